This design comes from an exercise in tuning for small area on the open sky130 flow, not from production work.
RTL that was checked went through simulation tests only; none was proved equivalent to the original.
Runs are listed by start time; runs that overlapped did not see each other's results, and the first one shown may already differ from the original design.
The series may have gaps, and a smaller design here may also do less where the tests do not look.
Only the layout flow was run in run 11; the RTL was not checked for function there.
No driver is modelled on the clock port, so clock power and skew are understated where the tree is cut down; a real chip needs a root buffer or a tree.
No activity file was given, so power comes from the tool's default toggle rates.

==> flow/design.v <==
`timescale 1ns / 1ps
module myDISP(
		input           clk,
		input           rst_n,
		input           key,
		output   [4:0]  vga_r,
		output   [5:0]  vga_g,
		output   [4:0]  vga_b,
		output          vga_vsync,
		output          vga_hsync,
		output  reg [16:0]    rom_addr,  
		input   [3:0]     rom_data   
    );
    parameter          HPIXEL    =  800;  
    parameter          VPIXEL    =  600;  
    parameter          VCLK      =  60;   
    parameter          VSYNCWIDTH      =  4;   
    parameter          VBACKPORCH      =  23;   
    parameter          VFRONTPORCH     =  1;   
    parameter          HSYNCWIDTH      =  128;   
    parameter          HBACKPORCH      =  88;   
    parameter          HFRONTPORCH     =  40;   
    parameter          VMAX            =  VSYNCWIDTH + VBACKPORCH + VPIXEL + VFRONTPORCH;  
    parameter          HMAX            =  HSYNCWIDTH + HBACKPORCH + HPIXEL + HFRONTPORCH;  
    reg    [11 : 0]    vcnt,hcnt;
	 reg    [15 : 0]    vga_color1,vga_color2;
    always@(posedge clk or negedge rst_n) begin
        if(!rst_n) begin
            hcnt <= 12'h000;
        end
        else begin
		      if(hcnt==HMAX)
                hcnt <= 12'h000;
				else 
				    hcnt <= hcnt + 12'h001;
        end 
    end
    always@(posedge clk or negedge rst_n) begin
        if(!rst_n) begin
            vcnt <= 12'h000;
        end
        else begin
    		  if(vcnt == VMAX) vcnt <= 12'h000;
			  else if(hcnt==HMAX) vcnt <= vcnt + 12'h001;
         end
    end
    assign vga_hsync =  ( (hcnt >= 0) && (hcnt < HSYNCWIDTH) ) ? 1'b0:1'b1;
    assign vga_vsync =  ( (vcnt >= 0) && (vcnt < VSYNCWIDTH) ) ? 1'b0:1'b1;
	 always@(negedge clk or negedge rst_n) begin
        if(!rst_n) vga_color1 <= 16'h0000;
        else begin
            if( hcnt==(HSYNCWIDTH + HBACKPORCH) ) 
					 vga_color1  <= {5'b11111,6'b00_0000,5'b00000};  
            else if( hcnt== (HSYNCWIDTH + HBACKPORCH  +100) )
                vga_color1<= {5'b11111,6'b10_0000,5'b00000};  
            else if( hcnt== (HSYNCWIDTH + HBACKPORCH +200) )        
                vga_color1  <= {5'b11111,6'b11_1111,5'b00000};  
            else if( hcnt== (HSYNCWIDTH + HBACKPORCH +300) )
                vga_color1  <= {5'b00000,6'b11_1111,5'b00000};  
            else if( hcnt== (HSYNCWIDTH + HBACKPORCH +400)  )
                vga_color1  <= {5'b00000,6'b11_1111,5'b11111};  
            else if( hcnt== (HSYNCWIDTH + HBACKPORCH +500) )
                vga_color1  <= {5'b00000,6'b00_0000,5'b11111};  
            else if( hcnt== (HSYNCWIDTH + HBACKPORCH +600) )
                vga_color1  <= {5'b10111,6'b00_0000,5'b11111};   
            else if( hcnt== (HSYNCWIDTH + HBACKPORCH +700) )
                vga_color1  <= {5'b11111,6'b11_1111,5'b11111};   
            else if ( hcnt > HSYNCWIDTH + HBACKPORCH +800 )  
                vga_color1  <= 16'h0000;
        end  
    end  
	 always@(posedge clk or negedge rst_n) begin
        if(!rst_n) begin
		       vga_color2  <= 16'hffff;
 				 rom_addr  <= 17'h0000;	
		  end
        else begin
				if ( ( vcnt >= VSYNCWIDTH+VBACKPORCH ) &&(vcnt < VSYNCWIDTH+VBACKPORCH + 300) 
				&& (hcnt>= HSYNCWIDTH+HBACKPORCH)&&(hcnt < HSYNCWIDTH+HBACKPORCH + 400 ))  begin
				    rom_addr <= ((vcnt- VSYNCWIDTH - VBACKPORCH))*400 + (hcnt- HSYNCWIDTH - HBACKPORCH);
					 vga_color2  <= {rom_data,1'b0,rom_data,2'b00,rom_data,1'b0}; 
				end
				else if ( ( vcnt >= VSYNCWIDTH+VBACKPORCH + 300) &&(vcnt < VSYNCWIDTH+VBACKPORCH + 600) 
				&& (hcnt>= HSYNCWIDTH+HBACKPORCH)&&(hcnt < HSYNCWIDTH+HBACKPORCH + 400 ))  begin
				    rom_addr <= ((vcnt- VSYNCWIDTH - VBACKPORCH -300))*400 + (hcnt- HSYNCWIDTH - HBACKPORCH);
					 vga_color2  <= {rom_data,1'b0,rom_data,2'b00,rom_data,1'b0}; 
				end
				else if ( ( vcnt >= VSYNCWIDTH+VBACKPORCH ) &&(vcnt < VSYNCWIDTH+VBACKPORCH + 300) 
				&& (hcnt>= HSYNCWIDTH+HBACKPORCH +400)&&(hcnt < HSYNCWIDTH+HBACKPORCH + 800 ))  begin
				    rom_addr <= ((vcnt- VSYNCWIDTH - VBACKPORCH))*400 + (hcnt- HSYNCWIDTH - HBACKPORCH-400);
					 vga_color2  <= {rom_data,1'b0,rom_data,2'b00,rom_data,1'b0}; 
				end
				else if ( ( vcnt >= VSYNCWIDTH+VBACKPORCH +300 ) &&(vcnt < VSYNCWIDTH+VBACKPORCH + 600) 
				&& (hcnt>= HSYNCWIDTH+HBACKPORCH +400)&&(hcnt < HSYNCWIDTH+HBACKPORCH + 800 ))  begin
				    rom_addr <= ((vcnt- VSYNCWIDTH - VBACKPORCH -300))*400 + (hcnt- HSYNCWIDTH - HBACKPORCH-400);
					 vga_color2  <= {rom_data,1'b0,rom_data,2'b00,rom_data,1'b0}; 
				end
				else begin
				    rom_addr <= 17'h0000;
					 vga_color2  <= 16'h0000; 
				end
        end  
    end  
	assign { vga_r, vga_g, vga_b} = key?vga_color2:vga_color1;
endmodule
==> flow/run.sh <==
#!/bin/bash
# synth_recipe.tcl (not shown) runs the flow's synth.tcl, then flattens the netlist and writes it again
# the make line also repeats each setting of config.mk as NAME=value (left out here)
make -C /OpenROAD-flow-scripts/flow DESIGN_CONFIG=/design/flow/config.mk WORK_HOME=/design/flow/orfs CLKGATE_MAP_FILE= SYNTH_SCRIPT=/design/flow/synth_recipe.tcl finish
==> flow/config.mk <==
export PLATFORM = sky130hd
export DESIGN_NAME = myDISP
export DESIGN_NICKNAME = myDISP
export VERILOG_FILES = /design/flow/design.v
export SDC_FILE = /design/flow/constraint.sdc
export NUM_CORES = 4
export LEC_CHECK = 0
export CAP_MARGIN = 20
export CORE_MARGIN = 2
export CORE_UTILIZATION = 40
export SLEW_MARGIN = 20
==> flow/constraint.sdc <==
create_clock -name core_clock -period 10.0 [get_ports {clk}]
set_input_delay 2.0000 -clock core_clock [delete_from_list [all_inputs] [get_ports {clk}]]
set_output_delay 2.0000 -clock core_clock [all_outputs]
set_load 0.01 [all_outputs]
==> impl_results.md, run 1 <==
* Outcome: finished clean
* WL final at 16,920 um
* Post-route DRC at 0
* Vias in the first global route at 5,718
* Clock latency at the later pin of the worst-skew pair at 320 ps
* Sequential area share after synthesis at 17.93%
* Setup Buffers After CTS at 0
* DRT iter0 DRCs at 398
* Maximum clock path buffer count at 2
* Htree depth at 2
* I/O Buffers at 41
* Count leader, synth: ha_1
* Clock skew at 24.00 ps
* Die Y at 137.7 um
* Post-Layout Cell Count at 1,119
* Core region area at around 17,000 um^2
* CTS root buffer: clkbuf_16
* Mapped Area at 7153 um^2
* Ys flop type: dfrtp_1
* Cells after Synth at slightly below 900
* Post-DP HPWL at 13,790 um
* Syn Nets at 1,005
* Chip width at 137.7 um
* Synth-to-layout area growth at 10.62%
* Critical path peak fanout at 5
* Ys async rst share at 100.0%
* Post-Place Cells at between 1k and 1.5k
* TritonCTS clock tree: yes
* Die Area at 18,970 um^2
* Largest stage delay on the critical path at 530 ps
* Overflow after GRT at 0
* PostCTS Resize Cnt at 0
* Critical path required time at approximately 8000 ps
* Setup TNS at 0 ps
* CP Launch Type: register
* Worst relative slew slack at 37.35%
* Largest net degree at the start of global routing at 34
* Vias at 5,957
* CTS Buf Count at 5
* # IOs at 42
* Initial Util at 41.07%
* Gpl congestion at 0.8784
* Row count at 48
* Sink Count at 51
* Min-delay worst type: reg2reg
* Yosys warning count at 1
* Kind of critical path: reg2out
* Arrival time worst endpoint at 6490 ps
* #FFs+latches synth at between 50 and 60
* Clock Pin Slew Worst Setup and Hold Paths at 50 ps
* Area share of the largest cell type after synthesis at 20.29%
* GRT Util Overall at around a fifth
* Worst-Margin Slew at 939.8 ps
* Fin nets at 1,032
* MaxCap Viol Count at 0
* CP endpoint kind: output pin
* Unrepaired setup endpoints after global routing: no
* Layout cells sized above 1 at 4.251%
* Synth top area cells: ha_1 20%, dfrtp_1 14%, xnor2_1 9.4%
* Commonest cells in the netlist: 116 x ha_1, 84 x inv_1, 77 x xnor2_1
* Mean Syn Cell Area at just over 8 um^2
* Hold buffers post-CTS at 0
* Antenna viol nets, final at 0
* Vias per cell at 5.324
* Post-synth top area cell: ha_1
* Placed cell area at 7767 um^2
* Slowest cell on crit path: clkdlybuf4s50_1
* Final Cell Area at between 7000 and 8000 um^2
* Initial antenna violation count at 0
* Distinct cells, synth at 73
* Post-synth EDFFs at 0
* Worst-path cell chain: nand2b_1, nand2_1, clkdlybuf4s50_1
* Final setup viols at 0
* WL/cell at 15.12 um
* Crit path max-delay family: buffers and inverters
* Initial DRT Pass Iterations at 5
* Global-route wire length before repair at between 20,000 and 30,000 um
* Antenna cell count at 0
* Max-slew violations at 0
* Hold Fails Final Rpt at 0
* Buf/Inv on CP at 1
metrics by stage:
| step | util (%) | worst slack, ps | hold WS, ps |
|---|---|---|---|
| after CTS | 45.43 | 1495 | 432.6 |
| after global routing | 45.43 | 1433 | 462.0 |
| after global placement | 44.60 | 1859 | 422.5 |
| after detailed placement | 44.60 | 1839 | 432.7 |
| after floorplan | - | 2256 | 411.0 |
| final | 45.43 | 1512 | 435.3 |
layout make-up:
| type | instances | area (um^2) |
|---|---|---|
| Fill cell | 1779 | 9504 |
| Multi-Input combinational cell | 705 | 5445 |
| Sequential cell | 51 | 1282 |
| Timing Repair Buffer | 46 | 442.9 |
| Inverter | 84 | 315.3 |
| Tap cell | 225 | 281.5 |
| Clock buffer | 5 | 125.1 |
| Clock inverter | 3 | 20.02 |
metal layers:
layer  share of wire, %  global-route usage [%]  vias up
met5                  0                       0        -
met4                1.6                   4.762        0
met3                3.3                   1.766       20
met2                 46                   31.45      119
met1                 49                   26.80     2753
li1                   -                       -     3065
cells by family after synthesis:
| family | count (synthesis) | synth area share, % |
|---|---|---|
| mux | 5 | 0.7346 |
| xor+xnor | 115 | 14.66 |
| fa+ha+maj | 132 | 24.77 |
| simple gates | 266 | 18.49 |
| compound gates | 186 | 17.42 |
| flops | 51 | 17.93 |
| other cells | 1 | 0.05242 |
| buf+inv | 110 | 5.947 |
registers in the layout, indices dropped and copies added (netlist names):
name,cells
vga_color1,5
hcnt,12
rom_addr,17
vga_color2,5
vcnt,12
path summary, 6_finish.rpt:
kind	depth (start not counted)	startpoint	endpoint	slack [ps]
max	3	vga_color1[4]	vga_b[1]	1510
min	1	vga_color1[9]	vga_color1[9]	440
max reg2reg	9	hcnt[0]	vga_color1[13]	2470
min reg2reg	1	vga_color1[9]	vga_color1[9]	440
max in group asynchronous	1	rst_n	vga_color1[14]	2800
min in group asynchronous	1	rst_n	hcnt[2]	1800
placed cells by master, fill, tap and decap left out, types with 9 or more instances in the layout:
cell and instances:
dfrtp_1 41, o21ai_0 28, nand2_1 72, clkdlybuf4s50_1 40, nor2b_1 13, a21oi_1 58, nor2_1 65, xnor2_1 77
o21bai_1 9, ha_1 116, nor3_1 20, nand3_1 26, xor2_1 35, fa_1 16, a21o_1 23, inv_1 84
Power of run 1 is not shown: the default activity estimate is doubtful for this run.
==> run 2, diff against run 1 <==
==> flow/design.v (replaced) <==
`timescale 1ns / 1ps
module myDISP(
		input           clk,
		input           rst_n,
		input           key,
		output   [4:0]  vga_r,
		output   [5:0]  vga_g,
		output   [4:0]  vga_b,
		output          vga_vsync,
		output          vga_hsync,
		output  [16:0]  rom_addr,
		input   [3:0]   rom_data
    );
    reg  [1:0]  hp, vp;
    reg  [8:0]  x;
    reg  [12:0] u;
    reg  [3:0]  d;
    wire hp0 = (hp == 2'd0);
    wire hp1 = (hp == 2'd1);
    wire hp2 = (hp == 2'd2);
    wire hp3 = (hp == 2'd3);
    wire ht  = hp1 | hp2;
    wire vt  = vp[0] ^ vp[1];
    wire x216 = x[7] & x[6] & x[4] & x[3];
    wire x399 = x[8] & x[7] & x[3] & x[2] & x[1] & x[0];
    wire x39  = x[5] & x[2] & x[1] & x[0];
    wire hend = (hp0 & x216) | (ht & x399) | (hp3 & x39);
    wire wrap = hp3 & x39;                   
    always @(posedge clk or negedge rst_n) begin
        if (!rst_n) begin
            hp <= 2'd0;
            x  <= 9'd0;
        end else if (hend) begin
            hp <= hp + 2'd1;
            x  <= 9'd0;
        end else begin
            x  <= x + 9'd1;
        end
    end
    wire u26   = u[4] & u[3] & u[1];
    wire u7499 = u[12] & u[11] & u[10] & u[8] & u[6] & u[3] & u[1] & u[0];
    wire vend  = (vp == 2'd0) ? u26 : u7499;
    always @(posedge clk or negedge rst_n) begin
        if (!rst_n) begin
            vp <= 2'd0;
            u  <= 13'd0;
        end else if (vp == 2'd3 && u[0]) begin
            vp <= 2'd0;
            u  <= 13'd0;
        end else if (wrap) begin
            if (vp != 2'd3 && vend) begin
                vp <= vp + 2'd1;
                u  <= 13'd0;
            end else begin
                u  <= u + 13'd1;
            end
        end else if (vt && ht) begin
            if (x399) begin
                if (hp1) u <= u - 13'd24;
            end else if (x[3:0] == 4'hf) begin
                u <= u + 13'd1;
            end
        end
    end
    always @(posedge clk) d <= rom_data;
    wire vis = vt & ht;
    assign rom_addr = vis ? {u, x[3:0]} : 17'd0;
    assign vga_hsync = ~(hp0 & ~x[8] & ~x[7]);
    assign vga_vsync = ~((vp == 2'd0) & ~u[4] & ~u[3] & ~u[2]);
    wire z = hp0 & (x[7:0] == 8'd0) & (vp == 2'd0) & (u[4:0] == 5'd0);
    wire [3:0] c2 = {4{z}} | ({4{vis}} & d);
    wire e     = hp0 & x216;                 
    wire f     = hp1 & x399;                 
    wire lt99  = x < 9'd99;
    wire lt199 = x < 9'd199;
    wire lt299 = x < 9'd299;
    wire ra = e | (hp1 & lt299) | (hp2 & ~lt199);
    wire rb = e | (hp1 & lt299) | (hp2 & ~lt299);
    wire ga = (hp1 & ~lt99)  | (hp2 & (lt99 | ~lt299));
    wire gb = (hp1 & ~lt199) | (hp2 & (lt99 | ~lt299));
    wire bb = hp2 | f;
    assign vga_r = key ? {c2, z}       : {ra, rb, ra, ra, ra};
    assign vga_g = key ? {c2, z, z}    : {ga, gb, gb, gb, gb, gb};
    assign vga_b = key ? {c2, z}       : {bb, bb, bb, bb, bb};
endmodule
==> impl_results.md, run 2 <==
* Outcome: finished clean
* Global-route wire length before repair at 10,400 um (-64%)
* Initial DRT Pass Iterations at 4 (-1)
* Fin nets at 333 (-68%)
* Simple-gate share of the synthesized area at 26.67% (+8.2 points)
* Final setup viols at 0 (unchanged)
* Vias per cell at 5.876 (+10%)
* Initial antenna violation count at 0 (unchanged)
* Clock Pin Slew Worst Setup and Hold Paths at 70 ps (+20 ps)
* MaxCap Viol Count at 0 (unchanged)
* Xor/xnor share of the synthesized area at 3.042% (-12 points)
* Post-synth top area cell: dfrtp_1
* Peak Freq at roughly 170 MHz
* CP Launch Type: input port
* Vias in the first global route at 2,042 (-64%)
* Clock power share at 42.4%
* Final period utilization at 59.30%
* Synth top area cells: dfrtp_1 28%, ha_1 6.0%, and3_1 5.7%
* Total power at 0.2440 mW
* Unrepaired setup endpoints after global routing: no
* Top Registers: u: 13 flops, x: 9 flops, d: 4 flops
* Overflow after GRT at 0 (unchanged)
* Setup Buffers After CTS at 0 (unchanged)
* Initial Util at 41.58% (+0.51 points)
* WL final at 6249 um (-63%)
* Layout cells sized above 1 at 5.380% (+1.1 points)
* PostCTS Resize Cnt at 0 (unchanged)
* Fin util at 50.77% (+5.3 points)
* Ys flop type: dfrtp_1
* Arrival time worst endpoint at 3930 ps (-2560 ps)
* Gpl congestion at 0.8621 (-1.9%)
* DRT iter0 DRCs at 166 (-58%)
* Max-slew violations at 0 (unchanged)
* Hold slack at 510.1 ps (+74.77 ps)
* Yosys warning count at 1 (unchanged)
* Pwr per Cell Area at 86.76 nW/um^2
* Compound-Gate Fraction of Synth Area at 22.76% (+5.3 points)
* Die Area at 6382 um^2 (-66%)
* Sequential area share after synthesis at 31.72% (+14 points)
* Minimum clock period at between 5000 and 6000 ps
* Mux cell area share after synthesis at 2.662% (+1.9 points)
* Buf/Inv on CP at 2 (+1)
* Worst relative slew slack at 38.88% (+1.5 points)
* Worst-Margin Slew at 909.8 ps (-29.94 ps)
* Ys async rst share at 86.67% (-13 points)
* GRT Util Overall at 20.84% (+1.8 points)
* I/O Buffers at 41 (unchanged)
* #FFs+latches synth at 30 (-41%)
* Slowest cell on crit path: a2111oi_0
* Hold Fails Final Rpt at 0 (unchanged)
* Post-DP HPWL at 4498 um (-67%)
* Syn Nets at 303 (-70%)
* Largest stage delay on the critical path at 760 ps (+230 ps)
* CP endpoint kind: output pin
* Antenna viol nets, final at 0 (unchanged)
* Most used cell along the critical path: clkdlybuf4s50_1
* Max IR drop VDD at 0.05462 mV
* Mapped Area at 2303 um^2 (-68%)
* Top reg by flops: u
* TritonCTS clock tree: yes
* Post-synth EDFFs at 0 (unchanged)
* Commonest non-fill, non-tap cells in the layout: 41 x clkdlybuf4s50_1, 26 x nor2_1, 26 x dfrtp_1, 21 x and3_1, 21 x nand2_1
* Chip width at 79.89 um (-42%)
* Largest net degree at the start of global routing at 27 (-21%)
* Synth Area in Adders at 5.975% (-19 points)
* Maximum clock path buffer count at 2 (unchanged)
* Synth-to-layout area growth at 22.11%
* Sw power at 0.05678 mW
* Critical path peak fanout at 11 (+6)
* Kind of critical path: in2out
* Setup TNS at 0 ps (unchanged)
* Cells after Synth at 285 (-67%)
* WL/cell at 16.11 um (+6.5%)
* Min-delay worst type: reg2reg
* Largest family of logic cells by synthesized area: simple AND/OR/NAND/NOR gates
* Vias at 2,280 (-62%)
* Sink Count at 30 (-41%)
* Core region area at 5540 um^2 (-68%)
* Htree depth at 2 (unchanged)
* Antenna cell count at 0 (unchanged)
* Crit path max-delay family: buffers and inverters
* Seq pwr share at 50.1%
* CTS root buffer: clkbuf_8
* Max reg flops at 13 (-4)
* LEAKAGE at approximately 1.2 nW
* Distinct cells, synth at 55 (-25%)
* Hold buffers post-CTS at 0 (unchanged)
* CTS Buf Count at 5 (unchanged)
* Post-route DRC at 0 (unchanged)
* Row count at 27 (-44%)
* Critical path required time at 8000 ps (about the same)
* Clock latency at the later pin of the worst-skew pair at 280 ps (-40 ps)
* Internal power at 0.1872 mW
* Mean Syn Cell Area at 8.082 um^2 (-2.2%)
* Die Y at 79.89 um (-42%)
* Logic pwr share at between 7 and 8%
* Sw Share at 23.27%
* Clock skew at 3.767 ps (-20.23 ps)
* # IOs at 42 (unchanged)
* Commonest non-fill, non-tap cell in the layout: clkdlybuf4s50_1
* Worst-path cell chain: clkdlybuf4s50_1, a2111oi_0, nor2_1, clkdlybuf4s50_1
* Area share of the largest cell type after synthesis at 28.25% (+8.0 points)
* Commonest cells in the netlist: 26 x dfrtp_1, 26 x nor2_1, 21 x and3_1, 21 x nand2_1, 18 x inv_1
==> run 2: cell types whose count changed after synthesis, sizes merged, moves of 16 or more <==
cell	before	now
o21ai	28	12
nand2	72	21
xor2	35	3
inv	84	18
nor2	65	26
fa	16	0
a21oi	58	15
ha	116	11
xnor2	77	5
a21o	23	2
==> run 2: area by class of cell <==
cell class / instances / area (um^2)
clock buffers: 7 / 86.33
clock inverters: 1 / 5.005
fillers: 561 / 2728
inverters: 18 / 67.56
multi-input cells: 217 / 1408
flip-flops and latches: 30 / 730.7
well taps: 72 / 90.09
repair buffers: 43 / 425.4
==> run 2: worst paths after layout <==
kind / from / endpoint / slack (ps) / cells past startpoint
worst max-delay path: key / vga_r[1] / 4070 / 4
worst min-delay path: u[12] / u[12] / 510 / 1
worst max register to register: hp[0] / u[7] / 7340 / 7
worst min register to register: u[12] / u[12] / 510 / 1
max in group asynchronous: rst_n / hp[0] / 7640 / 2
min in group asynchronous: rst_n / vp[1] / 2090 / 2
==> run 2: per-stage QoR <==
stage                     std cells  cell area [um^2]  worst slack, ps
after detailed placement        380              2721             4062
after CTS                       388              2813             4055
after global routing            388              2813             3835
after global placement          380              2721             4118
final                           388              2813             4070
after floorplan                 285              2303             5112
==> run 2: cells by family (layout without fill, tap and decap cells) <==
logic type,after synthesis,count (layout)
AO/OA/AOI/OAI,74,74
XOR/XNOR,8,8
adder cells (fa/ha/maj),11,11
buffers and inverters,38,69
flip-flops,30,30
multiplexers,6,6
AND/OR/NAND/NOR,118,118
==> run 2: power groups by stage <==
stage	combinational, mW	clock [mW]	sequential [mW]
floorplan	0.00679	0	0.125
global placement	0.0186	0	0.125
detailed placement	0.0186	0	0.125
CTS	0.0186	0.105	0.122
global route	0.0201	0.112	0.122
finish	0.0182	0.103	0.122
==> run 2: layer usage <==
metal	vias to the layer above	GRT usage, %	wire, um
li1	1104	-	-
met1	1110	32.22	3098
met2	61	29.00	2804
met3	5	4.072	292
met4	0	5.593	53
met5	-	0	0
==> run 3, diff against run 2 <==
--- a/flow/design.v
+++ b/flow/design.v
@@ -40,6 +40,8 @@
     wire u26   = u[4] & u[3] & u[1];
     wire u7499 = u[12] & u[11] & u[10] & u[8] & u[6] & u[3] & u[1] & u[0];
     wire vend  = (vp == 2'd0) ? u26 : u7499;
+    wire dn = vt & hp1 & x399;
+    wire up = wrap | (vt & ht & ~x399 & (x[3:0] == 4'hf));
     always @(posedge clk or negedge rst_n) begin
         if (!rst_n) begin
             vp <= 2'd0;
@@ -47,19 +49,11 @@
         end else if (vp == 2'd3 && u[0]) begin
             vp <= 2'd0;
             u  <= 13'd0;
-        end else if (wrap) begin
-            if (vp != 2'd3 && vend) begin
-                vp <= vp + 2'd1;
-                u  <= 13'd0;
-            end else begin
-                u  <= u + 13'd1;
-            end
-        end else if (vt && ht) begin
-            if (x399) begin
-                if (hp1) u <= u - 13'd24;
-            end else if (x[3:0] == 4'hf) begin
-                u <= u + 13'd1;
-            end
+        end else if (wrap & (vp != 2'd3) & vend) begin
+            vp <= vp + 2'd1;
+            u  <= 13'd0;
+        end else begin
+            u  <= u + {{8{dn}}, 1'b0, dn, 2'b00, up};
         end
     end
     always @(posedge clk) d <= rom_data;
==> flow/flow/run.sh (new file) <==
#!/bin/bash
# The standard layout (standard.sh, unchanged synthesis), except that the
# port buffers that buffer_ports inserts are buf_1 cells.
set -e
export BUFFER_PORTS_ARGS="-buffer_cell sky130_fd_sc_hd__buf_1"
bash standard.sh > standard.log 2>&1
==> flow/standard.sh (new file) <==
#!/bin/bash
# synth_recipe.tcl (not shown) runs the flow's synth.tcl, then flattens the netlist and writes it again
# the make line also repeats each setting of config.mk as NAME=value (left out here)
make -C /OpenROAD-flow-scripts/flow DESIGN_CONFIG=/design/flow/config.mk WORK_HOME=/design/flow/orfs CLKGATE_MAP_FILE= SYNTH_SCRIPT=/design/flow/synth_recipe.tcl "${@:-finish}"
removed: flow/run.sh
==> impl_results.md, run 3 <==
* Worst-Margin Slew at 684.3 ps (-225.5 ps)
* Commonest non-fill, non-tap cell in the layout: buf_1
* Vias in the first global route at 1,754 (-14%)
* Critical path peak fanout at 8 (-3)
* Min-delay worst type: reg2reg
* Mapped Area at 2091 um^2 (-9.2%)
* Overflow after GRT at 0 (unchanged)
* Slack of the worst reg-to-reg path at 6610 ps (-730 ps)
* Multi-input gate area at 1257 um^2 (-11%)
* CTS root buffer: clkbuf_8
* Minimum clock period at 4978 ps (-952.1 ps)
* Ys async rst share at 86.67% (unchanged)
* Final setup viols at 0 (unchanged)
* Clock skew at 7.170 ps (+3.403 ps)
* Antenna cell count at 0 (unchanged)
* Chip width at 76.30 um (-4.5%)
* Worst hold endpoint: x[0]
* Slowest cell on crit path: o31a_1
* Setup TNS at 0 ps (unchanged)
* Clock latency at the later pin of the worst-skew pair at 280 ps (about the same)
* #FFs+latches synth at 30 (unchanged)
* Top Registers: u: 13 flops, x: 9 flops, d: 4 flops
* PostCTS Resize Cnt at 0 (unchanged)
* Hold Fails Final Rpt at 0 (unchanged)
* Path depth of the worst reg2reg path at 10 (+3)
* Clock Pin Slew Worst Setup and Hold Paths at 60 ps (about the same)
* CTS Buf Count at 5 (unchanged)
* Sink Count at 30 (unchanged)
* CP Launch Type: input port
* Count leader, synth: nor2_1
* Mean Syn Cell Area at 8.604 um^2 (+6.5%)
* Kind of critical path: in2out
* WL final at 5021 um (-20%)
* Worst relative slew slack at 54.38% (+16 points)
* Commonest cells in the netlist: 30 x nor2_1, 26 x dfrtp_1, 23 x nand2_1
* I/O Buffers at 41 (unchanged)
* Pwr per Cell Area at 105.6 nW/um^2 (+22%)
* TritonCTS clock tree: yes
* Post-DP HPWL at 3682 um (-18%)
* Die Y at 76.30 um (-4.5%)
* Gpl congestion at 0.8235 (-4.5%)
* Fin util at 47.19% (-3.6 points)
* Register area at 730.7 um^2 (unchanged)
* Post-synth EDFFs at 0 (unchanged)
* WL/cell at 14.22 um (-12%)
* Area share of the largest cell type after synthesis at 31.12% (+2.9 points)
* DRT iter0 DRCs at 61 (-63%)
* Maximum clock path buffer count at 2 (unchanged)
* Buf/Inv on CP at 2 (unchanged)
* Top Layer Used: met4
* Met2 wire len at 2315 um (-17%)
* Sw Share at 21.35% (-1.9 points)
* Setup Buffers After CTS at 0 (unchanged)
* Max IR drop VDD at 0.05383 mV (-1.5%)
* Final period utilization at 49.78% (-9.5 points)
* Vias at 1,849 (-19%)
* Hold path depth at 1 (unchanged)
* Commonest non-fill, non-tap cells in the layout: 41 x buf_1, 30 x nor2_1, 26 x dfrtp_1, 23 x nand2_1, 18 x ha_1
* Die Area at 5821 um^2 (-8.8%)
* Post-route DRC at 0 (unchanged)
* Syn Nets at 268 (-12%)
* Initial DRT Pass Iterations at 4 (unchanged)
* Antenna viol nets, final at 0 (unchanged)
* Max-slew violations at 0 (unchanged)
* Crit path max-delay family: buffers and inverters
* Post-synth top area cell: dfrtp_1
* Distinct cells, synth at 48 (-13%)
* Logic pwr share at 4.5% (-3.0 points)
* Ys flop type: dfrtp_1
* Seq pwr share at 48.3% (-1.8 points)
* Largest stage delay on the critical path at 330 ps (-430 ps)
* Arrival time worst endpoint at 2980 ps (-950 ps)
* MaxCap Viol Count at 0 (unchanged)
* Internal power at 0.1989 mW (+6.2%)
* GRT Util Overall at 17.80% (-3.0 points)
* Hold_sp: x[0]
* Row count at 26 (-3.7%)
* Met1 wire length at 2458 um (-21%)
* Largest net degree at the start of global routing at 27 (unchanged)
* Peak Freq at 200.9 MHz (+19%)
* Sequential area share after synthesis at 34.95% (+3.2 points)
* Top reg by flops: u
* Initial Util at 41.20% (-0.38 points)
* Wire length on met3 at 208 um (-29%)
* CP endpoint kind: output pin
* Yosys warning count at 1 (unchanged)
* LEAKAGE at 1.163 nW (+0.32%)
* Fillers at 529 (-5.7%)
* Synth top area cells: dfrtp_1 31%, ha_1 11%, xnor2_1 5.4%
* Core region area at 5075 um^2 (-8.4%)
* Vias per cell at 5.238 (-11%)
* Fin nets at 307 (-7.8%)
* Critical path required time at 8000 ps (about the same)
* Initial antenna violation count at 0 (unchanged)
* Sw power at 0.05398 mW (-4.9%)
* Clock power share at 47.1% (+4.7 points)
* Hold buffers post-CTS at 0 (unchanged)
* Global-route wire length before repair at 8397 um (-19%)
* Cells after Synth at 243 (-15%)
* Max reg flops at 13 (unchanged)
* Outcome: finished clean
* Synth-to-layout area growth at 14.54%
* Unrepaired setup endpoints after global routing: no
* Layout cells sized above 1 at 7.420% (+2.0 points)
* Critical R2R Launch: hp[0]
* Reg-to-reg endpoint: u[11]
* # IOs at 42 (unchanged)
* Most used cell along the critical path: buf_1
* Worst-path cell chain: buf_1, o31a_1, or2_1, nand2_1, buf_1
* Htree depth at 2 (unchanged)
-- run 3: area by class of cell --
cell class	count	area share, %
well taps	70	3.657
clock buffers	5	2.874
repair buffers	43	7.053
clock inverters	3	1.672
inverters	11	1.724
flip-flops and latches	30	30.51
multi-input cells	191	52.51
-- run 3: how the worst max path moves through the flow --
stage / start / to / slack (ps) / cells past startpoint
after detailed placement: key / vga_b[3] / 5030 / 5
after global placement: key / vga_b[3] / 5040 / 5
after floorplan: key / vga_g[1] / 5370 / 4
after CTS: key / vga_b[3] / 5020 / 5
final: key / vga_b[3] / 5020 / 5
after global routing: key / vga_b[3] / 4890 / 5
-- run 3: cell families (layout without fill, tap and decap cells) --
| logic type | count (synthesis) | after routing | synth area share (%) |
|---|---|---|---|
| compound gates | 40 | 40 | 13.11 |
| xor+xnor | 20 | 20 | 8.378 |
| fa+ha+maj | 18 | 18 | 10.77 |
| buf+inv | 22 | 62 | 4.907 |
| flops | 30 | 30 | 34.95 |
| mux | 1 | 1 | 0.4788 |
| simple gates | 112 | 112 | 27.41 |
-- run 3: metal layers --
layer / GRT usage (%) / up-vias
li1: - / 938
met1: 23.50 / 861
met2: 29.91 / 45
met3: 4.028 / 5
met4: 3.818 / 0
met5: 0 / -
-- run 3: power by group through the flow --
stage	Combinational [mW]	Clock (mW)	Sequential [mW]
2_1_floorplan	0.00563	0	0.124
3_3_place_gp	0.0116	0	0.125
3_5_place_dp	0.0118	0	0.125
4_1_cts	0.0118	0.124	0.122
5_1_grt	0.0130	0.129	0.122
6_report	0.0115	0.119	0.122
-- run 3: worst reg2reg max path, cell delays in order, from the launching register on --
cell and delay [ps]:
dfrtp_1 370, inv_1 100, ha_1 710, nand2_1 210, o31ai_1 360, ha_1 270, nand4_1 180, a2111oi_0 630
a221oi_1 220, xor2_1 180, nor2_1 90
-- run 3: metrics by stage --
stage                     hold slack, ps  worst slack, ps  instances  instance area, um^2  power (mW)
after floorplan                    494.0             5371        243                 2091      0.1301
after global placement             537.0             5044        345                 2286      0.1362
after detailed placement           536.6             5031        345                 2286      0.1363
after CTS                          547.8             5024        353                 2395      0.2579
after global routing               587.6             4887        353                 2395      0.2641
final                              554.4             5022        353                 2395      0.2529
==> run 4, diff against run 3 <==
--- a/flow/config.mk
+++ b/flow/config.mk
@@ -8,4 +8,7 @@
 export CAP_MARGIN = 20
 export CORE_MARGIN = 2
 export CORE_UTILIZATION = 40
+export CTS_BUF_LIST = sky130_fd_sc_hd__clkbuf_4
+export CTS_CLUSTER_DIAMETER = 200
+export CTS_CLUSTER_SIZE = 40
 export SLEW_MARGIN = 20
==> impl_results.md, run 4 <==
* Outcome: finished clean
* Count leader, synth: nor2_1
* MaxCap Viol Count at 0 (unchanged)
* Final setup viols at 0 (unchanged)
* CTS root buffer: clkbuf_4
* Register area at 730.7 um^2 (unchanged)
* Ys flop type: dfrtp_1
* Syn Nets at 268 (unchanged)
* Setup Buffers After CTS at 0 (unchanged)
* Overflow after GRT at 0 (unchanged)
* Slack of the worst reg-to-reg path at 6600 ps (about the same)
* Row count at 26 (unchanged)
* Antenna viol nets, final at 0 (unchanged)
* DRT iter0 DRCs at 78 (+28%)
* Commonest non-fill, non-tap cell in the layout: buf_1
* Layout cells sized above 1 at 7.420% (unchanged)
* Worst relative slew slack at 53.87% (-0.51 points)
* Sequential area share after synthesis at 34.95% (unchanged)
* Sw Share at 22.65% (+1.3 points)
* Hold buffers post-CTS at 0 (unchanged)
* LEAKAGE at 1.150 nW (-1.1%)
* Critical path peak fanout at 8 (unchanged)
* Seq pwr share at 53.3% (+5.0 points)
* Worst hold endpoint: x[0]
* Pwr per Cell Area at 96.97 nW/um^2 (-8.2%)
* Top Registers: u: 13 flops, x: 9 flops, d: 4 flops
* Minimum clock period at 4977 ps (-1.080 ps)
* Internal power at 0.1773 mW (-11%)
* Buf/Inv on CP at 2 (unchanged)
* CTS Buf Count at 5 (unchanged)
* Post-synth top area cell: dfrtp_1
* Cells after Synth at 243 (unchanged)
* Vias at 1,861 (+0.65%)
* Ys async rst share at 86.67% (unchanged)
* Clock latency at the later pin of the worst-skew pair at 340 ps (+60 ps)
* #FFs+latches synth at 30 (unchanged)
* Maximum clock path buffer count at 2 (unchanged)
* Slowest cell on crit path: o31a_1
* Antenna cell count at 0 (unchanged)
* Crit path max-delay family: buffers and inverters
* CP endpoint kind: output pin
* Vias in the first global route at 1,771 (+0.97%)
* Initial Util at 41.20% (unchanged)
* WL final at 5016 um (about the same)
* Clock power share at 41.7% (-5.4 points)
* Hold_sp: x[0]
* Hold path depth at 1 (unchanged)
* Chip width at 76.30 um (unchanged)
* Sink Count at 30 (unchanged)
* Mapped Area at 2091 um^2 (unchanged)
* Sw power at 0.05190 mW (-3.8%)
* Post-synth EDFFs at 0 (unchanged)
* Clock skew at 13.28 ps (+6.111 ps)
* Kind of critical path: in2out
* Commonest cells in the netlist: 30 x nor2_1, 26 x dfrtp_1, 23 x nand2_1
* Initial antenna violation count at 0 (unchanged)
* Post-DP HPWL at 3682 um (unchanged)
* PostCTS Resize Cnt at 0 (unchanged)
* Logic pwr share at 5.0% (+0.5 points)
* TritonCTS clock tree: yes
* Max reg flops at 13 (unchanged)
* Unrepaired setup endpoints after global routing: no
* Path depth of the worst reg2reg path at 10 (unchanged)
* Commonest non-fill, non-tap cells in the layout: 41 x buf_1, 30 x nor2_1, 26 x dfrtp_1, 23 x nand2_1, 18 x ha_1
* Gpl congestion at 0.8235 (unchanged)
* Critical R2R Launch: hp[0]
* Multi-input gate area at 1257 um^2 (unchanged)
* Critical path required time at 8000 ps (about the same)
* Final period utilization at 49.77% (about the same)
* Worst-Margin Slew at 692.0 ps (+7.687 ps)
* I/O Buffers at 41 (unchanged)
* Htree depth at 2 (unchanged)
* Top reg by flops: u
* Fin nets at 307 (unchanged)
* Yosys warning count at 1 (unchanged)
* Area share of the largest cell type after synthesis at 31.12% (unchanged)
* Distinct cells, synth at 48 (unchanged)
* Worst-path cell chain: buf_1, o31a_1, or2_1, nand2_1, buf_1
* Min-delay worst type: reg2reg
* Vias per cell at 5.272 (+0.65%)
* Peak Freq at 200.9 MHz (about the same)
* WL/cell at 14.21 um (about the same)
* Synth top area cells: dfrtp_1 31%, ha_1 11%, xnor2_1 5.4%
* Most used cell along the critical path: buf_1
* Hold slack at 556.0 ps (+1.621 ps)
* GRT Util Overall at 17.93% (+0.13 points)
* # IOs at 42 (unchanged)
* Mean Syn Cell Area at 8.604 um^2 (unchanged)
* Core region area at 5075 um^2 (unchanged)
* CP Launch Type: input port
* Clock Pin Slew Worst Setup and Hold Paths at 90 ps (+30 ps)
* Initial DRT Pass Iterations at 4 (unchanged)
* Total power at 0.2292 mW (-9.4%)
* Largest stage delay on the critical path at 330 ps (about the same)
* Global-route wire length before repair at 8480 um (+0.99%)
* Max-slew violations at 0 (unchanged)
* Post-route DRC at 0 (unchanged)
* Fillers at 536 (+1.3%)
* Setup TNS at 0 ps (unchanged)
* Die Y at 76.30 um (unchanged)
* Max IR drop VDD at 0.05239 mV (-2.7%)
* Synth-to-layout area growth at 13.05%
* Hold Fails Final Rpt at 0 (unchanged)
* Die Area at 5821 um^2 (unchanged)
* Reg-to-reg endpoint: u[11]
* Largest net degree at the start of global routing at 27 (unchanged)
* Arrival time worst endpoint at 2980 ps (about the same)
## run 4: cell count changes in the layout (fill, tap and decap cells not counted)
cell,change
clkbuf_4,+5
clkbuf_8,-5
## run 4: worst reg2reg max path, stage by stage, from the launching register on
cell	delay, ps
dfrtp_1	380
inv_1	90
ha_1	720
nand2_1	210
o31ai_1	370
ha_1	280
nand4_1	180
a2111oi_0	620
a221oi_1	220
xor2_1	180
nor2_1	90
## run 4: worst max path at each step
stage | slack [ps] | startpoint | cells past startpoint | end
after floorplan | 5370 | key | 4 | vga_g[1]
after global placement | 5040 | key | 5 | vga_b[3]
after detailed placement | 5030 | key | 5 | vga_b[3]
after CTS | 5020 | key | 5 | vga_b[3]
after global routing | 4890 | key | 5 | vga_b[3]
final | 5020 | key | 5 | vga_b[3]
## run 4: power groups by stage
stage / Clock, mW / Sequential [mW] / Combinational (mW)
CTS: 0.0992 / 0.122 / 0.0118
global route: 0.105 / 0.122 / 0.0130
detailed placement: 0 / 0.125 / 0.0118
floorplan: 0 / 0.124 / 0.00563
global placement: 0 / 0.125 / 0.0116
finish: 0.0957 / 0.122 / 0.0115
## run 4: kinds of logic (layout without fill, tap and decap cells)
kind of cell / count (synthesis) / count (layout) / synth area share, %
compound gates: 40 / 40 / 13.11
xor+xnor: 20 / 20 / 8.378
fa+ha+maj: 18 / 18 / 10.77
buf+inv: 22 / 62 / 4.907
flops: 30 / 30 / 34.95
mux: 1 / 1 / 0.4788
simple gates: 112 / 112 / 27.41
## run 4: layout make-up
class,count,share of cell area [%]
clock buffer,5,1.588
clock inverter,3,1.694
inverter,11,1.747
multi-input combinational,191,53.20
sequential,30,30.92
tap,70,3.706
timing repair buffer,43,7.147
## run 4: metrics by stage
stage          util [%]  cell area (um^2)  cells  setup slack, ps
6_report          46.57              2364    353             5023
3_5_place_dp      45.04              2286    345             5031
2_1_floorplan         -              2091    243             5371
5_1_grt           46.57              2364    353             4887
3_3_place_gp      45.04              2286    345             5044
4_1_cts           46.57              2364    353             5024
## run 4: metal layers
metal | share of wire (%) | global-route usage, %
met3 | 4.6 | 3.318
met1 | 49 | 23.65
met2 | 45 | 29.82
met5 | 0 | 0
met4 | 1.7 | 5.636
==> run 5, diff against run 4 <==
==> flow/design.v (replaced) <==
`timescale 1ns / 1ps
module myDISP(
		input           clk,
		input           rst_n,
		input           key,
		output   [4:0]  vga_r,
		output   [5:0]  vga_g,
		output   [4:0]  vga_b,
		output          vga_vsync,
		output          vga_hsync,
		output  [16:0]  rom_addr,
		input   [3:0]   rom_data
    );
    reg  [1:0]  hp, vp;
    reg  [8:0]  x;
    reg  [12:0] u;
    reg  [3:0]  d;
    wire hp0 = (hp == 2'd0);
    wire hp1 = (hp == 2'd1);
    wire hp2 = (hp == 2'd2);
    wire hp3 = (hp == 2'd3);
    wire ht  = hp1 | hp2;
    wire vp0 = (vp == 2'd0);
    wire vp3 = (vp == 2'd3);
    wire vt  = vp[0] ^ vp[1];
    wire x216 = x[7] & x[6] & x[4] & x[3];
    wire x399 = x[8] & x[7] & x[3] & x[2] & x[1] & x[0];
    wire x39  = x[5] & x[2] & x[1] & x[0];
    wire hend = (hp0 & x216) | (ht & x399) | (hp3 & x39);
    wire wrap = hp3 & x39;                   
    always @(posedge clk) begin
        if (!rst_n) begin
            hp <= 2'd0;
            x  <= 9'd0;
        end else if (hend) begin
            hp <= hp + 2'd1;
            x  <= 9'd0;
        end else begin
            x  <= x + 9'd1;
        end
    end
    wire u26   = u[4] & u[3] & u[1];
    wire u7499 = u[12] & u[11] & u[10] & u[8] & u[6] & u[3] & u[1] & u[0];
    wire vend  = vp0 ? u26 : u7499;
    wire dn = vt & hp1 & x399;
    wire up = wrap | (vt & ht & ~x399 & (x[3:0] == 4'hf));
    always @(posedge clk) begin
        if (!rst_n) begin
            vp <= 2'd0;
            u  <= 13'd0;
        end else if (vp3 & u[0]) begin
            vp <= 2'd0;
            u  <= 13'd0;
        end else if (wrap & ~vp3 & vend) begin
            vp <= vp + 2'd1;
            u  <= 13'd0;
        end else begin
            u  <= u + {{8{dn}}, 1'b0, dn, 2'b00, up};
        end
    end
    always @(posedge clk) d <= rom_data;
    wire vis = vt & ht & rst_n;
    assign rom_addr = vis ? {u, x[3:0]} : 17'd0;
    assign vga_hsync = rst_n & ~(hp0 & ~x[8] & ~x[7]);
    assign vga_vsync = rst_n & ~(vp0 & ~u[4] & ~u[3] & ~u[2]);
    wire z = ~rst_n | (hp0 & (x[7:0] == 8'd0) & vp0 & (u[4:0] == 5'd0));
    wire kz = key & z;
    wire kv = key & vis;
    wire [3:0] nk2 = ~({4{kz}} | ({4{kv}} & d));
    wire nkz = ~kz;
    wire e     = hp0 & x216;                 
    wire f     = hp1 & x399;                 
    wire lt99  = x < 9'd99;
    wire lt199 = x < 9'd199;
    wire lt299 = x < 9'd299;
    wire nk    = ~key & rst_n;
    wire h1    = nk & hp1;
    wire h2    = nk & hp2;
    wire ek    = nk & e;
    wire fk    = nk & f;
    wire nra = ~(ek | (h1 & lt299) | (h2 & ~lt199));
    wire nrb = ~(ek | (h1 & lt299) | (h2 & ~lt299));
    wire nga = ~((h1 & ~lt99)  | (h2 & (lt99 | ~lt299)));
    wire ngb = ~((h1 & ~lt199) | (h2 & (lt99 | ~lt299)));
    wire nbb = ~(h2 | fk);
    assign vga_r = ~({nk2, nkz}      & {nra, nrb, nra, nra, nra});
    assign vga_g = ~({nk2, nkz, nkz} & {nga, ngb, ngb, ngb, ngb, ngb});
    assign vga_b = ~({nk2, nkz}      & {nbb, nbb, nbb, nbb, nbb});
endmodule
==> flow/flow/run.sh (replaced) <==
#!/bin/bash
# The standard layout (standard.sh, unchanged synthesis), except:
#  - the port buffers that buffer_ports inserts are buf_1 cells;
#  - CTS uses one sink cluster and no dummy loads.
set -e
export BUFFER_PORTS_ARGS="-buffer_cell sky130_fd_sc_hd__buf_1"
export CTS_ARGS="-sink_clustering_enable -repair_clock_nets -dont_use_dummy_load -sink_clustering_size 40 -sink_clustering_max_diameter 500 -buf_list sky130_fd_sc_hd__clkbuf_8 -root_buf sky130_fd_sc_hd__clkbuf_8"
bash standard.sh > standard.log 2>&1
--- a/flow/config.mk
+++ b/flow/config.mk
@@ -8,7 +8,4 @@
 export CAP_MARGIN = 20
 export CORE_MARGIN = 2
 export CORE_UTILIZATION = 40
-export CTS_BUF_LIST = sky130_fd_sc_hd__clkbuf_4
-export CTS_CLUSTER_DIAMETER = 200
-export CTS_CLUSTER_SIZE = 40
 export SLEW_MARGIN = 20
==> impl_results.md, run 5 <==
* Total power at 0.2288 mW (-0.18%)
* LEAKAGE at 0.8797 nW (-24%)
* Sw Share at 24.11% (+1.5 points)
* Hold slack at 476.8 ps (-79.21 ps)
* Post-synth EDFFs at 0 (unchanged)
* Vias per cell at 5.251 (-0.40%)
* MaxCap Viol Count at 0 (unchanged)
* Clock Pin Slew Worst Setup and Hold Paths at 50 ps (-40 ps)
* Post-synth top area cell: dfxtp_1
* Largest net degree at the start of global routing at 22 (-19%)
* Antenna cell count at 0 (unchanged)
* CP endpoint kind: output pin
* Vias in the first global route at 1,629 (-8.0%)
* Path depth of the worst reg2reg path at 11 (+1)
* Clock power share at 37.0% (-4.7 points)
* Commonest non-fill, non-tap cells in the layout: 41 x buf_1, 30 x dfxtp_1, 28 x nor2_1, 27 x nand2_1, 23 x and2_1
* Fin nets at 303 (-1.3%)
* Post-Layout Cell Count at 351 (-0.57%)
* Critical path peak fanout at 21 (+13)
* Mean Syn Cell Area at 8.073 um^2 (-6.2%)
* Chip width at 75.32 um (-1.3%)
* Cells after Synth at 252 (+3.7%)
* Post-Place Cells at 346 (+0.29%)
* Global-route wire length before repair at 7838 um (-7.6%)
* WL/cell at 13.51 um (-4.9%)
* Synth-to-layout area growth at 11.99%
* Hold buffers post-CTS at 0 (unchanged)
* Hold Fails Final Rpt at 0 (unchanged)
* Pwr per Cell Area at 100.4 nW/um^2 (+3.5%)
* Max reg flops at 13 (unchanged)
* Mapped Area at 2034 um^2 (-2.7%)
* Unrepaired setup endpoints after global routing: no
* Distinct cells, synth at 50 (+4.2%)
* Commonest non-fill, non-tap cell in the layout: buf_1
* Max IR drop VDD at 0.07065 mV (+35%)
* Reg-to-reg endpoint: u[12]
* Top Registers: u: 13 flops, x: 9 flops, d: 4 flops
* Clock skew at 6.003 ps (-7.277 ps)
* Final setup viols at 0 (unchanged)
* Crit path from: rst_n
* Critical path required time at 8000 ps (about the same)
* Sw power at 0.05515 mW (+6.3%)
* WL final at 4741 um (-5.5%)
* Sequential area share after synthesis at 29.52% (-5.4 points)
* Core region area at 4817 um^2 (-5.1%)
* CP Launch Type: input port
* Commonest cells in the netlist: 30 x dfxtp_1, 28 x nor2_1, 27 x nand2_1
* Initial DRT Pass Iterations at 4 (unchanged)
* # IOs at 42 (unchanged)
* Logic pwr share at 8.8% (+3.8 points)
* Slack of the worst reg-to-reg path at 7320 ps (+720 ps)
* Seq pwr share at 54.2% (+0.9 points)
* Gpl congestion at 0.8811 (+7.0%)
* Worst relative slew slack at 56.07% (+2.2 points)
* Row count at 25 (-3.8%)
* Overflow after GRT at 0 (unchanged)
* Internal power at 0.1736 mW (-2.1%)
* Kind of critical path: in2out
* Clock latency at the later pin of the worst-skew pair at 280 ps (-60 ps)
* Min-delay worst type: reg2reg
* Top reg by flops: u
* GRT Util Overall at 18.26% (+0.33 points)
* Arrival time worst endpoint at 3620 ps (+640 ps)
* Initial Util at 42.23% (+1.0 points)
* Maximum clock path buffer count at 2 (unchanged)
* Die Y at 75.32 um (-1.3%)
* Capture point of the critical path: vga_r[3]
* Critical R2R Launch: x[0]
* I/O Buffers at 41 (unchanged)
* Syn Nets at 269 (+0.37%)
* #FFs+latches synth at 30 (unchanged)
* Placed cell area at 2210 um^2 (-3.3%)
* Fin util at 47.30% (+0.73 points)
* CTS Buf Count at 5 (unchanged)
* Post-layout worst setup margin at 4377 ps (-645.9 ps)
* Final period utilization at 56.23% (+6.5 points)
* Synth top area cells: dfxtp_1 30%, and2_1 7.1%, ha_1 6.2%
* Layout cells sized above 1 at 7.042% (-0.38 points)
* Htree depth at 2 (unchanged)
* Antenna viol nets, final at 0 (unchanged)
* Minimum clock period at 5623 ps (+645.9 ps)
* Sink Count at 30 (unchanged)
* Initial antenna violation count at 0 (unchanged)
* Setup Buffers After CTS at 0 (unchanged)
* Ys async rst share at 0% (-87 points)
* Yosys warning count at 1 (unchanged)
* Post-route DRC at 0 (unchanged)
* Setup TNS at 0 ps (unchanged)
* Vias at 1,843 (-0.97%)
* Final Cell Area at 2278 um^2 (-3.6%)
* TritonCTS clock tree: yes
* PostCTS Resize Cnt at 0 (unchanged)
* Worst-Margin Slew at 659.0 ps (-33.03 ps)
* Pre-CTS setup slack at 4373 ps (-657.1 ps)
* Outcome: finished clean
* Area share of the largest cell type after synthesis at 29.52% (-1.6 points)
* Die Area at 5672 um^2 (-2.6%)
* Peak Freq at 177.9 MHz (-11%)
* CTS root buffer: clkbuf_8
* Max-slew violations at 0 (unchanged)
* Post-DP HPWL at 3563 um (-3.2%)
* Count leader, synth: dfxtp_1
* Ys flop type: dfxtp_1
* DRT iter0 DRCs at 116 (+49%)
run 5: cell count changes in the layout (fill, tap and decap cells not counted), moves of 5 or more:
cell      delta
dfrtp_1     -26
a31oi_1      -5
clkbuf_4     -5
ha_1         -8
nand3_1      +6
dfxtp_1     +26
and3_1      -11
and2_1      +22
clkbuf_8     +5
run 5: kinds of logic (layout without fill, tap and decap cells):
family,after synthesis,count (layout),synth area share (%)
XOR/XNOR,20,20,8.610
AO/OA/AOI/OAI,34,34,12.98
flip-flops,30,30,29.52
AND/OR/NAND/NOR,131,131,36.04
buffers and inverters,23,55,4.735
multiplexers,4,4,1.968
adder cells (fa/ha/maj),10,10,6.150
run 5: worst max-delay path, stage by stage:
cell	delay, ps
buf_1	330
and3_1	660
nand3_1	240
o21ai_0	120
or3_1	120
buf_1	150
run 5: area by class of cell:
cell class                 instances  area (um^2)
clock buffer                       5        68.82
fill                             534         2539
inverter                           9        33.78
multi-input combinational        199         1338
sequential                        30        600.6
tap                               67        83.83
timing repair buffer              41        153.9
run 5: per-layer routing:
layer / share of wire (%) / GRT usage, % / wire, um
met2: 43 / 26.38 / 2037
met4: 1.5 / 7.602 / 72
met5: 0 / 0 / 0
met1: 49 / 26.50 / 2343
met3: 6.1 / 3.571 / 287
run 5: worst min-delay path by stage:
| stage | startpoint | end | slack [ps] | cells past startpoint |
|---|---|---|---|---|
| floorplan | vp[1] | vp[1] | 450 | 2 |
| global placement | vp[1] | vp[1] | 470 | 2 |
| detailed placement | vp[1] | vp[1] | 470 | 2 |
| CTS | vp[1] | vp[1] | 480 | 2 |
| global route | vp[1] | vp[1] | 490 | 2 |
| finish | vp[1] | vp[1] | 480 | 2 |
run 5: power by group through the flow:
stage,clock network [mW],registers (mW),logic [mW]
2_1_floorplan,0,0.125,0.0146
3_3_place_gp,0,0.127,0.0200
3_5_place_dp,0,0.127,0.0202
4_1_cts,0.0871,0.124,0.0203
5_1_grt,0.0913,0.124,0.0225
6_report,0.0847,0.124,0.0201
==> run 6, diff against run 5 <==
==> flow/flow/run.sh (replaced) <==
#!/bin/bash
# The standard layout (standard.sh, unchanged synthesis), except:
#  - the port buffers that buffer_ports inserts are buf_1 cells;
#  - CTS uses one sink cluster and no dummy loads.
set -e
export BUFFER_PORTS_ARGS="-buffer_cell sky130_fd_sc_hd__buf_1"
export CTS_ARGS="-sink_clustering_enable -repair_clock_nets -dont_use_dummy_load -sink_clustering_size 40 -sink_clustering_max_diameter 500 -buf_list sky130_fd_sc_hd__clkbuf_4 -root_buf sky130_fd_sc_hd__clkbuf_4"
bash standard.sh > standard.log 2>&1
==> impl_results.md, run 6 <==
* Outcome: finished clean
* CTS Buf Count at 5 (unchanged)
* Kind of critical path: in2out
* Post-DP HPWL at 3563 um (unchanged)
* Internal power at 0.1522 mW (-12%)
* Synth-to-layout area growth at 10.46%
* Multi-input gate area at 1338 um^2 (unchanged)
* Gpl congestion at 0.8811 (unchanged)
* Sequential area share after synthesis at 29.52% (unchanged)
* Most used cell along the critical path: buf_1
* Post-Layout Cell Count at 351 (unchanged)
* Clock latency at the later pin of the worst-skew pair at 330 ps (+50 ps)
* Largest family of logic cells by synthesized area: simple AND/OR/NAND/NOR gates
* Mux cell area share after synthesis at 1.968% (unchanged)
* Worst-path cell chain: buf_1, and3_1, nand3_1, o21ai_0, or3_1, buf_1
* TritonCTS clock tree: yes
* Max-slew violations at 0 (unchanged)
* Ys flop type: dfxtp_1
* DRT iter0 DRCs at 83 (-28%)
* Vias at 1,859 (+0.87%)
* Die Y at 75.32 um (unchanged)
* Setup Buffers After CTS at 0 (unchanged)
* Buf/Inv on CP at 2 (unchanged)
* Clock Pin Slew Worst Setup and Hold Paths at 80 ps (+30 ps)
* Mapped Area at 2034 um^2 (unchanged)
* CP Launch Type: input port
* Core region area at 4817 um^2 (unchanged)
* Crit path max-delay family: simple AND/OR/NAND/NOR gates
* Fillers at 535 (+0.19%)
* Peak Freq at 178.3 MHz (+0.23%)
* PostCTS Resize Cnt at 0 (unchanged)
* Pre-CTS setup slack at 4373 ps (unchanged)
* Initial DRT Pass Iterations at 4 (unchanged)
* Worst-Margin Slew at 657.8 ps (-1.174 ps)
* Global-route wire length before repair at 7776 um (-0.79%)
* Syn Nets at 269 (unchanged)
* Top Registers: u: 13 flops, x: 9 flops, d: 4 flops
* Critical path peak fanout at 21 (unchanged)
* Largest stage delay on the critical path at 650 ps (about the same)
* Antenna cell count at 0 (unchanged)
* Min-delay worst type: reg2reg
* Grt met3 use at 3.571% (unchanged)
* Layout cells sized above 1 at 7.042% (unchanged)
* Hold buffers post-CTS at 0 (unchanged)
* Clock power share at 29.5% (-7.5 points)
* Unrepaired setup endpoints after global routing: no
* WL/cell at 13.49 um (-0.15%)
* Arrival time worst endpoint at 3610 ps (about the same)
* Maximum clock path buffer count at 2 (unchanged)
* Max reg flops at 13 (unchanged)
* Area share of the largest cell type after synthesis at 29.52% (unchanged)
* Slowest cell on crit path: and3_1
* Final setup viols at 0 (unchanged)
* Xor/xnor share of the synthesized area at 8.610% (unchanged)
* Sw Share at 25.46% (+1.4 points)
* Mean Syn Cell Area at 8.073 um^2 (unchanged)
* Count leader, synth: dfxtp_1
* LEAKAGE at 0.8668 nW (-1.5%)
* #FFs+latches synth at 30 (unchanged)
* Register area at 600.6 um^2 (unchanged)
* CP endpoint kind: output pin
* Chip width at 75.32 um (unchanged)
* Post-synth top area cell: dfxtp_1
* Setup TNS at 0 ps (unchanged)
* Top reg by flops: u
* Vias in the first global route at 1,633 (+0.25%)
* Commonest non-fill, non-tap cell in the layout: buf_1
* Die Area at 5672 um^2 (unchanged)
* Sink Count at 30 (unchanged)
* Initial Util at 42.23% (unchanged)
* Fin nets at 303 (unchanged)
* Post-layout worst setup margin at 4390 ps (+13.02 ps)
* Distinct cells, synth at 50 (unchanged)
* Synth top area cells: dfxtp_1 30%, and2_1 7.1%, ha_1 6.2%
* Critical path required time at 8000 ps (about the same)
* Clock skew at 12.64 ps (+6.637 ps)
* Largest net degree at the start of global routing at 22 (unchanged)
* # IOs at 42 (unchanged)
* Ys async rst share at 0% (unchanged)
* Yosys warning count at 1 (unchanged)
* Sw power at 0.05199 mW (-5.7%)
* Vias per cell at 5.296 (+0.87%)
* Antenna viol nets, final at 0 (unchanged)
* Post-route DRC at 0 (unchanged)
* Htree depth at 2 (unchanged)
* Post-Place Cells at 346 (unchanged)
* Row count at 25 (unchanged)
* Pwr per Cell Area at 90.86 nW/um^2 (-9.5%)
* CTS root buffer: clkbuf_4
* MaxCap Viol Count at 0 (unchanged)
* Post-synth EDFFs at 0 (unchanged)
* GRT Util Overall at 17.88% (-0.38 points)
* Worst relative slew slack at 56.15% (+0.078 points)
* Synth Area in Adders at 6.150% (unchanged)
* Global routing usage on met2 at 26.47% (+0.097 points)
* Commonest non-fill, non-tap cells in the layout: 41 x buf_1, 30 x dfxtp_1, 28 x nor2_1, 27 x nand2_1, 23 x and2_1
* Compound-Gate Fraction of Synth Area at 12.98% (unchanged)
* Final period utilization at 56.10% (-0.13 points)
* Hold Fails Final Rpt at 0 (unchanged)
* Commonest cells in the netlist: 30 x dfxtp_1, 28 x nor2_1, 27 x nand2_1
* Most used routing layer: met2
* Hold slack at 479.3 ps (+2.543 ps)
* Cells after Synth at 252 (unchanged)
* Total power at 0.2042 mW (-11%)
* Simple-gate share of the synthesized area at 36.04% (unchanged)
* WL final at 4734 um (-0.15%)
* I/O Buffers at 41 (unchanged)
* Minimum clock period at 5610 ps (-13.02 ps)
* Max IR drop VDD at 0.04248 mV (-40%)
* Overflow after GRT at 0 (unchanged)
* GR Util met1 at 26.28% (-0.22 points)
* Seq pwr share at 60.6% (+6.4 points)
* Initial antenna violation count at 0 (unchanged)
* Logic pwr share at 9.8% (+1.0 points)
==> run 6: cell counts after synthesis <==
No cell type changed its count.
==> run 6: routing by layer <==
layer | vias up | wire length, um
met5 | - | 0
met3 | 7 | 255
li1 | 927 | -
met4 | 0 | 45
met2 | 56 | 2017
met1 | 869 | 2415
==> run 6: final timing paths <==
path / endpoint / from / depth (start not counted) / slack, ps
setup / recovery: vga_r[3] / rst_n / 6 / 4390
hold / removal: vp[1] / vp[1] / 2 / 480
setup reg to reg: u[12] / x[0] / 11 / 7300
hold reg to reg: vp[1] / vp[1] / 2 / 480
==> run 6: cells by family after synthesis <==
group	after synthesis
flops	30
xor+xnor	20
mux	4
compound gates	34
buf+inv	23
fa+ha+maj	10
simple gates	131
==> run 6: through the flow <==
stage,utilization (%),cell area (um^2)
global placement,45.87,2210
detailed placement,45.87,2210
floorplan,-,2034
CTS,46.65,2247
global route,46.65,2247
finish,46.65,2247
==> run 6: final cells by class <==
type                            instances  share of cell area, %
Tap cell                               67                  3.731
Timing Repair Buffer                   41                  6.849
Multi-Input combinational cell        199                  59.52
Inverter                                9                  1.503
Clock buffer                            5                  1.670
Sequential cell                        30                  26.73
==> run 6: tightest hold or removal path: cells and delay by family, from the launching register on <==
family / cells / cell delay [ps]
AOI/OAI and AO/OA: 1 / 60
DFF: 1 / 330
and+or+nand+nor: 1 / 50
==> run 6: power groups by stage <==
stage	combinational, mW	sequential (mW)	clock, mW
5_1_grt	0.0225	0.124	0.0672
3_3_place_gp	0.0200	0.127	0
6_report	0.0201	0.124	0.0603
2_1_floorplan	0.0146	0.125	0
3_5_place_dp	0.0202	0.127	0
4_1_cts	0.0203	0.124	0.0632
==> run 7, diff against run 6 <==
==> flow/flow/run.sh (replaced) <==
#!/bin/bash
# The standard layout (standard.sh, unchanged synthesis), except:
#  - the port buffers that buffer_ports inserts are buf_1 cells;
#  - after floorplan, logic cells go back to their smallest drive strength;
#  - CTS options (no dummy loads).
set -e
export BUFFER_PORTS_ARGS="-buffer_cell sky130_fd_sc_hd__buf_1"
export POST_FLOORPLAN_TCL="$(pwd)/flow/downsize.tcl"
export CTS_ARGS="-repair_clock_nets -dont_use_dummy_load -buf_list sky130_fd_sc_hd__clkbuf_8 -root_buf sky130_fd_sc_hd__clkbuf_8"
bash standard.sh > standard.log 2>&1
==> flow/flow/downsize.tcl (new file) <==
set db [ord::get_db]
set n 0
foreach inst [[ord::get_db_block] getInsts] {
  set name [[$inst getMaster] getName]
  if {[regexp {^(sky130_fd_sc_hd__[a-z0-9]+)_([0-9]+)$} $name -> base drv] && $drv > 1} {
    foreach d {0 1} {
      set m [$db findMaster "${base}_$d"]
      if {$m != "NULL"} { break }
    }
    if {$m != "NULL" && [$m getName] != $name} {
      $inst swapMaster $m
      incr n
    }
  }
}
puts "downsize: $n cells set to their smallest drive strength"
==> impl_results.md, run 7 <==
* # IOs at 42 (unchanged)
* Synth top area cells: dfxtp_1 30%, and2_1 7.1%, ha_1 6.2%
* Pwr per Cell Area at 104.7 nW/um^2 (+15%)
* Setup Buffers After CTS at 0 (unchanged)
* Commonest cells in the netlist: 30 x dfxtp_1, 28 x nor2_1, 27 x nand2_1
* Post-synth top area cell: dfxtp_1
* TritonCTS clock tree: yes
* Initial DRT Pass Iterations at 4 (unchanged)
* Die Y at 75.32 um (unchanged)
* Setup TNS at 0 ps (unchanged)
* Chip width at 75.32 um (unchanged)
* Syn Nets at 269 (unchanged)
* Final setup viols at 0 (unchanged)
* Antenna cell count at 0 (unchanged)
* Ys async rst share at 0% (unchanged)
* Htree depth at 2 (unchanged)
* Vias per cell at 5.177 (-2.3%)
* Distinct cells, synth at 50 (unchanged)
* Commonest non-fill, non-tap cells in the layout: 41 x buf_1, 30 x dfxtp_1, 29 x nor2_1, 27 x nand2_1, 23 x and2_1
* Top Registers: u: 13 flops, x: 9 flops, d: 4 flops
* CP endpoint kind: output pin
* #FFs+latches synth at 30 (unchanged)
* Outcome: finished clean
* Die Area at 5672 um^2 (unchanged)
* Initial antenna violation count at 0 (unchanged)
* Mapped Area at 2034 um^2 (unchanged)
* Worst-Margin Slew at 1025 ps (+366.7 ps)
* Post-synth EDFFs at 0 (unchanged)
* Post-route DRC at 0 (unchanged)
* CP Launch Type: input port
* Sequential area share after synthesis at 29.52% (unchanged)
* Maximum clock path buffer count at 2 (unchanged)
* Yosys warning count at 1 (unchanged)
* Overflow after GRT at 0 (unchanged)
* Total power at 0.2283 mW (+12%)
* Vias at 1,817 (-2.3%)
* Reg-to-reg endpoint: u[8]
* Final period utilization at 54.93% (-1.2 points)
* GRT Util Overall at 16.56% (-1.3 points)
* Critical path required time at 8000 ps (about the same)
* Post-Place Cells at 346 (unchanged)
* Post-DP HPWL at 3438 um (-3.5%)
* I/O Buffers at 41 (unchanged)
* Layout cells sized above 1 at 1.761% (-5.3 points)
* Clock latency at the later pin of the worst-skew pair at 280 ps (-50 ps)
* Path depth of the worst reg2reg path at 10 (-1)
* Vias in the first global route at 1,542 (-5.6%)
* DRT iter0 DRCs at 93 (+12%)
* Hold Fails Final Rpt at 0 (unchanged)
* Hold buffers post-CTS at 0 (unchanged)
* Initial Util at 42.23% (unchanged)
* CTS Buf Count at 5 (unchanged)
* CTS root buffer: clkbuf_8
* Area share of the largest cell type after synthesis at 29.52% (unchanged)
* Sink Count at 30 (unchanged)
* Row count at 25 (unchanged)
* Critical path peak fanout at 21 (unchanged)
* Critical R2R Launch: x[2]
* Cells after Synth at 252 (unchanged)
* MaxCap Viol Count at 0 (unchanged)
* Largest net degree at the start of global routing at 22 (unchanged)
* Post-Layout Cell Count at 351 (unchanged)
* Synth-to-layout area growth at 7.134%
* Capture point of the critical path: vga_r[3]
* Gpl congestion at 0.8493 (-3.6%)
* Crit path from: rst_n
* Minimum clock period at 5493 ps (-116.6 ps)
* Clock skew at 11.54 ps (-1.105 ps)
* Unrepaired setup endpoints after global routing: no
* Max IR drop VDD at 0.06974 mV (+64%)
* WL final at 4466 um (-5.7%)
* Global-route wire length before repair at 7169 um (-7.8%)
* Max reg flops at 13 (unchanged)
* Fillers at 506 (-5.4%)
* Mean Syn Cell Area at 8.073 um^2 (unchanged)
* Arrival time worst endpoint at 3490 ps (-120 ps)
* Fin nets at 303 (unchanged)
* Peak Freq at 182.0 MHz (+2.1%)
* Kind of critical path: in2out
* Core region area at 4817 um^2 (unchanged)
* Ys flop type: dfxtp_1
* PostCTS Resize Cnt at 0 (unchanged)
* Antenna viol nets, final at 0 (unchanged)
* Max-slew violations at 0 (unchanged)
* LEAKAGE at 0.8416 nW (-2.9%)
* Hold slack at 488.9 ps (+9.579 ps)
* Min-delay worst type: reg2reg
* Slack of the worst reg-to-reg path at 7310 ps (about the same)
* Top reg by flops: u
* Commonest non-fill, non-tap cell in the layout: buf_1
* Clock Pin Slew Worst Setup and Hold Paths at 60 ps (-20 ps)
* WL/cell at 12.72 um (-5.7%)
* Worst relative slew slack at 31.17% (-25 points)
* Count leader, synth: dfxtp_1
-- run 7: cell counts after synthesis --
Identical to the previous run, type by type.
-- run 7: per-stage QoR --
stage	cell area, um^2	worst slack [ps]	utilization, %
final	2180	4507	45.25
after global routing	2180	4253	45.25
after CTS	2180	4450	45.25
after detailed placement	2111	4456	43.82
after global placement	2111	4521	43.82
after floorplan	2034	4870	-
-- run 7: metal layers --
| layer | wire, um | GRT usage [%] | vias up |
|---|---|---|---|
| li1 | - | - | 931 |
| met1 | 2233 | 23.84 | 849 |
| met2 | 2033 | 24.83 | 31 |
| met3 | 154 | 4.233 | 6 |
| met4 | 45 | 4.094 | 0 |
| met5 | 0 | 0 | - |
-- run 7: report_power, final --
part	switching, mW	internal, mW	leakage (nW)
clock network	0.0409	0.0447	0.0359
logic	0.0122	0.00713	0.562
registers	0.00196	0.121	0.244
total	0.0550	0.173	0.842
-- run 7: worst min path at each step --
stage                     cells past startpoint  endpoint  slack [ps]   from
after detailed placement                      2     vp[1]         480  vp[1]
final                                         2     vp[1]         490  vp[1]
after global placement                        2     vp[1]         470  vp[1]
after floorplan                               2     vp[1]         450  vp[1]
after CTS                                     2     vp[1]         490  vp[1]
after global routing                          2     vp[1]         520  vp[1]
-- run 7: kinds of logic after synthesis --
kind of cell               synth area share (%)
and+or+nand+nor                           36.04
AOI/OAI and AO/OA                         12.98
DFF                                       29.52
buffers and inverters                     4.735
xor gates and xnor gates                  8.610
adders and majority gates                 6.150
muxes                                     1.968
-- run 7: worst max-delay path, stage by stage --
cell     delay (ps)
buf_1           290
and3_1          580
nand3_1         230
o21ai_0         110
or3_1           120
buf_1           150
-- run 7: layout make-up --
| type | instances | area (um^2) | area share (%) |
|---|---|---|---|
| timing repair buffer | 41 | 153.9 | 7.061 |
| tap | 67 | 83.83 | 3.846 |
| clock buffer | 5 | 68.82 | 3.157 |
| sequential | 30 | 600.6 | 27.55 |
| multi-input combinational | 199 | 1239 | 56.83 |
| inverter | 9 | 33.78 | 1.550 |
==> run 8, diff against run 7 <==
--- a/flow/flow/run.sh
+++ b/flow/flow/run.sh
@@ -6,5 +6,5 @@
 set -e
 export BUFFER_PORTS_ARGS="-buffer_cell sky130_fd_sc_hd__buf_1"
 export POST_FLOORPLAN_TCL="$(pwd)/flow/downsize.tcl"
-export CTS_ARGS="-repair_clock_nets -dont_use_dummy_load -buf_list sky130_fd_sc_hd__clkbuf_8 -root_buf sky130_fd_sc_hd__clkbuf_8"
+export CTS_ARGS="-sink_clustering_enable -repair_clock_nets -dont_use_dummy_load -buf_list sky130_fd_sc_hd__clkbuf_2 -root_buf sky130_fd_sc_hd__clkbuf_4"
 bash standard.sh > standard.log 2>&1
==> impl_results.md, run 8 <==
* Yosys warning count at 1 (unchanged)
* Total power at 0.2048 mW (-10%)
* Sequential area share after synthesis at 29.52% (unchanged)
* Placed cell area at 2111 um^2 (unchanged)
* Max IR drop VDD at 0.05373 mV (-23%)
* Post-synth top area cell: dfxtp_1
* Gpl congestion at 0.8493 (unchanged)
* Max reg flops at 13 (unchanged)
* Die Area at 5672 um^2 (unchanged)
* Die Y at 75.32 um (unchanged)
* Mapped Area at 2034 um^2 (unchanged)
* Vias in the first global route at 1,546 (+0.26%)
* Pre-CTS setup slack at 4456 ps (unchanged)
* Top Registers: u: 13 flops, x: 9 flops, d: 4 flops
* Maximum clock path buffer count at 2 (unchanged)
* DRT iter0 DRCs at 109 (+17%)
* Sink Count at 30 (unchanged)
* Final setup viols at 0 (unchanged)
* Core region area at 4817 um^2 (unchanged)
* Worst relative slew slack at 30.95% (-0.22 points)
* Setup TNS at 0 ps (unchanged)
* Max-slew violations at 0 (unchanged)
* #FFs+latches synth at 30 (unchanged)
* Initial antenna violation count at 0 (unchanged)
* Syn Nets at 269 (unchanged)
* Commonest non-fill, non-tap cells in the layout: 41 x buf_1, 30 x dfxtp_1, 29 x nor2_1, 27 x nand2_1, 23 x and2_1
* Commonest cells in the netlist: 30 x dfxtp_1, 28 x nor2_1, 27 x nand2_1
* Most used cell along the critical path: buf_1
* Clock latency at the later pin of the worst-skew pair at 340 ps (+60 ps)
* Synth top area cells: dfxtp_1 30%, and2_1 7.1%, ha_1 6.2%
* PostCTS Resize Cnt at 0 (unchanged)
* Worst-Margin Slew at 1028 ps (+3.284 ps)
* Min-delay worst type: reg2reg
* Fin nets at 303 (unchanged)
* Global-route wire length before repair at 7196 um (+0.38%)
* Commonest non-fill, non-tap cell in the layout: buf_1
* Cells after Synth at 252 (unchanged)
* Largest net degree at the start of global routing at 22 (unchanged)
* Slowest cell on crit path: and3_1
* CP endpoint kind: output pin
* Final Cell Area at 2148 um^2 (-1.4%)
* Count leader, synth: dfxtp_1
* Mean Syn Cell Area at 8.073 um^2 (unchanged)
* Path depth of the worst reg2reg path at 10 (unchanged)
* Worst-path cell chain: buf_1, and3_1, nand3_1, o21ai_0, or3_1, buf_1
* Pwr per Cell Area at 95.33 nW/um^2 (-9.0%)
* Post-DP HPWL at 3438 um (unchanged)
* Layout cells sized above 1 at 1.761% (unchanged)
* Final period utilization at 55.02% (+0.093 points)
* Chip width at 75.32 um (unchanged)
* Initial Util at 42.23% (unchanged)
* Row count at 25 (unchanged)
* Fillers at 512 (+1.2%)
* MaxCap Viol Count at 0 (unchanged)
* Clock Pin Slew Worst Setup and Hold Paths at 80 ps (+20 ps)
* Kind of critical path: in2out
* Vias at 1,825 (+0.44%)
* Critical path peak fanout at 21 (unchanged)
* Synth-to-layout area growth at 5.597%
* I/O Buffers at 41 (unchanged)
* CTS root buffer: clkbuf_4
* CTS Buf Count at 5 (unchanged)
* Peak Freq at 181.7 MHz (-0.17%)
* Ys flop type: dfxtp_1
* Post-synth EDFFs at 0 (unchanged)
* Vias per cell at 5.199 (+0.44%)
* Overflow after GRT at 0 (unchanged)
* Antenna viol nets, final at 0 (unchanged)
* # IOs at 42 (unchanged)
* Minimum clock period at 5502 ps (+9.260 ps)
* Critical path required time at 8000 ps (about the same)
* Setup Buffers After CTS at 0 (unchanged)
* TritonCTS clock tree: yes
* Top reg by flops: u
* Ys async rst share at 0% (unchanged)
* LEAKAGE at 0.8286 nW (-1.5%)
* Antenna cell count at 0 (unchanged)
* WL final at 4472 um (+0.13%)
* Htree depth at 2 (unchanged)
* Hold path depth at 2 (unchanged)
* Distinct cells, synth at 50 (unchanged)
* CP Launch Type: input port
* Clock skew at 20.98 ps (+9.441 ps)
* Largest stage delay on the critical path at 590 ps (about the same)
* Hold Fails Final Rpt at 0 (unchanged)
* Initial DRT Pass Iterations at 4 (unchanged)
* Fin util at 44.60% (-0.65 points)
* Unrepaired setup endpoints after global routing: no
* WL/cell at 12.74 um (+0.13%)
* Arrival time worst endpoint at 3500 ps (about the same)
* Hold buffers post-CTS at 0 (unchanged)
* Post-route DRC at 0 (unchanged)
* Outcome: finished clean
* Slack of the worst reg-to-reg path at 7270 ps (-40 ps)
* Post-layout worst setup margin at 4498 ps (-9.260 ps)
* Area share of the largest cell type after synthesis at 29.52% (unchanged)
* GRT Util Overall at 16.56% (unchanged)
run 8: routing by layer:
layer	vias up	wire length (um)	GRT usage, %
met5	-	0	0
met4	0	43	3.509
met3	6	228	4.233
met2	50	2030	25.31
met1	838	2169	23.68
li1	931	-	-
run 8: cell families after synthesis:
logic type                 Yosys count  synth area share [%]
DFF                                 30                 29.52
adders and majority gates           10                 6.150
muxes                                4                 1.968
and+or+nand+nor                    131                 36.04
buffers and inverters               23                 4.735
AOI/OAI and AO/OA                   34                 12.98
xor gates and xnor gates            20                 8.610
run 8: worst max-delay path, delay by kind of cell:
family                 cells  cell delay [ps]
and+or+nand+nor            3              950
buffers and inverters      2              460
AOI/OAI and AO/OA          1              110
run 8: final timing paths:
kind | start | endpoint
hold / removal | vp[1] | vp[1]
hold reg to reg | vp[1] | vp[1]
setup reg to reg | x[2] | u[12]
setup / recovery | rst_n | vga_r[3]
run 8: cell type report:
type                       count  area [um^2]  area share, %
tap                           67        83.83          3.902
inverter                       9        33.78          1.573
multi-input combinational    199         1239          57.66
sequential                    30        600.6          27.96
timing repair buffer          41        153.9          7.164
clock buffer                   5        37.54          1.747
run 8: per-stage QoR:
stage          hold WS [ps]  std cells
4_1_cts               491.7        351
3_3_place_gp          468.5        346
5_1_grt               529.8        351
3_5_place_dp          478.4        346
2_1_floorplan         452.2        252
6_report              492.4        351
run 8: power by group:
group / leakage [nW] / total, mW / internal (mW) / switching, mW
sequential: 0.244 / 0.123 / 0.121 / 0.00198
combinational: 0.562 / 0.0193 / 0.00713 / 0.0122
clock: 0.0230 / 0.0623 / 0.0234 / 0.0388
==> run 9, diff against run 8 <==
--- a/flow/design.v
+++ b/flow/design.v
@@ -15,14 +15,14 @@
     reg  [8:0]  x;
     reg  [12:0] u;
     reg  [3:0]  d;
-    wire hp0 = (hp == 2'd0);
-    wire hp1 = (hp == 2'd1);
-    wire hp2 = (hp == 2'd2);
-    wire hp3 = (hp == 2'd3);
-    wire ht  = hp1 | hp2;
-    wire vp0 = (vp == 2'd0);
-    wire vp3 = (vp == 2'd3);
-    wire vt  = vp[0] ^ vp[1];
+    wire hp0 = ~hp[1] & ~hp[0];
+    wire hp1 = ~hp[1] &  hp[0];
+    wire hp2 =  hp[1] &  hp[0];
+    wire hp3 =  hp[1] & ~hp[0];
+    wire ht  = hp[0];
+    wire vp0 = ~vp[1] & ~vp[0];
+    wire vp3 =  vp[1] & ~vp[0];
+    wire vt  = vp[0];
     wire x216 = x[7] & x[6] & x[4] & x[3];
     wire x399 = x[8] & x[7] & x[3] & x[2] & x[1] & x[0];
     wire x39  = x[5] & x[2] & x[1] & x[0];
@@ -33,7 +33,7 @@
             hp <= 2'd0;
             x  <= 9'd0;
         end else if (hend) begin
-            hp <= hp + 2'd1;
+            hp <= {hp[0], ~hp[1]};
             x  <= 9'd0;
         end else begin
             x  <= x + 9'd1;
@@ -44,6 +44,28 @@
     wire vend  = vp0 ? u26 : u7499;
     wire dn = vt & hp1 & x399;
     wire up = wrap | (vt & ht & ~x399 & (x[3:0] == 4'hf));
+    reg [12:0] ut;
+    reg        c, b;
+    integer    i;
+    always @* begin
+        c = up;
+        b = dn;
+        for (i = 0; i < 13; i = i + 1) begin
+            if (i < 3) begin
+                ut[i] = c;
+            end else if (i == 3) begin
+                ut[i] = c | dn;
+                b     = dn & ~u[3];
+            end else if (i == 4) begin
+                ut[i] = c | (dn & u[3]);
+                b     = dn & ~(u[3] & u[4]);
+            end else begin
+                ut[i] = c | b;
+                b     = b & ~u[i];
+            end
+            c = c & u[i];
+        end
+    end
     always @(posedge clk) begin
         if (!rst_n) begin
             vp <= 2'd0;
@@ -52,10 +74,10 @@
             vp <= 2'd0;
             u  <= 13'd0;
         end else if (wrap & ~vp3 & vend) begin
-            vp <= vp + 2'd1;
+            vp <= {vp[0], ~vp[1]};
             u  <= 13'd0;
         end else begin
-            u  <= u + {{8{dn}}, 1'b0, dn, 2'b00, up};
+            u  <= u ^ ut;
         end
     end
     always @(posedge clk) d <= rom_data;
==> impl_results.md, run 9 <==
* CTS Buf Count at 5 (unchanged)
* Worst-Margin Slew at 842.6 ps (-185.2 ps)
* Critical path required time at 8000 ps (about the same)
* Post-DP HPWL at 3032 um (-12%)
* Minimum clock period at 5721 ps (+218.4 ps)
* Initial DRT Pass Iterations at 4 (unchanged)
* Internal power at 0.1546 mW (+1.8%)
* Core region area at 4414 um^2 (-8.4%)
* Largest net degree at the start of global routing at 16 (-27%)
* Arrival time worst endpoint at 3720 ps (+220 ps)
* Buf/Inv on CP at 3 (+1)
* Antenna cell count at 0 (unchanged)
* Commonest cells in the netlist: 37 x nor2_1, 30 x dfxtp_1, 21 x nand2_1
* MaxCap Viol Count at 0 (unchanged)
* Seq pwr share at 58.1% (-2.1 points)
* Htree depth at 2 (unchanged)
* Setup TNS at 0 ps (unchanged)
* Maximum clock path buffer count at 2 (unchanged)
* GRT Util Overall at 16.52% (-0.045 points)
* Vias at 1,697 (-7.0%)
* Critical path peak fanout at 15 (-29%)
* Worst relative slew slack at 43.62% (+13 points)
* Crit path max-delay family: simple AND/OR/NAND/NOR gates
* Hold Fails Final Rpt at 0 (unchanged)
* Peak Freq at 174.8 MHz (-3.8%)
* Mapped Area at 1861 um^2 (-8.5%)
* Synth top area cells: dfxtp_1 32%, nor2_1 7.5%, xor2_1 5.2%
* Antenna viol nets, final at 0 (unchanged)
* Most used cell along the critical path: buf_1
* TritonCTS clock tree: yes
* Distinct cells, synth at 53 (+6.0%)
* Commonest non-fill, non-tap cell in the layout: buf_1
* #FFs+latches synth at 30 (unchanged)
* Final Cell Area at 1959 um^2 (-8.8%)
* Kind of critical path: in2out
* CTS root buffer: clkbuf_4
* Worst-path cell chain: buf_1, inv_1, nor2_1, nand3_1, nand3b_1, buf_1
* Clock Pin Slew Worst Setup and Hold Paths at 80 ps (about the same)
* Placed cell area at 1922 um^2 (-9.0%)
* Sw power at 0.05884 mW (+11%)
* Clock skew at 27.51 ps (+6.537 ps)
* Gpl congestion at 0.8613 (+1.4%)
* Final setup viols at 0 (unchanged)
* I/O Buffers at 41 (unchanged)
* Final period utilization at 57.21% (+2.2 points)
* Yosys warning count at 1 (unchanged)
* Largest stage delay on the critical path at 710 ps (+120 ps)
* Syn Nets at 244 (-9.3%)
* Post-synth top area cell: dfxtp_1
* Fillers at 477 (-6.8%)
* Global-route wire length before repair at 6817 um (-5.3%)
* Commonest non-fill, non-tap cells in the layout: 41 x buf_1, 38 x nor2_1, 30 x dfxtp_1, 21 x nand2_1, 17 x inv_1
* Clock latency at the later pin of the worst-skew pair at 340 ps (about the same)
* Max reg flops at 13 (unchanged)
* Max IR drop VDD at 0.03609 mV (-33%)
* CP endpoint kind: output pin
* Sink Count at 30 (unchanged)
* Layout cells sized above 1 at 2.239% (+0.48 points)
* Synth-to-layout area growth at 5.313%
* DRT iter0 DRCs at 136 (+25%)
* Max-slew violations at 0 (unchanged)
* Initial Util at 42.15% (-0.085 points)
* Vias in the first global route at 1,481 (-4.2%)
* Top reg by flops: u
* Min-delay worst type: reg2reg
* Clock power share at 29.3% (-1.1 points)
* Post-route DRC at 0 (unchanged)
* LEAKAGE at 0.7432 nW (-10%)
* Top Registers: u: 13 flops, x: 9 flops, d: 4 flops
* CP Launch Type: input port
* Logic pwr share at 12.5% (+3.1 points)
* Pwr per Cell Area at 108.9 nW/um^2 (+14%)
* Ys flop type: dfxtp_1
* Die Y at 72.20 um (-4.1%)
* Slowest cell on crit path: nor2_1
* Hold buffers post-CTS at 0 (unchanged)
* Outcome: finished clean
* Setup Buffers After CTS at 0 (unchanged)
* WL/cell at 12.86 um (+0.93%)
* Vias per cell at 5.303 (+2.0%)
* Chip width at 72.20 um (-4.1%)
* Area share of the largest cell type after synthesis at 32.28% (+2.8 points)
* Post-synth EDFFs at 0 (unchanged)
* # IOs at 42 (unchanged)
* Unrepaired setup endpoints after global routing: no
* PostCTS Resize Cnt at 0 (unchanged)
* Mean Syn Cell Area at 8.020 um^2 (-0.66%)
* WL final at 4115 um (-8.0%)
* Sw Share at 27.57% (+1.7 points)
* Fin nets at 282 (-6.9%)
* Sequential area share after synthesis at 32.28% (+2.8 points)
* Cells after Synth at 232 (-7.9%)
* Overflow after GRT at 0 (unchanged)
* Die Area at 5213 um^2 (-8.1%)
* Initial antenna violation count at 0 (unchanged)
* Count leader, synth: nor2_1
* Row count at 24 (-4.0%)
* Ys async rst share at 0% (unchanged)
run 9: cell types whose count changed after synthesis, moves of 4 or more:
cell / before / now
inv_1: 9 / 17
and2_1: 23 / 13
nor3_1: 4 / 13
nand3_1: 16 / 10
clkbuf_1: 8 / 1
nor2_1: 28 / 37
and3_1: 5 / 1
a31oi_1: 0 / 6
nand2_1: 27 / 21
a21oi_1: 10 / 4
ha_1: 10 / 5
run 9: power by group through the flow:
stage | Combinational, mW | Sequential (mW) | Clock, mW
after CTS | 0.0270 | 0.124 | 0.0636
after global placement | 0.0269 | 0.127 | 0
final | 0.0267 | 0.124 | 0.0626
after global routing | 0.0300 | 0.124 | 0.0699
after detailed placement | 0.0269 | 0.127 | 0
after floorplan | 0.0221 | 0.126 | 0
run 9: final cells by class:
cell class / instances / area (um^2) / area share, %
Timing Repair Buffer: 42 / 161.4 / 8.238
Inverter: 17 / 63.81 / 3.257
Tap cell: 52 / 65.06 / 3.321
Multi-Input combinational cell: 174 / 1031 / 52.62
Clock buffer: 5 / 37.54 / 1.916
Sequential cell: 30 / 600.6 / 30.65
run 9: cell families after synthesis:
group                    after synthesis  share of synthesized area [%]
AND/OR/NAND/NOR                      120                          34.50
multiplexers                           1                         0.5380
flip-flops                            30                          32.28
AO/OA/AOI/OAI                         30                          13.65
buffers and inverters                 28                          7.195
adder cells (fa/ha/maj)                5                          3.362
XOR/XNOR                              18                          8.473
run 9: final timing paths:
check / startpoint / to / slack [ps] / depth (start not counted)
worst max-delay path: rst_n / vga_g[5] / 4280 / 6
worst min-delay path: x[0] / x[0] / 510 / 1
worst max register to register: hp[1] / u[8] / 6980 / 11
worst min register to register: x[0] / x[0] / 510 / 1
run 9: per-stage QoR:
| stage | utilization (%) | hold WS, ps | power, mW | instances | worst slack, ps |
|---|---|---|---|---|---|
| after floorplan | - | 462.3 | 0.1480 | 232 | 5125 |
| after global placement | 43.54 | 477.6 | 0.1537 | 315 | 4386 |
| after detailed placement | 43.54 | 486.6 | 0.1536 | 315 | 4264 |
| after CTS | 44.39 | 506.7 | 0.2145 | 320 | 4257 |
| after global routing | 44.39 | 538.4 | 0.2243 | 320 | 3904 |
| final | 44.39 | 511.4 | 0.2134 | 320 | 4279 |
run 9: routing by layer:
metal	wire (um)	global-route usage, %	vias up
li1	-	-	869
met1	2019	22.26	771
met2	1774	25.28	50
met3	262	4.306	7
met4	59	6.289	0
met5	0	0	-
==> run 10, diff against run 9 <==
==> flow/flow/run.sh (replaced) <==
#!/bin/bash
# The standard layout (standard.sh, unchanged synthesis), except:
#  - the port buffers that buffer_ports inserts are buf_1 cells;
#  - after floorplan, logic cells go back to their smallest drive strength
#    and the logic between registers is re-mapped for area (restructure);
#  - CTS with clkbuf_2 leaves, a clkbuf_4 root and no dummy loads.
set -e
LIB=/OpenROAD-flow-scripts/flow/platforms/sky130hd/lib/sky130_fd_sc_hd__tt_025C_1v80.lib
DONT_USE=$(make -s -C /OpenROAD-flow-scripts/flow DESIGN_CONFIG=$(pwd)/config.mk print-DONT_USE_CELLS 2>/dev/null | sed 's/^DONT_USE_CELLS[:=]* *//')
echo "dont use: $DONT_USE" > libfilter.log
python3 flow/libfilter.py $LIB $(pwd)/rmp.lib $DONT_USE >> libfilter.log 2>&1
export RMP_LIB="$(pwd)/rmp.lib"
export BUFFER_PORTS_ARGS="-buffer_cell sky130_fd_sc_hd__buf_1"
export POST_FLOORPLAN_TCL="$(pwd)/flow/downsize.tcl"
export CTS_ARGS="-sink_clustering_enable -repair_clock_nets -dont_use_dummy_load -buf_list sky130_fd_sc_hd__clkbuf_2 -root_buf sky130_fd_sc_hd__clkbuf_4"
bash standard.sh > standard.log 2>&1
--- a/flow/flow/downsize.tcl
+++ b/flow/flow/downsize.tcl
@@ -14,3 +14,11 @@
   }
 }
 puts "downsize: $n cells set to their smallest drive strength"
+
+# Re-map the logic for area with OpenROAD's restructure (ABC).
+file mkdir [file join $::env(OBJECTS_DIR) rmp]
+report_design_area
+restructure -target area -liberty_file $::env(RMP_LIB) \
+  -tielo_port sky130_fd_sc_hd__conb_1/LO -tiehi_port sky130_fd_sc_hd__conb_1/HI \
+  -work_dir [file join $::env(OBJECTS_DIR) rmp] -abc_logfile [file join $::env(LOG_DIR) rmp_abc.log]
+report_design_area
==> flow/flow/libfilter.py (new file) <==
# Write a copy of a liberty file without the cells named on the command line
# (the platform's DONT_USE_CELLS), for restructure's ABC run.
import re, sys
src, dst = sys.argv[1], sys.argv[2]
drop = set(sys.argv[3:])
out = []
skip = False
depth = 0
for line in open(src):
    if not skip:
        m = re.match(r'\s*cell\s*\(\s*"?([\w]+)"?\s*\)', line)
        if m and m.group(1) in drop:
            skip = True
            depth = 0
    if skip:
        depth += line.count('{') - line.count('}')
        if depth <= 0 and '}' in line:
            skip = False
        continue
    out.append(line)
open(dst, 'w').writelines(out)
==> impl_results.md, run 10 <==
* Post-synth top area cell: dfxtp_1
* Slack of the worst reg-to-reg path at 6620 ps (-360 ps)
* Synth top area cells: dfxtp_1 32%, nor2_1 7.5%, xor2_1 5.2%
* MaxCap Viol Count at 0 (unchanged)
* Largest stage delay on the critical path at 550 ps (-160 ps)
* Initial DRT Pass Iterations at 4 (unchanged)
* Pwr per Cell Area at 112.7 nW/um^2 (+3.4%)
* Top Registers: u: 13 flops, x: 9 flops, d: 4 flops
* Max IR drop VDD at 0.04098 mV (+14%)
* Clock Pin Slew Worst Setup and Hold Paths at 90 ps (about the same)
* Hold buffers post-CTS at 0 (unchanged)
* Vias in the first global route at 1,399 (-5.5%)
* CP endpoint kind: output pin
* Initial antenna violation count at 0 (unchanged)
* Mean Syn Cell Area at 8.020 um^2 (unchanged)
* Chip width at 72.20 um (unchanged)
* Final setup viols at 0 (unchanged)
* Post-DP HPWL at 2925 um (-3.5%)
* Sequential area share after synthesis at 32.28% (unchanged)
* DRT iter0 DRCs at 96 (-29%)
* CP Launch Type: input port
* Max-slew violations at 0 (unchanged)
* Outcome: finished clean
* Critical path required time at 8000 ps (about the same)
* Core region area at 4414 um^2 (unchanged)
* Arrival time worst endpoint at 3830 ps (+110 ps)
* Post-route DRC at 0 (unchanged)
* #FFs+latches synth at 30 (unchanged)
* Synth-to-layout area growth at -1.009%
* Post-Layout Cell Count at 324 (+1.3%)
* CTS root buffer: clkbuf_4
* Commonest cells in the netlist: 37 x nor2_1, 30 x dfxtp_1, 21 x nand2_1
* Final period utilization at 58.27% (+1.1 points)
* Setup TNS at 0 ps (unchanged)
* Min-delay worst type: reg2reg
* Ys async rst share at 0% (unchanged)
* Unrepaired setup endpoints after global routing: no
* PostCTS Resize Cnt at 0 (unchanged)
* Syn Nets at 244 (unchanged)
* WL/cell at 11.89 um (-7.5%)
* Die Area at 5213 um^2 (unchanged)
* Cells after Synth at 232 (unchanged)
* Hold Fails Final Rpt at 0 (unchanged)
* Worst-path cell chain: buf_1, clkinv_1, or4_1, nor2_1, a32oi_1, clkinv_1, a31oi_1, o21ai_0, or2_0, buf_1
* # IOs at 42 (unchanged)
* Commonest non-fill, non-tap cell in the layout: nor2_1
* Overflow after GRT at 0 (unchanged)
* I/O Buffers at 41 (unchanged)
* Maximum clock path buffer count at 2 (unchanged)
* Htree depth at 2 (unchanged)
* Count leader, synth: nor2_1
* CTS Buf Count at 5 (unchanged)
* Minimum clock period at 5827 ps (+106.5 ps)
* Vias per cell at 5.062 (-4.6%)
* Top reg by flops: u
* Antenna cell count at 0 (unchanged)
* Largest net degree at the start of global routing at 23 (+7)
* Sink Count at 30 (unchanged)
* Peak Freq at 171.6 MHz (-1.8%)
* Fillers at 494 (+3.6%)
* Die Y at 72.20 um (unchanged)
* Distinct cells, synth at 53 (unchanged)
* Kind of critical path: in2out
* Gpl congestion at 0.8220 (-4.6%)
* Max reg flops at 13 (unchanged)
* Post-Place Cells at 319 (+1.3%)
* Clock latency at the later pin of the worst-skew pair at 330 ps (about the same)
* Critical path peak fanout at 6 (-9)
* WL final at 3852 um (-6.4%)
* Vias at 1,640 (-3.4%)
* TritonCTS clock tree: yes
* Global-route wire length before repair at 6327 um (-7.2%)
* Yosys warning count at 1 (unchanged)
* LEAKAGE at 0.5764 nW (-22%)
* Clock skew at 17.10 ps (-10.41 ps)
* Fin nets at 281 (-0.35%)
* Mapped Area at 1861 um^2 (unchanged)
* Slowest cell on crit path: or4_1
* Commonest non-fill, non-tap cells in the layout: 57 x nor2_1, 41 x buf_1, 41 x clkinv_1, 30 x dfxtp_1, 13 x o21ai_0
* Layout cells sized above 1 at 1.838% (-0.40 points)
* Worst-Margin Slew at 997.6 ps (+155.0 ps)
* GRT Util Overall at 15.78% (-0.74 points)
* Total power at 0.2075 mW (-2.8%)
* Worst relative slew slack at 33.04% (-11 points)
* Initial Util at 42.15% (unchanged)
* Setup Buffers After CTS at 0 (unchanged)
* Antenna viol nets, final at 0 (unchanged)
* Ys flop type: dfxtp_1
* Area share of the largest cell type after synthesis at 32.28% (unchanged)
* Row count at 24 (unchanged)
* Post-synth EDFFs at 0 (unchanged)
-- run 10: path summary, 6_finish.rpt --
kind,from,to,cells past startpoint
min reg2reg,x[0],x[0],1
max,key,vga_r[2],10
min,x[0],x[0],1
max reg2reg,x[0],u[11],16
-- run 10: area by class of cell --
| cell class | count | area, um^2 | area share [%] |
|---|---|---|---|
| clock buffer | 5 | 37.54 | 2.038 |
| inverter | 41 | 153.9 | 8.356 |
| multi-input combinational | 155 | 830.8 | 45.11 |
| sequential | 30 | 600.6 | 32.61 |
| tap | 52 | 65.06 | 3.533 |
| timing repair buffer | 41 | 153.9 | 8.356 |
-- run 10: worst max-delay path: cells and delay by family --
| kind | cells | cell delay, ps |
|---|---|---|
| and+or+nand+nor | 3 | 830 |
| buffers and inverters | 4 | 630 |
| AOI/OAI and AO/OA | 3 | 380 |
-- run 10: layer usage --
layer  up-vias  part of all wire (%)  global-route usage [%]
met4         0                  0.93                   6.709
met5         -                     0                       0
met2        37                    42                   22.63
met1       717                    51                   21.56
li1        880                     -                       -
met3         6                   5.9                   5.278
-- run 10: through the flow --
step / area, um^2 / util (%) / setup slack [ps] / hold WS [ps]
finish: 1842 / 41.72 / 4173 / 461.6
global route: 1842 / 41.72 / 3976 / 498.9
CTS: 1842 / 41.72 / 4171 / 463.2
detailed placement: 1804 / 40.87 / 4210 / 442.2
global placement: 1804 / 40.87 / 4298 / 430.2
floorplan: 1861 / - / 5125 / 462.3
-- run 10: logic make-up after synthesis --
group / synth area share, %
compound gates: 13.65
fa+ha+maj: 3.362
simple gates: 34.50
buf+inv: 7.195
flops: 32.28
mux: 0.5380
xor+xnor: 8.473
-- run 10: where the power goes --
group	internal, mW	switching, mW	total (mW)	leakage (nW)
clock	0.0234	0.0390	0.0624	0.0230
combinational	0.00790	0.0152	0.0231	0.310
sequential	0.121	0.000925	0.122	0.244
total	0.152	0.0551	0.208	0.576
==> run 11, diff against run 10 <==
--- a/flow/design.v
+++ b/flow/design.v
@@ -28,6 +28,16 @@
     wire x39  = x[5] & x[2] & x[1] & x[0];
     wire hend = (hp0 & x216) | (ht & x399) | (hp3 & x39);
     wire wrap = hp3 & x39;                   
+    reg [8:0] xt;
+    reg       xc;
+    integer   j;
+    always @* begin
+        xc = 1'b1;
+        for (j = 0; j < 9; j = j + 1) begin
+            xt[j] = xc;
+            xc    = xc & x[j];
+        end
+    end
     always @(posedge clk) begin
         if (!rst_n) begin
             hp <= 2'd0;
@@ -36,7 +46,7 @@
             hp <= {hp[0], ~hp[1]};
             x  <= 9'd0;
         end else begin
-            x  <= x + 9'd1;
+            x  <= x ^ xt;
         end
     end
     wire u26   = u[4] & u[3] & u[1];
--- a/flow/flow/run.sh
+++ b/flow/flow/run.sh
@@ -12,5 +12,6 @@
 export RMP_LIB="$(pwd)/rmp.lib"
 export BUFFER_PORTS_ARGS="-buffer_cell sky130_fd_sc_hd__buf_1"
 export POST_FLOORPLAN_TCL="$(pwd)/flow/downsize.tcl"
-export CTS_ARGS="-sink_clustering_enable -repair_clock_nets -dont_use_dummy_load -buf_list sky130_fd_sc_hd__clkbuf_2 -root_buf sky130_fd_sc_hd__clkbuf_4"
+export CTS_ARGS="-sink_clustering_enable -repair_clock_nets -dont_use_dummy_load -buf_list sky130_fd_sc_hd__clkbuf_4 -root_buf sky130_fd_sc_hd__clkbuf_16"
+export POST_CTS_TCL="$(pwd)/flow/clocktree.tcl"
 bash standard.sh > standard.log 2>&1
==> flow/flow/clocktree.tcl (new file) <==
# After CTS: drive every register clock pin straight from the root clock
# buffer, removing the leaf buffers of the (balanced, two-level) H-tree.
set block [ord::get_db_block]
set n 0
foreach inst [$block getInsts] {
  if {![regexp {^clkbuf_[0-9]+_[0-9]+__f_} [$inst getName]]} { continue }
  set in_net [[$inst findITerm A] getNet]
  set out_net [[$inst findITerm X] getNet]
  foreach it [$out_net getITerms] {
    if {[$it getInst] == $inst} { continue }
    $it disconnect
    $it connect $in_net
  }
  [$inst findITerm A] disconnect
  [$inst findITerm X] disconnect
  odb::dbInst_destroy $inst
  odb::dbNet_destroy $out_net
  incr n
}
puts "clocktree: removed $n leaf clock buffers"
estimate_parasitics -placement
report_clock_skew
report_check_types -max_slew -max_capacitance -violators
==> impl_results.md, run 11 <==
* Outcome: finished clean
* Antenna cell count at 0 (unchanged)
* Ys flop type: dfxtp_1
* Top Registers: u: 13 flops, x: 9 flops, d: 4 flops
* Most used cell along the critical path: buf_1
* Global-route wire length before repair at 6375 um (+0.76%)
* Initial DRT Pass Iterations at 4 (unchanged)
* Count leader, synth: dfxtp_1
* DRT iter0 DRCs at 243 (+150%)
* Global routing usage on met2 at 25.15% (+2.5 points)
* LEAKAGE at 0.5199 nW (-9.8%)
* Most used routing layer: met2
* Syn Nets at 262 (+7.4%)
* Max IR drop VDD at 0.07227 mV (+76%)
* Buf/Inv on CP at 3 (-1)
* Synth-to-layout area growth at -9.085%
* Min-delay worst type: reg2reg
* Layout cells sized above 1 at 0.7722% (-1.1 points)
* Die Y at 74.90 um (+3.7%)
* Vias in the first global route at 1,386 (-0.93%)
* Clock Pin Slew Worst Setup and Hold Paths at 110 ps (+20 ps)
* Commonest non-fill, non-tap cells in the layout: 41 x buf_1, 41 x nor2_1, 39 x clkinv_1, 30 x dfxtp_1, 11 x or2_0
* Grt met3 use at 1.874% (-3.4 points)
* Worst-Margin Slew at 887.9 ps (-109.8 ps)
* Post-DP HPWL at 2936 um (+0.37%)
* #FFs+latches synth at 30 (unchanged)
* Slowest cell on crit path: a311oi_1
* Largest stage delay on the critical path at 320 ps (-230 ps)
* Setup TNS at 0 ps (unchanged)
* MaxCap Viol Count at 0 (unchanged)
* Overflow after GRT at 0 (unchanged)
* Max reg flops at 13 (unchanged)
* Clock latency at the later pin of the worst-skew pair at 170 ps (-160 ps)
* Crit path max-delay family: compound AO/OA/AOI/OAI gates
* Mean Syn Cell Area at 8.240 um^2 (+2.8%)
* Hold Fails Final Rpt at 0 (unchanged)
* Critical path peak fanout at 8 (+2)
* Worst relative slew slack at 40.64% (+7.6 points)
* Arrival time worst endpoint at 3830 ps (about the same)
* Final period utilization at 58.30% (about the same)
* Core region area at 4786 um^2 (+8.4%)
* Synth top area cells: dfxtp_1 30%, and2_1 7.5%, ha_1 6.8%
* # IOs at 42 (unchanged)
* Initial antenna violation count at 0 (unchanged)
* Peak Freq at 171.5 MHz (about the same)
* Worst-path cell chain: buf_1, clkinv_1, a31oi_1, nor3_1, a311oi_1, o21ai_0, or2_0, buf_1
* Die Area at 5610 um^2 (+7.6%)
* Largest net degree at the start of global routing at 31 (+35%)
* Top reg by flops: u
* Critical path required time at 8000 ps (about the same)
* Kind of critical path: in2out
* Commonest cells in the netlist: 30 x dfxtp_1, 24 x and2_1, 18 x nand3_1
* Vias at 1,639 (-0.061%)
* Gpl congestion at 0.8247 (+0.33%)
* Total power at 0.1910 mW (-8.0%)
* Chip width at 74.90 um (+3.7%)
* I/O Buffers at 41 (unchanged)
* Post-synth EDFFs at 0 (unchanged)
* Minimum clock period at 5830 ps (+3.130 ps)
* Ys async rst share at 0% (unchanged)
* Fillers at 530 (+7.3%)
* Row count at 25 (+4.2%)
* Clock skew at 9.480 ps (-7.620 ps)
* Sink Count at 30 (unchanged)
* Vias per cell at 5.028 (-0.67%)
* Post-route DRC at 0 (unchanged)
* Max-slew violations at 0 (unchanged)
* Distinct cells, synth at 57 (+7.5%)
* Antenna viol nets, final at 0 (unchanged)
* Post-synth top area cell: dfxtp_1
* Mapped Area at 2011 um^2 (+8.1%)
* Initial Util at 42.01% (-0.14 points)
* Fin nets at 268 (-4.6%)
* GR Util met1 at 23.91% (+2.3 points)
* CP Launch Type: input port
* WL/cell at 11.81 um (-0.69%)
* Cells after Synth at 244 (+5.2%)
* CP endpoint kind: output pin
* WL final at 3849 um (about the same)
* Sequential area share after synthesis at 29.87% (-2.4 points)
* Yosys warning count at 1 (unchanged)
* Final setup viols at 0 (unchanged)
* Pwr per Cell Area at 104.5 nW/um^2 (-7.3%)
* Area share of the largest cell type after synthesis at 29.87% (-2.4 points)
* GRT Util Overall at 16.23% (+0.45 points)
* Unrepaired setup endpoints after global routing: no
==> run 11: cell count changes in the layout (fill, tap and decap cells not counted), sizes merged, moves of 3 or more <==
cell / delta
nand3: +4
nand2: -4
a21oi: +4
o311a: -4
nor2b: +3
clkbuf: -4
o21ai: -4
nor2: -16
==> run 11: power breakdown <==
part	internal, mW	total (mW)	switching, mW
clock network	0.0186	0.0489	0.0302
registers	0.121	0.122	0.000868
logic	0.00714	0.0201	0.0130
total	0.147	0.191	0.0441
==> run 11: metrics by stage <==
step / cells / instance area [um^2] / hold slack [ps] / setup WS [ps] / utilization [%]
global route: 326 / 1828 / 527.8 / 3897 / 38.20
global placement: 325 / 1803 / 441.9 / 4308 / 37.67
detailed placement: 325 / 1803 / 453.8 / 4209 / 37.67
floorplan: 244 / 2011 / 486.9 / 5063 / -
finish: 326 / 1828 / 480.3 / 4170 / 38.20
==> run 11: layout make-up <==
type / count / area [um^2] / share of cell area (%)
Multi-Input combinational cell: 147 / 810.8 / 44.35
Sequential cell: 30 / 600.6 / 32.85
Timing Repair Buffer: 42 / 161.4 / 8.830
Inverter: 39 / 146.4 / 8.008
Tap cell: 67 / 83.83 / 4.586
Clock buffer: 1 / 25.02 / 1.369
==> run 11: kinds of logic after synthesis <==
| logic type | synth area share, % |
|---|---|
| simple gates | 35.16 |
| compound gates | 18.48 |
| mux | 2.489 |
| buf+inv | 5.849 |
| xor+xnor | 1.307 |
| flops | 29.87 |
| fa+ha+maj | 6.845 |
==> run 11: worst paths after layout <==
kind / start / endpoint / slack [ps] / cells past startpoint
max: rst_n / vga_r[2] / 4170 / 8
min: x[0] / x[0] / 480 / 1
max reg2reg: x[0] / u[12] / 6440 / 12
min reg2reg: x[0] / x[0] / 480 / 1
==> run 11: metal layers <==
metal  up-vias  wire length [um]
li1        860                 -
met1       709              1801
met2        62              1683
met3         8               289
met4         0                74
met5         -                 0
==> run 11: worst register-to-register path: cells and delay by family, from the launching register on <==
family                 cells  cell delay [ps]
AND/OR/NAND/NOR            7             2230
buffers and inverters      3              540
flip-flops                 1              390
AO/OA/AOI/OAI              2              330
==> run 12, diff against run 11 <==
--- a/flow/design.v
+++ b/flow/design.v
@@ -95,7 +95,9 @@
     assign rom_addr = vis ? {u, x[3:0]} : 17'd0;
     assign vga_hsync = rst_n & ~(hp0 & ~x[8] & ~x[7]);
     assign vga_vsync = rst_n & ~(vp0 & ~u[4] & ~u[3] & ~u[2]);
-    wire z = ~rst_n | (hp0 & (x[7:0] == 8'd0) & vp0 & (u[4:0] == 5'd0));
+    reg  zr;
+    always @(posedge clk) zr <= ~rst_n;
+    wire z = ~rst_n | zr;
     wire kz = key & z;
     wire kv = key & vis;
     wire [3:0] nk2 = ~({4{kz}} | ({4{kv}} & d));
--- a/flow/flow/run.sh
+++ b/flow/flow/run.sh
@@ -3,7 +3,9 @@
 #  - the port buffers that buffer_ports inserts are buf_1 cells;
 #  - after floorplan, logic cells go back to their smallest drive strength
 #    and the logic between registers is re-mapped for area (restructure);
-#  - CTS with clkbuf_2 leaves, a clkbuf_4 root and no dummy loads.
+#  - CTS builds its tree with no dummy loads; after CTS every register clock
+#    pin is driven by the single clkbuf_16 root buffer (flow/clocktree.tcl),
+#    so all registers sit at the same clock level.
 set -e
 LIB=/OpenROAD-flow-scripts/flow/platforms/sky130hd/lib/sky130_fd_sc_hd__tt_025C_1v80.lib
 DONT_USE=$(make -s -C /OpenROAD-flow-scripts/flow DESIGN_CONFIG=$(pwd)/config.mk print-DONT_USE_CELLS 2>/dev/null | sed 's/^DONT_USE_CELLS[:=]* *//')
==> impl_results.md, run 12 <==
* Count leader, synth: dfxtp_1
* Simple-gate share of the synthesized area at 35.50% (+0.34 points)
* Post-route DRC at 0 (unchanged)
* Sink Count at 31 (+3.3%)
* Commonest non-fill, non-tap cell in the layout: nor2_1
* Xor/xnor share of the synthesized area at 1.391% (+0.084 points)
* CP Launch Type: input port
* Crit path from: rst_n
* Worst-Margin Slew at 852.6 ps (-35.28 ps)
* Max reg flops at 13 (unchanged)
* LEAKAGE at 0.5200 nW (about the same)
* Cells after Synth at 233 (-4.5%)
* Post-layout worst setup margin at 4166 ps (-4.180 ps)
* Path depth of the worst reg2reg path at 12 (unchanged)
* Largest family of logic cells by synthesized area: simple AND/OR/NAND/NOR gates
* Clock skew at 5.269 ps (-4.211 ps)
* Synth top area cells: dfxtp_1 33%, and2_1 7.6%, ha_1 6.6%
* Synth Area in Adders at 6.623% (-0.22 points)
* Initial antenna violation count at 0 (unchanged)
* Post-DP HPWL at 2724 um (-7.2%)
* MaxCap Viol Count at 0 (unchanged)
* Mean Syn Cell Area at 8.109 um^2 (-1.6%)
* Core region area at 4629 um^2 (-3.3%)
* Layout cells sized above 1 at 0.7874% (+0.015 points)
* Top reg by flops: u
* Area share of the largest cell type after synthesis at 32.85% (+3.0 points)
* Gpl congestion at 0.8128 (-1.4%)
* Worst hold endpoint: x[0]
* Peak Freq at 171.4 MHz (about the same)
* Reg-to-reg endpoint: u[12]
* Overflow after GRT at 0 (unchanged)
* DRT iter0 DRCs at 161 (-34%)
* Final setup viols at 0 (unchanged)
* WL/cell at 11.85 um (+0.34%)
* Antenna viol nets, final at 0 (unchanged)
* CP endpoint kind: output pin
* Synth-to-layout area growth at -5.563%
* Global-route wire length before repair at 5754 um (-9.7%)
* Antenna cell count at 0 (unchanged)
* Slack of the worst reg-to-reg path at 6210 ps (-230 ps)
* Ys async rst share at 0% (unchanged)
* Fin nets at 263 (-1.9%)
* Mux cell area share after synthesis at 2.119% (-0.37 points)
* Hold path depth at 1 (unchanged)
* Worst relative slew slack at 43.00% (+2.4 points)
* Row count at 25 (unchanged)
* Final period utilization at 58.34% (about the same)
* Worst-path cell chain: buf_1, clkinv_1, nor4_1, clkinv_1, o21ai_0, or2_0, buf_1
* Critical R2R Launch: x[0]
* Initial Util at 40.81% (-1.2 points)
* # IOs at 42 (unchanged)
* Max IR drop VDD at 0.08469 mV (+17%)
* Largest stage delay on the critical path at 520 ps (+200 ps)
* Hold slack at 459.3 ps (-20.98 ps)
* Hold Fails Final Rpt at 0 (unchanged)
* #FFs+latches synth at 31 (+3.3%)
* I/O Buffers at 41 (unchanged)
* Initial DRT Pass Iterations at 7 (+3)
* Hold_sp: x[0]
* Mapped Area at 1889 um^2 (-6.0%)
* Commonest non-fill, non-tap cells in the layout: 43 x nor2_1, 41 x buf_1, 36 x clkinv_1, 31 x dfxtp_1, 18 x o21ai_0
* Pwr per Cell Area at 108.0 nW/um^2 (+3.4%)
* Unrepaired setup endpoints after global routing: no
* Sequential area share after synthesis at 32.85% (+3.0 points)
* Arrival time worst endpoint at 3830 ps (about the same)
* Kind of critical path: in2out
* Max-slew violations at 0 (unchanged)
* Clock latency at the later pin of the worst-skew pair at 180 ps (about the same)
* Yosys warning count at 1 (unchanged)
* Clock Pin Slew Worst Setup and Hold Paths at 120 ps (about the same)
* Slowest cell on crit path: nor4_1
* Critical path peak fanout at 10 (+2)
* Vias at 1,602 (-2.3%)
* Minimum clock period at 5834 ps (+4.180 ps)
* Largest net degree at the start of global routing at 32 (+3.2%)
* Compound-Gate Fraction of Synth Area at 17.09% (-1.4 points)
* Die Area at 5289 um^2 (-5.7%)
* Post-synth top area cell: dfxtp_1
* Vias in the first global route at 1,316 (-5.1%)
* Critical path required time at 8000 ps (about the same)
* GRT Util Overall at 15.67% (-0.56 points)
* Syn Nets at 250 (-4.6%)
* Commonest cells in the netlist: 31 x dfxtp_1, 23 x and2_1, 14 x nand2_1
* Outcome: finished clean
* Post-synth EDFFs at 0 (unchanged)
* WL final at 3649 um (-5.2%)
* Chip width at 72.73 um (-2.9%)
* Min-delay worst type: reg2reg
* Distinct cells, synth at 49 (-14%)
* Vias per cell at 5.201 (+3.5%)
* Pre-CTS setup slack at 4194 ps (-15.43 ps)
* Setup TNS at 0 ps (unchanged)
* Die Y at 72.73 um (-2.9%)
* Ys flop type: dfxtp_1
* Top Registers: u: 13 flops, x: 9 flops, d: 4 flops
==> run 12: logic make-up (layout without fill, tap and decap cells) <==
group,Yosys count,count (layout)
AOI/OAI and AO/OA,49,56
adders and majority gates,10,0
DFF,31,31
muxes,4,0
xor gates and xnor gates,3,0
buffers and inverters,21,79
and+or+nand+nor,115,88
==> run 12: worst max-delay path by stage <==
stage,to,slack (ps)
floorplan,vga_g[1],5090
global placement,vga_g[4],4300
detailed placement,vga_g[3],4190
global route,vga_g[3],3900
finish,vga_g[3],4170
==> run 12: metrics by stage <==
step	cells	utilization [%]	total power, mW	instance area, um^2
floorplan	233	-	0.1405	1889
global placement	307	38.00	0.1442	1759
detailed placement	307	38.00	0.1443	1759
global route	308	38.54	0.2020	1784
finish	308	38.54	0.1928	1784
==> run 12: critical path, delay by kind of cell <==
family,cells,cell delay (ps)
AOI/OAI and AO/OA,1,370
buffers and inverters,4,790
and+or+nand+nor,2,680
==> run 12: where the power goes <==
group	leakage [nW]	total [mW]	switching, mW	internal (mW)
sequential	0.252	0.126	0.000678	0.125
clock	0.0123	0.0514	0.0326	0.0188
combinational	0.256	0.0153	0.0102	0.00512
==> run 12: final cells by class <==
| class | count | area, um^2 |
|---|---|---|
| Timing Repair Buffer | 42 | 161.4 |
| Clock buffer | 1 | 25.02 |
| Inverter | 36 | 135.1 |
| Fill cell | 516 | 2845 |
| Tap cell | 54 | 67.56 |
| Sequential cell | 31 | 620.6 |
| Multi-Input combinational cell | 144 | 774.5 |
==> run 12: layer usage <==
layer  share of wire (%)  GRT usage (%)
met5                   0              0
met4                0.79          2.675
met3                 6.0          1.796
met2                  46          24.14
met1                  47          23.79
==> run 13, diff against run 12 <==
--- a/flow/design.v
+++ b/flow/design.v
@@ -38,7 +38,7 @@
             xc    = xc & x[j];
         end
     end
-    always @(posedge clk) begin
+    always @(posedge clk or negedge rst_n) begin
         if (!rst_n) begin
             hp <= 2'd0;
             x  <= 9'd0;
@@ -76,7 +76,7 @@
             c = c & u[i];
         end
     end
-    always @(posedge clk) begin
+    always @(posedge clk or negedge rst_n) begin
         if (!rst_n) begin
             vp <= 2'd0;
             u  <= 13'd0;
@@ -91,13 +91,18 @@
         end
     end
     always @(posedge clk) d <= rom_data;
-    wire vis = vt & ht & rst_n;
+    wire vis = vt & ht;
     assign rom_addr = vis ? {u, x[3:0]} : 17'd0;
-    assign vga_hsync = rst_n & ~(hp0 & ~x[8] & ~x[7]);
-    assign vga_vsync = rst_n & ~(vp0 & ~u[4] & ~u[3] & ~u[2]);
+    assign vga_hsync = ~(hp0 & ~x[8] & ~x[7]);
+    assign vga_vsync = ~(vp0 & ~u[4] & ~u[3] & ~u[2]);
     reg  zr;
-    always @(posedge clk) zr <= ~rst_n;
-    wire z = ~rst_n | zr;
+    always @(posedge clk or negedge rst_n) begin
+        if (!rst_n)
+            zr <= 1'b1;
+        else
+            zr <= ~rst_n;
+    end
+    wire z = zr;
     wire kz = key & z;
     wire kv = key & vis;
     wire [3:0] nk2 = ~({4{kz}} | ({4{kv}} & d));
@@ -107,7 +112,7 @@
     wire lt99  = x < 9'd99;
     wire lt199 = x < 9'd199;
     wire lt299 = x < 9'd299;
-    wire nk    = ~key & rst_n;
+    wire nk    = ~key;
     wire h1    = nk & hp1;
     wire h2    = nk & hp2;
     wire ek    = nk & e;
==> impl_results.md, run 13 <==
* Area share of the largest cell type after synthesis at 32.68% (-0.16 points)
* Die Y at 74.55 um (+2.5%)
* Die Area at 5557 um^2 (+5.1%)
* Fin nets at 252 (-4.2%)
* Post-layout worst setup margin at 4616 ps (+450.6 ps)
* Max IR drop VDD at 0.08734 mV (+3.1%)
* Top reg by flops: u
* Final setup viols at 0 (unchanged)
* Yosys warning count at 1 (unchanged)
* Worst-path cell chain: buf_1, clkinv_1, a222oi_1, o21ai_0, or2_0, buf_1
* Initial antenna violation count at 0 (unchanged)
* Minimum clock period at 5384 ps (-450.6 ps)
* Max reg flops at 13 (unchanged)
* Ys async rst share at 87.10% (+87 points)
* Setup TNS at 0 ps (unchanged)
* Ys flop type: dfrtp_1
* Synth-to-layout area growth at -4.337%
* Synth top area cells: dfrtp_1 33%, and3_1 7.5%, ha_1 6.3%
* Critical path required time at 8000 ps (about the same)
* Distinct cells, synth at 49 (unchanged)
* GRT Util Overall at 16.32% (+0.66 points)
* Chip width at 74.55 um (+2.5%)
* #FFs+latches synth at 31 (unchanged)
* Commonest cells in the netlist: 26 x dfrtp_1, 24 x and3_1, 17 x nand2_1
* Sequential area share after synthesis at 38.03% (+5.2 points)
* Vias in the first global route at 1,413 (+7.4%)
* Most used cell along the critical path: buf_1
* Core region area at 4755 um^2 (+2.7%)
* Largest stage delay on the critical path at 370 ps (-150 ps)
* Post-Layout Cell Count at 310 (+0.65%)
* Min-delay worst type: reg2reg
* Top Registers: u: 13 flops, x: 9 flops, d: 4 flops
* Peak Freq at 185.7 MHz (+8.4%)
* Clock skew at 5.840 ps (+0.5701 ps)
* Mapped Area at 1991 um^2 (+5.4%)
* Mean Syn Cell Area at 8.887 um^2 (+9.6%)
* Slack of the worst reg-to-reg path at 6210 ps (about the same)
* Antenna cell count at 0 (unchanged)
* Antenna viol nets, final at 0 (unchanged)
* Cells after Synth at 224 (-3.9%)
* Sink Count at 31 (unchanged)
* Max-slew violations at 0 (unchanged)
* Post-DP HPWL at 2923 um (+7.3%)
* Hold slack at 470.4 ps (+11.10 ps)
* Vias at 1,584 (-1.1%)
* Unrepaired setup endpoints after global routing: no
* DRT iter0 DRCs at 112 (-30%)
* Hold Fails Final Rpt at 0 (unchanged)
* Post-synth EDFFs at 0 (unchanged)
* Kind of critical path: in2out
* WL/cell at 12.72 um (+7.4%)
* Pwr per Cell Area at 98.46 nW/um^2 (-8.9%)
* Worst relative slew slack at 46.04% (+3.0 points)
* WL final at 3943 um (+8.1%)
* LEAKAGE at 0.7117 nW (+37%)
* Clock Pin Slew Worst Setup and Hold Paths at 110 ps (about the same)
* Final period utilization at 53.84% (-4.5 points)
* I/O Buffers at 41 (unchanged)
* Initial DRT Pass Iterations at 4 (-3)
* Layout cells sized above 1 at 0.8230% (+0.036 points)
* Critical path peak fanout at 7 (-3)
* CP endpoint kind: output pin
* CP Launch Type: input port
* Largest net degree at the start of global routing at 32 (unchanged)
* Commonest non-fill, non-tap cell in the layout: buf_1
* # IOs at 42 (unchanged)
* Fin util at 40.05% (+1.5 points)
* Commonest non-fill, non-tap cells in the layout: 41 x buf_1, 34 x nor2_1, 32 x clkinv_1, 26 x dfrtp_1, 16 x o21ai_0
* Post-route DRC at 0 (unchanged)
* Global-route wire length before repair at 6313 um (+9.7%)
* Outcome: finished clean
* Syn Nets at 241 (-3.6%)
* Slowest cell on crit path: a222oi_1
* Arrival time worst endpoint at 3380 ps (-450 ps)
* Initial Util at 41.87% (+1.1 points)
* Clock latency at the later pin of the worst-skew pair at 170 ps (about the same)
* Count leader, synth: dfrtp_1
* MaxCap Viol Count at 0 (unchanged)
* Post-Place Cells at 309 (+0.65%)
* Worst-Margin Slew at 805.6 ps (-47.01 ps)
* Row count at 25 (unchanged)
* Post-synth top area cell: dfrtp_1
* Vias per cell at 5.110 (-1.8%)
* Overflow after GRT at 0 (unchanged)
* Pre-CTS setup slack at 4637 ps (+443.6 ps)
* Gpl congestion at 0.7742 (-4.7%)
-- run 13: cell count changes in the layout (fill, tap and decap cells not counted), moves of 3 or more --
cell	delta
nor2_1	-9
nand3_1	+3
and3_1	+4
dfxtp_1	-27
a21oi_1	-5
clkinv_1	-4
dfrtp_1	+26
-- run 13: cells by family (layout without fill, tap and decap cells) --
group | count (synthesis) | count (layout) | share of synthesized area (%)
compound gates | 45 | 51 | 17.03
mux | 5 | 0 | 2.514
buf+inv | 23 | 75 | 5.028
flops | 31 | 31 | 38.03
fa+ha+maj | 10 | 0 | 6.285
simple gates | 106 | 86 | 29.35
xor+xnor | 4 | 0 | 1.760
-- run 13: path summary, 6_finish.rpt --
kind / end / cells after the start / from
setup / recovery: vga_r[2] / 6 / key
max in group asynchronous: zr / 2 / rst_n
min in group asynchronous: u[4] / 2 / rst_n
setup reg to reg: u[12] / 13 / x[0]
hold reg to reg: x[0] / 1 / x[0]
hold / removal: x[0] / 1 / x[0]
-- run 13: routing by layer --
| layer | track usage, % | routed length [um] | up-vias |
|---|---|---|---|
| li1 | - | - | 805 |
| met1 | 23.36 | 1924 | 754 |
| met2 | 26.94 | 1857 | 23 |
| met3 | 1.626 | 128 | 2 |
| met4 | 3.373 | 34 | 0 |
| met5 | 0 | 0 | - |
-- run 13: area by class of cell --
type / instances / area, um^2
Fill cell: 514 / 2850
Sequential cell: 31 / 757.0
Multi-Input combinational cell: 137 / 757.0
Timing Repair Buffer: 42 / 161.4
Inverter: 32 / 120.1
Tap cell: 67 / 83.83
Clock buffer: 1 / 25.02
-- run 13: stage by stage --
| step | area [um^2] | total power, mW |
|---|---|---|
| 5_1_grt | 1904 | 0.1964 |
| 2_1_floorplan | 1991 | 0.1336 |
| 3_5_place_dp | 1879 | 0.1402 |
| 6_report | 1904 | 0.1875 |
| 3_3_place_gp | 1879 | 0.1402 |
-- run 13: worst max-delay path: cells and delay by family --
family	cells	cell delay [ps]
AO/OA/AOI/OAI	2	590
AND/OR/NAND/NOR	1	240
buffers and inverters	3	550
-- run 13: power by group --
| group | total [mW] | leakage [nW] | switching (mW) | internal [mW] |
|---|---|---|---|---|
| sequential | 0.127 | 0.393 | 0.000365 | 0.126 |
| combinational | 0.0109 | 0.307 | 0.00728 | 0.00361 |
| clock | 0.0500 | 0.0123 | 0.0313 | 0.0187 |
| total | 0.187 | 0.712 | 0.0390 | 0.149 |

## static timing again, ports no longer ideal
The flow's constraints put no driver on any port. The routed layouts listed below were extracted and timed again, unchanged, in two steps. Step 1 sets driving cells, clkbuf_16 on the clock port and buf_2 on the other inputs (assumed; they add their load-dependent delay and slew). Step 2, shift: input delay + t, output delay - t, t = (earliest + latest rising clock arrival at the registers) / 2. This alone moves slack from input paths to output paths. a / b / c = no drivers / after step 1 / after step 2; a / b = the first two.
run | t (ns) | setup slack, ns | hold WS [ns]
run 2 | 0.313 | 4.070 / 4.047 / 4.047 | 0.510 / 0.510 / 0.510
run 3 | 0.301 | 5.022 / 4.993 / 4.993 | 0.554 / 0.554 / 0.554
run 4 | 0.354 | 5.023 / 4.993 / 4.993 | 0.556 / 0.556 / 0.556
run 5 | 0.308 | 4.377 / 4.356 / 4.356 | 0.477 / 0.477 / 0.477
run 6 | 0.345 | 4.390 / 4.369 / 4.369 | 0.479 / 0.479 / 0.479
run 7 | 0.300 | 4.507 / 4.486 / 4.486 | 0.489 / 0.489 / 0.489
run 8 | 0.350 | 4.498 / 4.476 / 4.476 | 0.492 / 0.492 / 0.492
run 9 | 0.347 | 4.279 / 4.255 / 4.255 | 0.511 / 0.511 / 0.511
run 10 | 0.346 | 4.173 / 4.146 / 4.146 | 0.462 / 0.462 / 0.462
run 11 | 0.200 | 4.170 / 4.148 / 4.148 | 0.480 / 0.480 / 0.480
run 12 | 0.203 | 4.166 / 4.139 / 4.139 | 0.459 / 0.459 / 0.459
run 13 | 0.201 | 4.616 / 4.588 / 4.588 | 0.470 / 0.470 / 0.470
After both steps every run listed still meets setup and hold. The setup slack of run 4, which loses most, moves by -0.030 ns with the drivers and by -0.030 ns with both steps.
